This design comes from an exercise in tuning for a short achievable clock period and few clock cycles on the open sky130 flow, not from production work.
The RTL was checked by simulation tests, not by an equivalence proof against the original design.
Runs are listed by start time; runs that overlapped did not see each other's results, and the first one shown may already differ from the original design.
Not every run is shown, and edits may drop behaviour that the tests do not exercise.
Power is estimated from default activity; no workload was simulated.

`flow/config.mk`:
```
export PLATFORM = sky130hd
export DESIGN_NAME = cpu
export DESIGN_NICKNAME = cpu
export VERILOG_FILES = /design/flow/design.v
export SDC_FILE = /design/flow/constraint.sdc
export NUM_CORES = 4
export LEC_CHECK = 0
export CAP_MARGIN = 20
export CORE_MARGIN = 2
export CORE_UTILIZATION = 40
export SLEW_MARGIN = 20
```
`flow/constraint.sdc`:
```
create_clock -name core_clock -period 20.0 [get_ports {clk}]
set_input_delay 4.0000 -clock core_clock [delete_from_list [all_inputs] [get_ports {clk}]]
set_output_delay 4.0000 -clock core_clock [all_outputs]
set_load 0.01 [all_outputs]
```
`flow/design.v`:
```
module Extend1to32(in, out);
	input wire in;
	output wire [31:0] out;
	assign out = {{31{1'b0}}, {in}};
endmodule
module Extend26to28(in, out);
	input wire [25:0] in;
	output wire [27:0] out;
	assign out = {{2{1'b0}}, {in}};
endmodule
module Extend8to32(in, out);
	input wire [7:0] in;
	output wire [31:0] out;
	assign out = {{24{1'b0}}, {in}};
endmodule
module Load(mem_data, load_type, out_data);
  input wire [1:0] load_type;
  input wire [31:0] mem_data;
  output wire [31:0] out_data;
  assign out_data = (load_type == 2'b00) ? { {24{mem_data[7]}} , mem_data[7:0] } : ((load_type == 2'b01)? { {16{mem_data[15]}} , mem_data[15:0] } : ((load_type == 2'b10)? mem_data : ((load_type == 2'b11)? 32'b0 : 32'b0)));
endmodule
module ShiftLeft2(in,out);
	input wire [31:0] in;
	output wire [31:0] out;
	assign out = in << 2;
endmodule
module SignExtend16to32(in, out);
	input wire [15:0] in;
	output wire [31:0] out;
	assign out = (in[15] == 1'b1) ? {{16{1'b1}}, {in}} : {{16{1'b0}}, {in}};
endmodule
module Store(MemData, B, StoreType, data);
	input wire [1:0] StoreType;
	input wire [31:0] B;
	input wire [31:0] MemData;
	output wire [31:0] data;
	assign data = (StoreType == 2'd0)?{MemData[31:8], B[7:0]}:  
		(StoreType == 2'd1)?{MemData[31:16], B[15:0]}:  
		(StoreType == 2'd2)?{B}: 
		(StoreType == 2'd3); 
endmodule
module mux16(in_0, in_1, in_2, in_3, in_4, in_5, in_6, in_7, in_8, in_9, in_10, in_11, in_12, in_13, in_14, in_15, control, out);
	input wire [31:0] in_0, in_1, in_2, in_3, in_4, in_5, in_6, in_7, in_8, in_9, in_10, in_11, in_12, in_13, in_14, in_15;
	input wire [3:0] control;
	output reg [31:0] out;
	always @(*) begin
		case(control)
			4'b0000: out = in_0;
			4'b0001: out = in_1;
			4'b0010: out = in_2;
			4'b0011: out = in_3;
			4'b0100: out = in_4;
			4'b0101: out = in_5;
			4'b0110: out = in_6;
			4'b0111: out = in_7;
			4'b1000: out = in_8;
			4'b1001: out = in_9;
			4'b1010: out = in_10;
			4'b1011: out = in_11;
			4'b1100: out = in_12;
			4'b1101: out = in_13;
			4'b1110: out = in_14;
			4'b1111: out = in_15;
		endcase
	end
endmodule	
module mux2(in_0, in_1, control, out);
	input wire [31:0] in_0, in_1;
	input wire control;
	output reg [31:0] out;
	always @(*) begin
		case(control)
			0: out = in_0;
			1: out = in_1;
		endcase
	end
endmodule	
module mux4(in_0, in_1, in_2, in_3, control, out);
	input wire [31:0] in_0, in_1, in_2, in_3;
	input wire [1:0] control;
	output reg [31:0] out;
	always @(*) begin
		case(control)
			2'b00: out = in_0;
			2'b01: out = in_1;
			2'b10: out = in_2;
			2'b11: out = in_3;
		endcase
	end
endmodule	
module mux8(in_0, in_1, in_2, in_3, in_4, in_5, in_6, in_7, control, out);
	input wire [31:0] in_0, in_1, in_2, in_3, in_4, in_5, in_6, in_7;
	input wire [2:0] control;
	output reg [31:0] out;
	always @(*) begin
		case(control)
			3'b000: out = in_0;
			3'b001: out = in_1;
			3'b010: out = in_2;
			3'b011: out = in_3;
			3'b100: out = in_4;
			3'b101: out = in_5;
			3'b110: out = in_6;
			3'b111: out = in_7;
		endcase
	end
endmodule	
module Registrador(clk, reset, load, entrada, saida);
	input wire clk, reset, load;
	input wire [31:0] entrada;
	output reg [31:0] saida;
	always @(posedge clk) begin
		if (reset)
			saida <= 32'd0;
		else if (load)
			saida <= entrada;
	end
endmodule
module Instr_Reg(clk, reset, load_ir, entrada, instr31_26, instr25_21, instr20_16, instr15_0);
	input wire clk, reset, load_ir;
	input wire [31:0] entrada;
	output reg [5:0] instr31_26;
	output reg [4:0] instr25_21;
	output reg [4:0] instr20_16;
	output reg [15:0] instr15_0;
	always @(posedge clk) begin
		if (reset) begin
			instr31_26 <= 6'd0;
			instr25_21 <= 5'd0;
			instr20_16 <= 5'd0;
			instr15_0  <= 16'd0;
		end else if (load_ir) begin
			instr31_26 <= entrada[31:26];
			instr25_21 <= entrada[25:21];
			instr20_16 <= entrada[20:16];
			instr15_0  <= entrada[15:0];
		end
	end
endmodule
module Banco_reg(clk, reset, regWrite, readReg1, readReg2, writeReg, writeData, readData1, readData2);
	input wire clk, reset, regWrite;
	input wire [4:0] readReg1, readReg2, writeReg;
	input wire [31:0] writeData;
	output wire [31:0] readData1, readData2;
	reg [31:0] Reg [0:31];
	integer i;
	assign readData1 = Reg[readReg1];
	assign readData2 = Reg[readReg2];
	always @(posedge clk) begin
		if (reset) begin
			for (i = 0; i < 32; i = i + 1)
				Reg[i] <= 32'd0;
		end else if (regWrite) begin
			Reg[writeReg] <= writeData;
		end
	end
endmodule
module RegDesloc(clk, reset, shift, n, entrada, saida);
	input wire clk, reset;
	input wire [2:0] shift;
	input wire [4:0] n;
	input wire [31:0] entrada;
	output wire [31:0] saida;
	reg [31:0] temp;
	assign saida = temp;
	always @(posedge clk) begin
		if (reset)
			temp <= 32'd0;
		else begin
			case (shift)
				3'b001: temp <= entrada;
				3'b010: temp <= temp << n;
				3'b011: temp <= temp >> n;
				3'b100: temp <= $signed(temp) >>> n;
				3'b101: temp <= (temp >> n) | (temp << (6'd32 - {1'b0, n}));
				3'b110: temp <= (temp << n) | (temp >> (6'd32 - {1'b0, n}));
				default: temp <= temp;
			endcase
		end
	end
endmodule
module Ula32(a, b, seletor, s, overflow, negativo, z, igual, maior, menor);
	input wire [31:0] a, b;
	input wire [2:0] seletor;
	output reg [31:0] s;
	output wire overflow, negativo, z, igual, maior, menor;
	reg [31:0] novo_B;
	wire [31:0] soma_temp;
	wire [32:0] carry;
	wire cin = seletor[1];
	always @(*) begin
		case (seletor)
			3'b001: novo_B = b;
			3'b100: novo_B = 32'd1;
			default: novo_B = ~b;
		endcase
	end
	assign carry[0] = cin;
	genvar k;
	generate
		for (k = 0; k < 32; k = k + 1) begin : g_add
			assign soma_temp[k] = a[k] ^ novo_B[k] ^ carry[k];
			assign carry[k+1] = (carry[k] & (a[k] | novo_B[k])) | (a[k] & novo_B[k]);
		end
	endgenerate
	always @(*) begin
		case (seletor)
			3'b000: s = a;
			3'b001: s = soma_temp;
			3'b010: s = soma_temp;
			3'b011: s = a & b;
			3'b110: s = a ^ b;
			3'b101: s = ~a;
			3'b100: s = soma_temp;
			default: s = 32'd0;
		endcase
	end
	assign overflow = carry[32] ^ carry[31];
	assign negativo = s[31];
	assign z = (s == 32'd0);
	assign igual = (soma_temp == 32'd0) ? ~overflow : 1'b0;
	assign maior = ((~soma_temp[31] & ~overflow) | (overflow & ~a[31])) & ~igual;
	assign menor = (soma_temp[31] & ~overflow) | (overflow & a[31]);
endmodule
module mult(clk, rst, mult_start, mult_end, A, B, hi, lo);
input wire clk, rst, mult_start;
input wire signed [31:0] A, B;
output reg [31:0] hi, lo;
output reg mult_end;
reg signed [63:0] ADD, SUB, P;
reg [31:0] mult_control;
reg [4:0] N;
reg diff_bit, do_mult;
always @(posedge clk) begin
	if (rst) begin
		N <= 5'd0;
		P <= 64'd0;
		diff_bit <= 0;
		mult_end <= 1'b0;
		do_mult <= 1'b0;
	end
	else if (~do_mult && mult_start) begin
		ADD <= { {32{A[31]}}, {A[31:0]} };
		SUB <= -{ {32{A[31]}}, {A[31:0]} };
		mult_control <= B;
		P <=  64'b0;
		do_mult <= 1'b1;
		mult_end <= 1'b0;
	end
	else if (do_mult) begin
		if (N!=5'd31) begin
			if (diff_bit!=mult_control[0]) begin
				if (diff_bit) begin
					P <= P + (ADD<<N);
				end
				else begin
					P <= P + (SUB<<N);
				end
			end
			diff_bit <= mult_control[0];
			mult_control <= mult_control >> 1;
			N <= N + 5'b1;
		end
		else begin
			if (diff_bit!=mult_control[0]) begin
				if (diff_bit) begin
					{hi,lo} <= P + (ADD<<N);
					P <= P + (ADD<<N);
				end
				else begin
					{hi,lo} <= P + (SUB<<N);
					P <= P + (SUB<<N);
				end
			end
			else begin
				{hi,lo} <= P;
			end
			do_mult <= 1'b0;
			diff_bit <= 1'b0;
			mult_end <= 1'b1;
			N <= 5'b0;
		end
	end
	else begin
		mult_end <= 1'b0;
	end
end
endmodule
module div(clk, rst, div_start, dividend, divisor, div_end, hi, lo, div_by_zero);
input wire clk, rst, div_start;
input wire signed [31:0] dividend, divisor;
output reg div_end, div_by_zero;
output reg [31:0] hi, lo;
reg signed [63:0] divisor_acc, dividend_acc;
reg signed [31:0] quotient;
reg [4:0] N;
reg do_div, diff_bit;
always @(posedge clk) begin
	if (rst) begin
		do_div = 1'b0;
		div_end <= 1'b0;
		div_by_zero <= 1'b0;
	end
	else if (~do_div && div_start) begin
		if (divisor==32'b0) begin  
			div_by_zero <= 1'b1;
		end else begin
			if (divisor[31]!=dividend[31]) begin  
				divisor_acc <=  { {~divisor[31]}, {-divisor[31:0]}, {31{1'b0}} };
				diff_bit<=1'b1;
			end
			else begin  
				divisor_acc <=  { {divisor[31]}, {divisor[31:0]}, {31{1'b0}} };	
				diff_bit<=1'b0;
			end
			dividend_acc <=  { {32{dividend[31]}} , {dividend[31:0]} };
			quotient <= 32'd0;
			do_div <= 1'b1;
			div_end <= 1'b0;
			N = 5'd31;
		end
	end
	else if (do_div) begin
		if (N!=0) begin
			if ( (dividend_acc>=divisor_acc && ~divisor_acc[63]) || (dividend_acc<=divisor_acc && divisor_acc[63]) ) begin
				dividend_acc <= dividend_acc - divisor_acc;
				quotient <= (diff_bit) ? quotient - (32'b1 << N) : quotient + (32'b1 << N);
			end
			divisor_acc <= divisor_acc >>> 1;
			N <= N-1;
		end
		else begin
			if ((dividend_acc>=divisor_acc && ~divisor_acc[63]) || (dividend_acc<=divisor_acc && divisor_acc[63])) begin
				hi <= (dividend_acc[31:0] - divisor_acc[31:0]);
				lo <= (diff_bit) ? quotient - (32'b1 << N) : quotient + (32'b1 << N);
			end
			else begin
				hi <= dividend_acc[31:0];
				lo <= quotient;
			end
			div_end <= 1'b1;
			N = 5'd31;
			do_div = 1'b0;
		end
	end
	else begin
		div_end <= 1'b0;
		div_by_zero <= 1'b0;
	end
end
endmodule
module controle (next_state, clock, reset, div_zero, overflow, mult_ctrl, div_ctrl, ir_write, reg_write, alu_out_write, write_mem, epc_write, pc_write, pc_write_cond, hi_ctrl, lo_ctrl, load_type, store_type, branch_type, alu_srca, alu_srcb, shift_srca, shift_srcb, alu_op, iord, pc_src, reg_dst, shift, mem_to_reg, mult_end, div_end, funct, opcode);
  input wire clock;
  input wire reset;
  input wire div_zero;
  input wire overflow;
  input wire mult_end;
  input wire div_end;
  input wire [5:0] funct;
  input wire [5:0] opcode;
  output reg mult_ctrl;
  output reg div_ctrl;
  output reg ir_write;
  output reg reg_write;
  output reg alu_out_write;
  output reg write_mem;
  output reg epc_write;
  output reg pc_write;
  output reg pc_write_cond;
  output reg hi_ctrl;
  output reg lo_ctrl;
  output reg [1:0] load_type;
  output reg [1:0] store_type;
  output reg [1:0] branch_type;
  output reg [1:0] alu_srca;
  output reg [1:0] alu_srcb;
  output reg [1:0] shift_srca;
  output reg [1:0] shift_srcb;
  output reg [2:0] alu_op;
  output reg [2:0] iord;
  output reg [2:0] pc_src;
  output reg [2:0] reg_dst;
  output reg [2:0] shift;
  output reg [3:0] mem_to_reg;
  reg opcode_inex;
  reg ovf_en;  
  reg overflow_ctrl;
  reg div_zero_ctrl;
  reg [5:0] wait_counter;
  output reg [5:0] next_state;
  parameter RESET = 6'h0;
  parameter FETCH = 6'h1;
  parameter FETCH_WAIT = 6'h2;
  parameter DECODE = 6'h4;
  parameter ADD = 6'h5;
  parameter AND = 6'h6;
  parameter DIV = 6'h7;
  parameter MULT = 6'h8;
  parameter JR = 6'h9;
  parameter MFHI = 6'hA;
  parameter MFLO = 6'hB;
  parameter SLL = 6'hC;
  parameter SLLV = 6'hD;
  parameter SLT = 6'hE;
  parameter SRA = 6'hF;
  parameter SRAV = 6'h10;
  parameter SRL = 6'h11;
  parameter SUB = 6'h12;
  parameter BREAK = 6'h13;
  parameter RTE = 6'h14;
  parameter ADDI = 6'h15;
  parameter ADDIU = 6'h16;
  parameter BEQ = 6'h17;
  parameter BNE = 6'h18;
  parameter BLE = 6'h19;
  parameter BGT = 6'h1A;
  parameter BEQM = 6'h1B;
  parameter LB = 6'h1C;
  parameter LH = 6'h1D;
  parameter LUI = 6'h1E;
  parameter LW = 6'h1F;
  parameter SB = 6'h20;
  parameter SH = 6'h21;
  parameter SLTI = 6'h22;
  parameter SW = 6'h23;
  parameter J = 6'h24;
  parameter JAL = 6'h25;
  parameter ALU_EXECUTE = 6'h26;
  parameter IMEDIATE_END = 6'h27;
  parameter DIV_WAIT = 6'h28;
  parameter DIV_END = 6'h29;
  parameter MULT_WAIT = 6'h2A;
  parameter MULT_END = 6'h2B;
  parameter SHIFT_END = 6'h2C;
  parameter SLT_2 = 6'h2D;
  parameter SLTI_2 = 6'h2E;
  parameter BEQM_WAIT = 6'h2F;
  parameter BEQM_END = 6'h30;
  parameter LOAD_WAIT = 6'h31;
  parameter LOAD_END = 6'h32;
  parameter STORE_WAIT = 6'h33;
  parameter EXCEPTION = 6'h34;
  parameter OVERFLOW = 6'h35;
  parameter DIV_ZERO = 6'h36;
  parameter OPCODE_INEX = 6'h37;
  parameter EXCEPTION_WAIT = 6'h38;
  parameter EXCEPTION_END = 6'h39;
  parameter SHIFT_INIT = 6'h3A;
  parameter LOAD_STORE_INIT = 6'h3B;
  parameter LOAD_BEFORE_STORE = 6'h3C;
  parameter LOAD_BEFORE_STORE_WAIT = 6'h3D;
  parameter LUI_END = 6'h3E;
  parameter OPCODE_R = 6'h0;
  parameter OPCODE_ADDI = 6'h8;
  parameter OPCODE_ADDIU = 6'h9;
  parameter OPCODE_BEQ = 6'h4;
  parameter OPCODE_BNE = 6'h5;
  parameter OPCODE_BLE = 6'h6;
  parameter OPCODE_BGT = 6'h7;
  parameter OPCODE_BEQM = 6'h1;
  parameter OPCODE_LB = 6'h20;
  parameter OPCODE_LH = 6'h21;
  parameter OPCODE_LUI = 6'hf;
  parameter OPCODE_LW = 6'h23;
  parameter OPCODE_SB = 6'h28;
  parameter OPCODE_SH = 6'h29;
  parameter OPCODE_SLTI = 6'ha;
  parameter OPCODE_SW = 6'h2b;
  parameter OPCODE_J = 6'h2;
  parameter OPCODE_JAL = 6'h3;
  parameter FUNCT_ADD = 6'h20;
  parameter FUNCT_AND = 6'h24;
  parameter FUNCT_DIV = 6'h1a;
  parameter FUNCT_MULT = 6'h18;
  parameter FUNCT_JR = 6'h8;
  parameter FUNCT_MFHI = 6'h10;
  parameter FUNCT_MFLO = 6'h12;
  parameter FUNCT_SLL = 6'h0;
  parameter FUNCT_SLLV = 6'h4;
  parameter FUNCT_SLT = 6'h2a;
  parameter FUNCT_SRA = 6'h3;
  parameter FUNCT_SRAV = 6'h7;
  parameter FUNCT_SRL = 6'h2;
  parameter FUNCT_SUB = 6'h22;
  parameter FUNCT_BREAK = 6'hd;
  parameter FUNCT_RTE = 6'h13;
  always @ (posedge clock)
    begin: control
      ovf_en <= 1'b0;
      if (reset == 1'b1) begin
        overflow_ctrl <= 1'b0;
        div_zero_ctrl <= 1'b0;
        opcode_inex <= 1'b0;
        wait_counter <= 6'd0;
        iord <= 1'b0;
        write_mem <= 1'b0;
        ir_write <= 1'b0;
        alu_srca <= 2'b00;
        alu_srcb <= 2'b00;
        alu_op <= 3'b000;
        pc_src <= 3'b001;
        pc_write <= 1'b0;
        mult_ctrl <= 1'b0;
        div_ctrl <= 1'b0;
        reg_write <= 1'b0;
        epc_write <= 1'b0;
        pc_write_cond <= 1'b0;
        hi_ctrl <= 1'b0;
        lo_ctrl <= 1'b0;
        load_type <= 2'b0;
        store_type <= 2'b0;
        branch_type <= 2'b0;
        shift_srca <= 2'b0;
        shift_srcb <= 2'b0;
        reg_dst <= 3'b0;
        shift <= 3'b0;
        mem_to_reg <= 4'b0;
        alu_out_write <=1'b0;
        reg_dst <= 3'b100;
        mem_to_reg <= 4'b0110;
        reg_write <= 1'b1;
        next_state <= FETCH;
      end
      else if (overflow_ctrl == 1'b0 && overflow == 1'b1 && ovf_en == 1'b1 || div_zero_ctrl == 1'b0 && div_zero == 1'b1) begin
        div_zero_ctrl <= div_zero;
        overflow_ctrl <= overflow;
        next_state <= EXCEPTION;
      end 
      else begin
         case (next_state)
        FETCH: begin
          iord <= 1'b0;
          write_mem <= 1'b0;
          ir_write <= 1'b0;
          alu_srca <= 2'b00;
          alu_srcb <= 2'b01;
          alu_op <= 3'b001;
          pc_src <= 3'b001;
          pc_write <= 1'b0;
          mult_ctrl <= 1'b0;
          div_ctrl <= 1'b0;
          reg_write <= 1'b0;
          epc_write <= 1'b0;
          pc_write_cond <= 1'b0;
          hi_ctrl <= 1'b0;
          lo_ctrl <= 1'b0;
          load_type <= 2'b0;
          store_type <= 2'b0;
          branch_type <= 2'b0;
          shift_srca <= 2'b0;
          shift_srcb <= 2'b0;
          reg_dst <= 3'b0;
          shift <= 3'b0;
          mem_to_reg <= 4'b0;
          alu_out_write <=1'b1;
          next_state <= FETCH_WAIT;
        end
        FETCH_WAIT: begin
          pc_write <= 1'b0;
          reg_write <= 1'b0;
          ir_write <= 1'b0;
          alu_out_write <=1'b0;
          if(wait_counter==6'd2)begin
            wait_counter=6'd0;
            next_state <= DECODE;
          end 
          else if (wait_counter==6'd1) begin
            ir_write <= 1'b1;
            pc_write <= 1'b1;
            wait_counter <= wait_counter +1;
          end
          else begin
            wait_counter <= wait_counter + 1;
          end  
        end
        DECODE: begin
          iord <= 1'b0;
          write_mem <= 1'b0;
          ir_write <= 1'b0;
          alu_srca <= 2'b00;
          alu_srcb <= 2'b00;
          alu_op <= 3'b000;
          pc_src <= 3'b001;
          pc_write <= 1'b0;
          mult_ctrl <= 1'b0;
          div_ctrl <= 1'b0;
          reg_write <= 1'b0;
          epc_write <= 1'b0;
          pc_write_cond <= 1'b0;
          hi_ctrl <= 1'b0;
          lo_ctrl <= 1'b0;
          load_type <= 2'b0;
          store_type <= 2'b0;
          branch_type <= 2'b0;
          shift_srca <= 2'b0;
          shift_srcb <= 2'b0;
          reg_dst <= 3'b0;
          shift <= 3'b0;
          mem_to_reg <= 4'b0;
          alu_out_write <=1'b0;
          alu_srca <= 2'b00;
          alu_srcb <= 2'b11;
          alu_op <= 3'b001;
          alu_out_write <=1'b1;
          case (opcode)
            OPCODE_R: begin
              case (funct)
                FUNCT_ADD: begin
                  next_state <= ADD;
                end
                FUNCT_AND: begin
                  next_state <= AND;
                end
                FUNCT_SUB: begin
                  next_state <= SUB;
                end
                FUNCT_DIV: begin
                  next_state <= DIV;
                end
                FUNCT_MULT: begin
                  next_state <= MULT;
                end
                FUNCT_MFHI: begin
                  next_state <= MFHI;
                end
                FUNCT_MFLO: begin
                  next_state <= MFLO;
                end
                FUNCT_JR: begin
                  next_state <= JR;
                end
                FUNCT_BREAK: begin
                  next_state <= BREAK;
                end
                FUNCT_RTE: begin
                  next_state <= RTE;
                end
                FUNCT_SLL: begin
                  shift_srca <= 2'b01;
                  shift_srcb <= 2'b00;
                  shift <= 001;
                  next_state <= SHIFT_INIT;
                end
                FUNCT_SLLV: begin
                  shift_srca <= 2'b00;
                  shift_srcb <= 2'b01;
                  shift <= 001;
                  next_state <= SHIFT_INIT;
                end
                FUNCT_SRA: begin
                  next_state <= SHIFT_INIT;
                  shift_srca <= 2'b01;
                  shift_srcb <= 2'b00;
                  shift <= 001;
                end
                FUNCT_SRAV: begin
                  shift_srca <= 2'b00;
                  shift_srcb <= 2'b01;
                  shift <= 001;
                  next_state <= SHIFT_INIT;
                end
                FUNCT_SRL: begin
                  shift_srca <= 2'b01;
                  shift_srcb <= 2'b00;
                  shift <= 001;
                  next_state <= SHIFT_INIT;
                end
                FUNCT_SLT: begin
                  next_state <= SLT;
                end
                default: begin
                  opcode_inex <= 1'b1;
                  next_state <= EXCEPTION;
                end
              endcase
            end
            OPCODE_ADDI: begin
              next_state <= ADDI;
            end
            OPCODE_ADDIU: begin
              next_state <= ADDIU;
            end
            OPCODE_LUI: begin
              shift_srca <= 2'b10;
              shift_srcb <= 2'b10;
              shift <= 001;
              next_state <= SHIFT_INIT;
            end
            OPCODE_SLTI: begin
              next_state <= SLTI;
            end
            OPCODE_BEQ: begin
              next_state <= BEQ;
            end
            OPCODE_BNE: begin
              next_state <= BNE;
            end
            OPCODE_BLE: begin
              next_state <= BLE;
            end
            OPCODE_BGT: begin
              next_state <= BGT;
            end
            OPCODE_BEQM: begin
              next_state <= BEQM;
            end
            OPCODE_LB: begin
              next_state <= LOAD_STORE_INIT;
            end
            OPCODE_LH: begin
              next_state <= LOAD_STORE_INIT;
            end
            OPCODE_LW: begin
              next_state <= LOAD_STORE_INIT;
            end
            OPCODE_SB: begin
              next_state <= LOAD_STORE_INIT;
            end
            OPCODE_SH: begin
              next_state <= LOAD_STORE_INIT;
            end
            OPCODE_SW: begin
              next_state <= LOAD_STORE_INIT;
            end
            OPCODE_J: begin
              next_state <= J;
            end
            OPCODE_JAL: begin
              next_state <= JAL;
            end
            default: begin
              opcode_inex <= 1'b1;
              next_state <= EXCEPTION;
            end
          endcase
        end
        ADD: begin
          iord <= 1'b0;
          write_mem <= 1'b0;
          ir_write <= 1'b0;
          alu_srca <= 2'b00;
          alu_srcb <= 2'b00;
          alu_op <= 3'b000;
          pc_src <= 3'b001;
          pc_write <= 1'b0;
          mult_ctrl <= 1'b0;
          div_ctrl <= 1'b0;
          reg_write <= 1'b0;
          epc_write <= 1'b0;
          pc_write_cond <= 1'b0;
          hi_ctrl <= 1'b0;
          lo_ctrl <= 1'b0;
          load_type <= 2'b0;
          store_type <= 2'b0;
          branch_type <= 2'b0;
          shift_srca <= 2'b0;
          shift_srcb <= 2'b0;
          reg_dst <= 3'b0;
          shift <= 3'b0;
          mem_to_reg <= 4'b0;
          alu_out_write <=1'b0;
          alu_srca <= 2'b01;
          alu_srcb <= 2'b00;
          alu_op <= 3'b001;
          alu_out_write <=1'b1;
          ovf_en <= 1'b1;
          next_state <= ALU_EXECUTE;
        end
        AND: begin
          iord <= 1'b0;
          write_mem <= 1'b0;
          ir_write <= 1'b0;
          alu_srca <= 2'b00;
          alu_srcb <= 2'b00;
          alu_op <= 3'b000;
          pc_src <= 3'b001;
          pc_write <= 1'b0;
          mult_ctrl <= 1'b0;
          div_ctrl <= 1'b0;
          reg_write <= 1'b0;
          epc_write <= 1'b0;
          pc_write_cond <= 1'b0;
          hi_ctrl <= 1'b0;
          lo_ctrl <= 1'b0;
          load_type <= 2'b0;
          store_type <= 2'b0;
          branch_type <= 2'b0;
          shift_srca <= 2'b0;
          shift_srcb <= 2'b0;
          reg_dst <= 3'b0;
          shift <= 3'b0;
          mem_to_reg <= 4'b0;
          alu_out_write <=1'b0;
          alu_srca <= 2'b01;
          alu_srcb <= 2'b00;
          alu_op <= 3'b011;
          alu_out_write <=1'b1;
          next_state <= ALU_EXECUTE;
        end
        SUB: begin
          iord <= 1'b0;
          write_mem <= 1'b0;
          ir_write <= 1'b0;
          alu_srca <= 2'b00;
          alu_srcb <= 2'b00;
          alu_op <= 3'b000;
          pc_src <= 3'b001;
          pc_write <= 1'b0;
          mult_ctrl <= 1'b0;
          div_ctrl <= 1'b0;
          reg_write <= 1'b0;
          epc_write <= 1'b0;
          pc_write_cond <= 1'b0;
          hi_ctrl <= 1'b0;
          lo_ctrl <= 1'b0;
          load_type <= 2'b0;
          store_type <= 2'b0;
          branch_type <= 2'b0;
          shift_srca <= 2'b0;
          shift_srcb <= 2'b0;
          reg_dst <= 3'b0;
          shift <= 3'b0;
          mem_to_reg <= 4'b0;
          alu_out_write <=1'b0;
          alu_srca <= 2'b01;
          alu_srcb <= 2'b00;
          alu_op <= 3'b010;
          alu_out_write <=1'b1;
          ovf_en <= 1'b1;
          next_state <= ALU_EXECUTE;
        end
        ALU_EXECUTE: begin
          iord <= 1'b0;
          write_mem <= 1'b0;
          ir_write <= 1'b0;
          alu_srca <= 2'b00;
          alu_srcb <= 2'b00;
          alu_op <= 3'b000;
          pc_src <= 3'b001;
          pc_write <= 1'b0;
          mult_ctrl <= 1'b0;
          div_ctrl <= 1'b0;
          reg_write <= 1'b0;
          epc_write <= 1'b0;
          pc_write_cond <= 1'b0;
          hi_ctrl <= 1'b0;
          lo_ctrl <= 1'b0;
          load_type <= 2'b0;
          store_type <= 2'b0;
          branch_type <= 2'b0;
          shift_srca <= 2'b0;
          shift_srcb <= 2'b0;
          reg_dst <= 3'b0;
          shift <= 3'b0;
          mem_to_reg <= 4'b0;
          alu_out_write <=1'b0;
          mem_to_reg <= 4'b0000;
          reg_write <= 1'b1;
          reg_dst <= 3'b001;
          next_state <= FETCH;
        end
        DIV: begin
          iord <= 1'b0;
          write_mem <= 1'b0;
          ir_write <= 1'b0;
          alu_srca <= 2'b00;
          alu_srcb <= 2'b00;
          alu_op <= 3'b000;
          pc_src <= 3'b001;
          pc_write <= 1'b0;
          mult_ctrl <= 1'b0;
          div_ctrl <= 1'b0;
          reg_write <= 1'b0;
          epc_write <= 1'b0;
          pc_write_cond <= 1'b0;
          hi_ctrl <= 1'b0;
          lo_ctrl <= 1'b0;
          load_type <= 2'b0;
          store_type <= 2'b0;
          branch_type <= 2'b0;
          shift_srca <= 2'b0;
          shift_srcb <= 2'b0;
          reg_dst <= 3'b0;
          shift <= 3'b0;
          mem_to_reg <= 4'b0;
          alu_out_write <=1'b0;
          div_ctrl <= 1'b1;
          next_state <= DIV_WAIT;
        end
        DIV_WAIT: begin
          div_ctrl <= 1'b0;
          hi_ctrl <= 1'b1;
          lo_ctrl <= 1'b1;
          if (div_end == 1'b1) begin
            next_state <= DIV_END;
          end else begin
            next_state <= DIV_WAIT;
          end
        end
        DIV_END: begin
          iord <= 1'b0;
          write_mem <= 1'b0;
          ir_write <= 1'b0;
          alu_srca <= 2'b00;
          alu_srcb <= 2'b00;
          alu_op <= 3'b000;
          pc_src <= 3'b001;
          pc_write <= 1'b0;
          mult_ctrl <= 1'b0;
          div_ctrl <= 1'b0;
          reg_write <= 1'b0;
          epc_write <= 1'b0;
          pc_write_cond <= 1'b0;
          hi_ctrl <= 1'b0;
          lo_ctrl <= 1'b0;
          load_type <= 2'b0;
          store_type <= 2'b0;
          branch_type <= 2'b0;
          shift_srca <= 2'b0;
          shift_srcb <= 2'b0;
          reg_dst <= 3'b0;
          shift <= 3'b0;
          mem_to_reg <= 4'b0;
          alu_out_write <=1'b0;
          hi_ctrl <= 1'b1;
          lo_ctrl <= 1'b1;
          next_state <= FETCH;
        end
        MULT: begin
          iord <= 1'b0;
          write_mem <= 1'b0;
          ir_write <= 1'b0;
          alu_srca <= 2'b00;
          alu_srcb <= 2'b00;
          alu_op <= 3'b000;
          pc_src <= 3'b001;
          pc_write <= 1'b0;
          mult_ctrl <= 1'b0;
          div_ctrl <= 1'b0;
          reg_write <= 1'b0;
          epc_write <= 1'b0;
          pc_write_cond <= 1'b0;
          hi_ctrl <= 1'b0;
          lo_ctrl <= 1'b0;
          load_type <= 2'b0;
          store_type <= 2'b0;
          branch_type <= 2'b0;
          shift_srca <= 2'b0;
          shift_srcb <= 2'b0;
          reg_dst <= 3'b0;
          shift <= 3'b0;
          mem_to_reg <= 4'b0;
          alu_out_write <=1'b0;
          mult_ctrl <= 1'b1;
          next_state <= MULT_WAIT;
        end
        MULT_WAIT: begin
          mult_ctrl <= 1'b0;
          hi_ctrl <= 1'b0;
          lo_ctrl <= 1'b0;
          if (mult_end == 1'b1) begin
            next_state <= MULT_END;
          end else begin
            next_state <= MULT_WAIT;
          end
        end
        MULT_END: begin
          iord <= 1'b0;
          write_mem <= 1'b0;
          ir_write <= 1'b0;
          alu_srca <= 2'b00;
          alu_srcb <= 2'b00;
          alu_op <= 3'b000;
          pc_src <= 3'b001;
          pc_write <= 1'b0;
          mult_ctrl <= 1'b0;
          div_ctrl <= 1'b0;
          reg_write <= 1'b0;
          epc_write <= 1'b0;
          pc_write_cond <= 1'b0;
          hi_ctrl <= 1'b0;
          lo_ctrl <= 1'b0;
          load_type <= 2'b0;
          store_type <= 2'b0;
          branch_type <= 2'b0;
          shift_srca <= 2'b0;
          shift_srcb <= 2'b0;
          reg_dst <= 3'b0;
          shift <= 3'b0;
          mem_to_reg <= 4'b0;
          alu_out_write <=1'b0;
          hi_ctrl <= 1'b0;
          lo_ctrl <= 1'b0;
          next_state <= FETCH;
        end
        MFHI: begin
          iord <= 1'b0;
          write_mem <= 1'b0;
          ir_write <= 1'b0;
          alu_srca <= 2'b00;
          alu_srcb <= 2'b00;
          alu_op <= 3'b000;
          pc_src <= 3'b001;
          pc_write <= 1'b0;
          mult_ctrl <= 1'b0;
          div_ctrl <= 1'b0;
          reg_write <= 1'b0;
          epc_write <= 1'b0;
          pc_write_cond <= 1'b0;
          hi_ctrl <= 1'b0;
          lo_ctrl <= 1'b0;
          load_type <= 2'b0;
          store_type <= 2'b0;
          branch_type <= 2'b0;
          shift_srca <= 2'b0;
          shift_srcb <= 2'b0;
          reg_dst <= 3'b0;
          shift <= 3'b0;
          mem_to_reg <= 4'b0;
          alu_out_write <=1'b0;
          reg_dst <= 3'b001;
          mem_to_reg <= 4'b0100;
          reg_write <= 1'b1;
          next_state <= FETCH;
        end
        MFLO: begin
          iord <= 1'b0;
          write_mem <= 1'b0;
          ir_write <= 1'b0;
          alu_srca <= 2'b00;
          alu_srcb <= 2'b00;
          alu_op <= 3'b000;
          pc_src <= 3'b001;
          pc_write <= 1'b0;
          mult_ctrl <= 1'b0;
          div_ctrl <= 1'b0;
          reg_write <= 1'b0;
          epc_write <= 1'b0;
          pc_write_cond <= 1'b0;
          hi_ctrl <= 1'b0;
          lo_ctrl <= 1'b0;
          load_type <= 2'b0;
          store_type <= 2'b0;
          branch_type <= 2'b0;
          shift_srca <= 2'b0;
          shift_srcb <= 2'b0;
          reg_dst <= 3'b0;
          shift <= 3'b0;
          mem_to_reg <= 4'b0;
          alu_out_write <=1'b0;
          reg_dst <= 3'b001;
          mem_to_reg <= 4'b0101;
          reg_write <= 1'b1;
          next_state <= FETCH;
        end
        JR: begin
          iord <= 1'b0;
          write_mem <= 1'b0;
          ir_write <= 1'b0;
          alu_srca <= 2'b00;
          alu_srcb <= 2'b00;
          alu_op <= 3'b000;
          pc_src <= 3'b001;
          pc_write <= 1'b0;
          mult_ctrl <= 1'b0;
          div_ctrl <= 1'b0;
          reg_write <= 1'b0;
          epc_write <= 1'b0;
          pc_write_cond <= 1'b0;
          hi_ctrl <= 1'b0;
          lo_ctrl <= 1'b0;
          load_type <= 2'b0;
          store_type <= 2'b0;
          branch_type <= 2'b0;
          shift_srca <= 2'b0;
          shift_srcb <= 2'b0;
          reg_dst <= 3'b0;
          shift <= 3'b0;
          mem_to_reg <= 4'b0;
          alu_out_write <=1'b0;
          pc_src <= 3'b100;
          pc_write <= 1'b1;
          next_state <= FETCH;
        end
        BREAK: begin
          iord <= 1'b0;
          write_mem <= 1'b0;
          ir_write <= 1'b0;
          alu_srca <= 2'b00;
          alu_srcb <= 2'b00;
          alu_op <= 3'b000;
          pc_src <= 3'b001;
          pc_write <= 1'b0;
          mult_ctrl <= 1'b0;
          div_ctrl <= 1'b0;
          reg_write <= 1'b0;
          epc_write <= 1'b0;
          pc_write_cond <= 1'b0;
          hi_ctrl <= 1'b0;
          lo_ctrl <= 1'b0;
          load_type <= 2'b0;
          store_type <= 2'b0;
          branch_type <= 2'b0;
          shift_srca <= 2'b0;
          shift_srcb <= 2'b0;
          reg_dst <= 3'b0;
          shift <= 3'b0;
          mem_to_reg <= 4'b0;
          alu_out_write <=1'b0;
          alu_srca <= 2'b00;
          alu_srcb <= 2'b01;
          alu_op <= 3'b010;
          pc_src <= 3'b001;
          pc_write <= 1'b1;
          alu_out_write <=1'b1;
          next_state <= FETCH;
        end
        RTE: begin
          iord <= 1'b0;
          write_mem <= 1'b0;
          ir_write <= 1'b0;
          alu_srca <= 2'b00;
          alu_srcb <= 2'b00;
          alu_op <= 3'b000;
          pc_src <= 3'b001;
          pc_write <= 1'b0;
          mult_ctrl <= 1'b0;
          div_ctrl <= 1'b0;
          reg_write <= 1'b0;
          epc_write <= 1'b0;
          pc_write_cond <= 1'b0;
          hi_ctrl <= 1'b0;
          lo_ctrl <= 1'b0;
          load_type <= 2'b0;
          store_type <= 2'b0;
          branch_type <= 2'b0;
          shift_srca <= 2'b0;
          shift_srcb <= 2'b0;
          reg_dst <= 3'b0;
          shift <= 3'b0;
          mem_to_reg <= 4'b0;
          alu_out_write <=1'b0;
          pc_src <= 3'b010;
          pc_write <= 1'b1;
          next_state <= FETCH;
        end
        SHIFT_INIT: begin
          shift <= 3'b001;
          case(opcode)
            OPCODE_R: begin
              case (funct) 
                FUNCT_SLL: begin
                  next_state <= SLL;
                end
                FUNCT_SLLV: begin
                  next_state <= SLLV;
                end
                FUNCT_SRA: begin
                  next_state <= SRA;
                end
                FUNCT_SRAV: begin
                  next_state <= SRAV;
                end
                FUNCT_SRL: begin
                  next_state <= SRL;
                end
              endcase 
            end
            OPCODE_LUI:begin
              next_state <= LUI;
            end
          endcase
        end
        SLL: begin
          iord <= 1'b0;
          write_mem <= 1'b0;
          ir_write <= 1'b0;
          alu_srca <= 2'b00;
          alu_srcb <= 2'b00;
          alu_op <= 3'b000;
          pc_src <= 3'b001;
          pc_write <= 1'b0;
          mult_ctrl <= 1'b0;
          div_ctrl <= 1'b0;
          reg_write <= 1'b0;
          epc_write <= 1'b0;
          pc_write_cond <= 1'b0;
          hi_ctrl <= 1'b0;
          lo_ctrl <= 1'b0;
          load_type <= 2'b0;
          store_type <= 2'b0;
          branch_type <= 2'b0;
          shift_srca <= 2'b0;
          shift_srcb <= 2'b0;
          reg_dst <= 3'b0;
          shift <= 3'b0;
          mem_to_reg <= 4'b0;
          alu_out_write <=1'b0;
          shift_srca <= 2'b01;
          shift_srcb <= 2'b00;
          shift <= 3'b010;
          next_state <= SHIFT_END;
        end
        SLLV: begin
          iord <= 1'b0;
          write_mem <= 1'b0;
          ir_write <= 1'b0;
          alu_srca <= 2'b0;
          alu_srcb <= 2'b0;
          alu_op <= 3'b0;
          pc_src <= 3'b0;
          pc_write <= 1'b0;
          mult_ctrl <= 1'b0;
          div_ctrl <= 1'b0;
          reg_write <= 1'b0;
          epc_write <= 1'b0;
          pc_write_cond <= 1'b0;
          hi_ctrl <= 1'b0;
          lo_ctrl <= 1'b0;
          load_type <= 2'b0;
          store_type <= 2'b0;
          branch_type <= 2'b0;
          reg_dst <= 3'b0;
          mem_to_reg <= 4'b0;
          shift_srca <= 2'b0;
          shift_srcb <= 2'b0;
          shift <= 3'b0;
          alu_out_write <=1'b0;
          shift_srca <= 2'b00;
          shift_srcb <= 2'b01;
          shift <= 3'b010;
          next_state <= SHIFT_END;
        end
        SRA: begin
          iord <= 1'b0;
          write_mem <= 1'b0;
          ir_write <= 1'b0;
          alu_srca <= 2'b0;
          alu_srcb <= 2'b0;
          alu_op <= 3'b0;
          pc_src <= 3'b0;
          pc_write <= 1'b0;
          mult_ctrl <= 1'b0;
          div_ctrl <= 1'b0;
          reg_write <= 1'b0;
          epc_write <= 1'b0;
          pc_write_cond <= 1'b0;
          hi_ctrl <= 1'b0;
          lo_ctrl <= 1'b0;
          load_type <= 2'b0;
          store_type <= 2'b0;
          branch_type <= 2'b0;
          reg_dst <= 3'b0;
          mem_to_reg <= 4'b0;
          shift_srca <= 2'b0;
          shift_srcb <= 2'b0;
          shift <= 3'b0;
          alu_out_write <=1'b0;
          shift_srca <= 2'b01;
          shift_srcb <= 2'b00;
          shift <= 3'b100;
          next_state <= SHIFT_END;
        end
        SRAV: begin
          iord <= 1'b0;
          write_mem <= 1'b0;
          ir_write <= 1'b0;
          alu_srca <= 2'b0;
          alu_srcb <= 2'b0;
          alu_op <= 3'b0;
          pc_src <= 3'b0;
          pc_write <= 1'b0;
          mult_ctrl <= 1'b0;
          div_ctrl <= 1'b0;
          reg_write <= 1'b0;
          epc_write <= 1'b0;
          pc_write_cond <= 1'b0;
          hi_ctrl <= 1'b0;
          lo_ctrl <= 1'b0;
          load_type <= 2'b0;
          store_type <= 2'b0;
          branch_type <= 2'b0;
          reg_dst <= 3'b0;
          mem_to_reg <= 4'b0;
          shift_srca <= 2'b0;
          shift_srcb <= 2'b0;
          shift <= 3'b0;
          alu_out_write <=1'b0;
          shift_srca <= 2'b00;
          shift_srcb <= 2'b01;
          shift <= 3'b100;
          next_state <= SHIFT_END;
        end
        SRL: begin
          iord <= 1'b0;
          write_mem <= 1'b0;
          ir_write <= 1'b0;
          alu_srca <= 2'b0;
          alu_srcb <= 2'b0;
          alu_op <= 3'b0;
          pc_src <= 3'b0;
          pc_write <= 1'b0;
          mult_ctrl <= 1'b0;
          div_ctrl <= 1'b0;
          reg_write <= 1'b0;
          epc_write <= 1'b0;
          pc_write_cond <= 1'b0;
          hi_ctrl <= 1'b0;
          lo_ctrl <= 1'b0;
          load_type <= 2'b0;
          store_type <= 2'b0;
          branch_type <= 2'b0;
          reg_dst <= 3'b0;
          mem_to_reg <= 4'b0;
          shift_srca <= 2'b0;
          shift_srcb <= 2'b0;
          shift <= 3'b0;
          alu_out_write <=1'b0;
          shift_srca <= 2'b01;
          shift_srcb <= 2'b00;
          shift <= 3'b011;
          next_state <= SHIFT_END;
        end
        SHIFT_END: begin
          iord <= 1'b0;
          write_mem <= 1'b0;
          ir_write <= 1'b0;
          alu_srca <= 2'b0;
          alu_srcb <= 2'b0;
          alu_op <= 3'b0;
          pc_src <= 3'b0;
          pc_write <= 1'b0;
          mult_ctrl <= 1'b0;
          div_ctrl <= 1'b0;
          reg_write <= 1'b0;
          epc_write <= 1'b0;
          pc_write_cond <= 1'b0;
          hi_ctrl <= 1'b0;
          lo_ctrl <= 1'b0;
          load_type <= 2'b0;
          store_type <= 2'b0;
          branch_type <= 2'b0;
          reg_dst <= 3'b0;
          mem_to_reg <= 4'b0;
          shift_srca <= 2'b0;
          shift_srcb <= 2'b0;
          shift <= 3'b0;
          alu_out_write <=1'b0;
          mem_to_reg <= 4'b1010;
          reg_dst <= 3'b01;
          reg_write <= 1'b1;
          next_state <= FETCH;
        end
        SLT: begin
          iord <= 1'b0;
          write_mem <= 1'b0;
          ir_write <= 1'b0;
          alu_srca <= 2'b0;
          alu_srcb <= 2'b0;
          alu_op <= 3'b0;
          pc_src <= 3'b0;
          pc_write <= 1'b0;
          mult_ctrl <= 1'b0;
          div_ctrl <= 1'b0;
          reg_write <= 1'b0;
          epc_write <= 1'b0;
          pc_write_cond <= 1'b0;
          hi_ctrl <= 1'b0;
          lo_ctrl <= 1'b0;
          load_type <= 2'b0;
          store_type <= 2'b0;
          branch_type <= 2'b0;
          reg_dst <= 3'b0;
          mem_to_reg <= 4'b0;
          shift_srca <= 2'b0;
          shift_srcb <= 2'b0;
          shift <= 3'b0;
          alu_out_write <=1'b0;
          alu_srca <= 2'b01;
          alu_srcb <= 2'b00;
          alu_op <= 3'b111;
          alu_out_write <=1'b1;
          mem_to_reg <= 4'b0011;
          reg_dst <= 3'b01;
          reg_write <= 1'b1;
          next_state <= FETCH;
        end
        ADDI: begin
          iord <= 1'b0;
          write_mem <= 1'b0;
          ir_write <= 1'b0;
          alu_srca <= 2'b00;
          alu_srcb <= 2'b00;
          alu_op <= 3'b000;
          pc_src <= 3'b001;
          pc_write <= 1'b0;
          mult_ctrl <= 1'b0;
          div_ctrl <= 1'b0;
          reg_write <= 1'b0;
          epc_write <= 1'b0;
          pc_write_cond <= 1'b0;
          hi_ctrl <= 1'b0;
          lo_ctrl <= 1'b0;
          load_type <= 2'b00;
          store_type <= 2'b00;
          branch_type <= 2'b00;
          shift_srca <= 2'b00;
          shift_srcb <= 2'b00;
          reg_dst <= 3'b000;
          shift <= 3'b000;
          mem_to_reg <= 4'b0000;
          alu_out_write <=1'b0;
          alu_srca <= 2'b01;
          alu_srcb <= 2'b10;
          alu_op <= 3'b001;
          alu_out_write <=1'b1;
          ovf_en <= 1'b1;
          next_state <= IMEDIATE_END;
        end
        ADDIU: begin
          iord <= 1'b0;
          write_mem <= 1'b0;
          ir_write <= 1'b0;
          alu_srca <= 2'b00;
          alu_srcb <= 2'b00;
          alu_op <= 3'b000;
          pc_src <= 3'b001;
          pc_write <= 1'b0;
          mult_ctrl <= 1'b0;
          div_ctrl <= 1'b0;
          reg_write <= 1'b0;
          epc_write <= 1'b0;
          pc_write_cond <= 1'b0;
          hi_ctrl <= 1'b0;
          lo_ctrl <= 1'b0;
          load_type <= 2'b00;
          store_type <= 2'b00;
          branch_type <= 2'b00;
          shift_srca <= 2'b00;
          shift_srcb <= 2'b00;
          reg_dst <= 3'b000;
          shift <= 3'b000;
          mem_to_reg <= 4'b0000;
          alu_out_write <=1'b0;
          alu_srca <= 2'b01;
          alu_srcb <= 2'b10;
          alu_op <= 3'b001;
          alu_out_write <=1'b1;
          next_state <= IMEDIATE_END;
        end
        LUI: begin
          iord <= 1'b0;
          write_mem <= 1'b0;
          ir_write <= 1'b0;
          alu_srca <= 2'b00;
          alu_srcb <= 2'b00;
          alu_op <= 3'b000;
          pc_src <= 3'b001;
          pc_write <= 1'b0;
          mult_ctrl <= 1'b0;
          div_ctrl <= 1'b0;
          reg_write <= 1'b0;
          epc_write <= 1'b0;
          pc_write_cond <= 1'b0;
          hi_ctrl <= 1'b0;
          lo_ctrl <= 1'b0;
          load_type <= 2'b00;
          store_type <= 2'b00;
          branch_type <= 2'b00;
          shift_srca <= 2'b00;
          shift_srcb <= 2'b00;
          reg_dst <= 3'b000;
          shift <= 3'b000;
          mem_to_reg <= 4'b0000;
          alu_out_write <=1'b0;
          shift_srca <= 2'b10;
          shift_srcb <= 2'b10;
          shift <= 3'b010;
          next_state <= LUI_END;
        end
        LUI_END: begin
          iord <= 1'b0;
          write_mem <= 1'b0;
          ir_write <= 1'b0;
          alu_srca <= 2'b00;
          alu_srcb <= 2'b00;
          alu_op <= 3'b000;
          pc_src <= 3'b001;
          pc_write <= 1'b0;
          mult_ctrl <= 1'b0;
          div_ctrl <= 1'b0;
          reg_write <= 1'b0;
          epc_write <= 1'b0;
          pc_write_cond <= 1'b0;
          hi_ctrl <= 1'b0;
          lo_ctrl <= 1'b0;
          load_type <= 2'b00;
          store_type <= 2'b00;
          branch_type <= 2'b00;
          shift_srca <= 2'b00;
          shift_srcb <= 2'b00;
          reg_dst <= 3'b000;
          shift <= 3'b000;
          mem_to_reg <= 4'b0000;
          alu_out_write <=1'b0;
          mem_to_reg <= 4'b1010;
          reg_dst <= 3'b000;
          reg_write <= 1'b1;
          next_state <= FETCH;
        end
        IMEDIATE_END: begin
          iord <= 1'b0;
          write_mem <= 1'b0;
          ir_write <= 1'b0;
          alu_srca <= 2'b00;
          alu_srcb <= 2'b00;
          alu_op <= 3'b000;
          pc_src <= 3'b001;
          pc_write <= 1'b0;
          mult_ctrl <= 1'b0;
          div_ctrl <= 1'b0;
          reg_write <= 1'b0;
          epc_write <= 1'b0;
          pc_write_cond <= 1'b0;
          hi_ctrl <= 1'b0;
          lo_ctrl <= 1'b0;
          load_type <= 2'b00;
          store_type <= 2'b00;
          branch_type <= 2'b00;
          shift_srca <= 2'b00;
          shift_srcb <= 2'b00;
          reg_dst <= 3'b000;
          shift <= 3'b000;
          mem_to_reg <= 4'b0000;
          alu_out_write <=1'b0;
          mem_to_reg <= 4'b0000;
          reg_dst <= 3'b000;
          reg_write <= 1'b1;
          next_state <= FETCH;
        end
        SLTI: begin
          iord <= 1'b0;
          write_mem <= 1'b0;
          ir_write <= 1'b0;
          alu_srca <= 2'b00;
          alu_srcb <= 2'b00;
          alu_op <= 3'b000;
          pc_src <= 3'b001;
          pc_write <= 1'b0;
          mult_ctrl <= 1'b0;
          div_ctrl <= 1'b0;
          reg_write <= 1'b0;
          epc_write <= 1'b0;
          pc_write_cond <= 1'b0;
          hi_ctrl <= 1'b0;
          lo_ctrl <= 1'b0;
          load_type <= 2'b00;
          store_type <= 2'b00;
          branch_type <= 2'b00;
          shift_srca <= 2'b00;
          shift_srcb <= 2'b00;
          reg_dst <= 3'b000;
          shift <= 3'b000;
          mem_to_reg <= 4'b0000;
          alu_out_write <=1'b0;
          alu_srca <= 2'b01;
          alu_srcb <= 2'b10;
          alu_op <= 3'b111;
          alu_out_write <=1'b1;
          mem_to_reg <= 4'b0011;
          reg_dst <= 3'b000;
          reg_write <= 1'b1;
          next_state <= FETCH;
        end
        BEQ: begin
          iord <= 1'b0;
          write_mem <= 1'b0;
          ir_write <= 1'b0;
          alu_srca <= 2'b00;
          alu_srcb <= 2'b00;
          alu_op <= 3'b000;
          pc_src <= 3'b001;
          pc_write <= 1'b0;
          mult_ctrl <= 1'b0;
          div_ctrl <= 1'b0;
          reg_write <= 1'b0;
          epc_write <= 1'b0;
          pc_write_cond <= 1'b0;
          hi_ctrl <= 1'b0;
          lo_ctrl <= 1'b0;
          load_type <= 2'b00;
          store_type <= 2'b00;
          branch_type <= 2'b00;
          shift_srca <= 2'b00;
          shift_srcb <= 2'b00;
          reg_dst <= 3'b000;
          shift <= 3'b000;
          mem_to_reg <= 4'b0000;
          alu_out_write <=1'b0;
          alu_srca <= 2'b01;
          alu_srcb <= 2'b00;
          alu_op <= 3'b010;
          alu_out_write <=1'b1;
          pc_src <= 3'b011;
          branch_type <= 2'b10;
          pc_write_cond <= 1'b1;
          next_state <= FETCH;
        end
        BNE: begin
          iord <= 1'b0;
          write_mem <= 1'b0;
          ir_write <= 1'b0;
          alu_srca <= 2'b00;
          alu_srcb <= 2'b00;
          alu_op <= 3'b000;
          pc_src <= 3'b001;
          pc_write <= 1'b0;
          mult_ctrl <= 1'b0;
          div_ctrl <= 1'b0;
          reg_write <= 1'b0;
          epc_write <= 1'b0;
          pc_write_cond <= 1'b0;
          hi_ctrl <= 1'b0;
          lo_ctrl <= 1'b0;
          load_type <= 2'b00;
          store_type <= 2'b00;
          branch_type <= 2'b00;
          shift_srca <= 2'b00;
          shift_srcb <= 2'b00;
          reg_dst <= 3'b000;
          shift <= 3'b000;
          mem_to_reg <= 4'b0000;
          alu_out_write <=1'b0;
          alu_srca <= 2'b01;
          alu_srcb <= 2'b00;
          alu_op <= 3'b010;
          alu_out_write <=1'b1;
          pc_src <= 3'b011;
          branch_type <= 2'b11;
          pc_write_cond <= 1'b1;
          next_state <= FETCH;
        end
        BLE: begin
          iord <= 1'b0;
          write_mem <= 1'b0;
          ir_write <= 1'b0;
          alu_srca <= 2'b00;
          alu_srcb <= 2'b00;
          alu_op <= 3'b000;
          pc_src <= 3'b001;
          pc_write <= 1'b0;
          mult_ctrl <= 1'b0;
          div_ctrl <= 1'b0;
          reg_write <= 1'b0;
          epc_write <= 1'b0;
          pc_write_cond <= 1'b0;
          hi_ctrl <= 1'b0;
          lo_ctrl <= 1'b0;
          load_type <= 2'b00;
          store_type <= 2'b00;
          branch_type <= 2'b00;
          shift_srca <= 2'b00;
          shift_srcb <= 2'b00;
          reg_dst <= 3'b000;
          shift <= 3'b000;
          mem_to_reg <= 4'b0000;
          alu_out_write <=1'b0;
          alu_srca <= 2'b01;
          alu_srcb <= 2'b00;
          alu_op <= 3'b111;
          alu_out_write <=1'b1;
          pc_src <= 3'b011;
          branch_type <= 2'b00;
          pc_write_cond <= 1'b1;
          next_state <= FETCH;
        end
        BGT: begin
          iord <= 1'b0;
          write_mem <= 1'b0;
          ir_write <= 1'b0;
          alu_srca <= 2'b00;
          alu_srcb <= 2'b00;
          alu_op <= 3'b000;
          pc_src <= 3'b001;
          pc_write <= 1'b0;
          mult_ctrl <= 1'b0;
          div_ctrl <= 1'b0;
          reg_write <= 1'b0;
          epc_write <= 1'b0;
          pc_write_cond <= 1'b0;
          hi_ctrl <= 1'b0;
          lo_ctrl <= 1'b0;
          load_type <= 2'b00;
          store_type <= 2'b00;
          branch_type <= 2'b00;
          shift_srca <= 2'b00;
          shift_srcb <= 2'b00;
          reg_dst <= 3'b000;
          shift <= 3'b000;
          mem_to_reg <= 4'b0000;
          alu_out_write <=1'b0;
          alu_srca <= 2'b01;
          alu_srcb <= 2'b00;
          alu_op <= 3'b111;
          alu_out_write <=1'b1;
          pc_src <= 3'b011;
          branch_type <= 2'b01;
          pc_write_cond <= 1'b1;
          next_state <= FETCH;
        end
        BEQM: begin
          iord <= 1'b0;
          write_mem <= 1'b0;
          ir_write <= 1'b0;
          alu_srca <= 2'b00;
          alu_srcb <= 2'b00;
          alu_op <= 3'b000;
          pc_src <= 3'b001;
          pc_write <= 1'b0;
          mult_ctrl <= 1'b0;
          div_ctrl <= 1'b0;
          reg_write <= 1'b0;
          epc_write <= 1'b0;
          pc_write_cond <= 1'b0;
          hi_ctrl <= 1'b0;
          lo_ctrl <= 1'b0;
          load_type <= 2'b00;
          store_type <= 2'b00;
          branch_type <= 2'b00;
          shift_srca <= 2'b00;
          shift_srcb <= 2'b00;
          reg_dst <= 3'b000;
          shift <= 3'b000;
          mem_to_reg <= 4'b0000;
          alu_out_write <=1'b0;
          iord <= 3'b001;
          write_mem <= 1'b0;
          load_type <= 2'b10;
          next_state <= BEQM_WAIT;
        end
        BEQM_WAIT: begin
          if (wait_counter==6'd1) begin
            next_state <= BEQM_END;
            wait_counter <=6'd0;
          end
          else begin
          wait_counter <= wait_counter + 1;
          end
        end
        BEQM_END: begin
          iord <= 1'b0;
          write_mem <= 1'b0;
          ir_write <= 1'b0;
          alu_srca <= 2'b00;
          alu_srcb <= 2'b00;
          alu_op <= 3'b000;
          pc_src <= 3'b001;
          pc_write <= 1'b0;
          mult_ctrl <= 1'b0;
          div_ctrl <= 1'b0;
          reg_write <= 1'b0;
          epc_write <= 1'b0;
          pc_write_cond <= 1'b0;
          hi_ctrl <= 1'b0;
          lo_ctrl <= 1'b0;
          load_type <= 2'b00;
          store_type <= 2'b00;
          branch_type <= 2'b00;
          shift_srca <= 2'b00;
          shift_srcb <= 2'b00;
          reg_dst <= 3'b000;
          shift <= 3'b000;
          mem_to_reg <= 4'b0000;
          alu_out_write <=1'b0;
          alu_srca <= 2'b10;
          alu_srcb <= 2'b00;
          alu_op <= 3'b010;
          alu_out_write <=1'b1;
          pc_src <= 3'b011;
          branch_type <= 2'b10;
          pc_write_cond <= 1'b1;
          next_state <= FETCH;
        end
        LOAD_STORE_INIT: begin
          iord <= 1'b0;
          write_mem <= 1'b0;
          ir_write <= 1'b0;
          alu_srca <= 2'b00;
          alu_srcb <= 2'b00;
          alu_op <= 3'b000;
          pc_src <= 3'b001;
          pc_write <= 1'b0;
          mult_ctrl <= 1'b0;
          div_ctrl <= 1'b0;
          reg_write <= 1'b0;
          epc_write <= 1'b0;
          pc_write_cond <= 1'b0;
          hi_ctrl <= 1'b0;
          lo_ctrl <= 1'b0;
          load_type <= 2'b00;
          store_type <= 2'b00;
          branch_type <= 2'b00;
          shift_srca <= 2'b00;
          shift_srcb <= 2'b00;
          reg_dst <= 3'b000;
          shift <= 3'b000;
          mem_to_reg <= 4'b0000;
          alu_out_write <=1'b0;
          alu_srca <= 2'b01;
          alu_srcb <= 2'b10;
          alu_op <= 3'b001;
          alu_out_write <=1'b1;
          case(opcode)
            OPCODE_LB: begin
              next_state <= LB;
            end
            OPCODE_LH: begin
              next_state <= LH;
            end
            OPCODE_LW: begin
              next_state <= LW;
            end
            OPCODE_SB: begin
              next_state <= LOAD_BEFORE_STORE;
            end
            OPCODE_SH: begin
              next_state <= LOAD_BEFORE_STORE;
            end
            OPCODE_SW: begin
              next_state <= LOAD_BEFORE_STORE;
            end
          endcase
        end
        LB: begin
          iord <= 1'b0;
          write_mem <= 1'b0;
          ir_write <= 1'b0;
          alu_srca <= 2'b00;
          alu_srcb <= 2'b00;
          alu_op <= 3'b000;
          pc_src <= 3'b001;
          pc_write <= 1'b0;
          mult_ctrl <= 1'b0;
          div_ctrl <= 1'b0;
          reg_write <= 1'b0;
          epc_write <= 1'b0;
          pc_write_cond <= 1'b0;
          hi_ctrl <= 1'b0;
          lo_ctrl <= 1'b0;
          load_type <= 2'b00;
          store_type <= 2'b00;
          branch_type <= 2'b00;
          shift_srca <= 2'b00;
          shift_srcb <= 2'b00;
          reg_dst <= 3'b000;
          shift <= 3'b000;
          mem_to_reg <= 4'b0000;
          alu_out_write <=1'b0;
          iord <= 3'b101;
          write_mem <= 1'b0;
          load_type <= 2'b00;
          next_state <= LOAD_WAIT;
        end
        LH: begin
          iord <= 1'b0;
          write_mem <= 1'b0;
          ir_write <= 1'b0;
          alu_srca <= 2'b00;
          alu_srcb <= 2'b00;
          alu_op <= 3'b000;
          pc_src <= 3'b001;
          pc_write <= 1'b0;
          mult_ctrl <= 1'b0;
          div_ctrl <= 1'b0;
          reg_write <= 1'b0;
          epc_write <= 1'b0;
          pc_write_cond <= 1'b0;
          hi_ctrl <= 1'b0;
          lo_ctrl <= 1'b0;
          load_type <= 2'b00;
          store_type <= 2'b00;
          branch_type <= 2'b00;
          shift_srca <= 2'b00;
          shift_srcb <= 2'b00;
          reg_dst <= 3'b000;
          shift <= 3'b000;
          mem_to_reg <= 4'b0000;
          alu_out_write <=1'b0;
          iord <= 3'b101;
          write_mem <= 1'b0;
          load_type <= 2'b01;
          next_state <= LOAD_WAIT;
        end
        LW: begin
          iord <= 1'b0;
          write_mem <= 1'b0;
          ir_write <= 1'b0;
          alu_srca <= 2'b00;
          alu_srcb <= 2'b00;
          alu_op <= 3'b000;
          pc_src <= 3'b001;
          pc_write <= 1'b0;
          mult_ctrl <= 1'b0;
          div_ctrl <= 1'b0;
          reg_write <= 1'b0;
          epc_write <= 1'b0;
          pc_write_cond <= 1'b0;
          hi_ctrl <= 1'b0;
          lo_ctrl <= 1'b0;
          load_type <= 2'b00;
          store_type <= 2'b00;
          branch_type <= 2'b00;
          shift_srca <= 2'b00;
          shift_srcb <= 2'b00;
          reg_dst <= 3'b000;
          shift <= 3'b000;
          mem_to_reg <= 4'b0000;
          alu_out_write <=1'b0;
          iord <= 3'b101;
          write_mem <= 1'b0;
          load_type <= 2'b10;
          next_state <= LOAD_WAIT;
        end
        LOAD_WAIT: begin
          if (wait_counter==6'd1) begin
            next_state <= LOAD_END;
            wait_counter <=6'd0;
          end
          else begin
          wait_counter <= wait_counter + 1;
          end
        end
        LOAD_END: begin
          iord <= 1'b0;
          write_mem <= 1'b0;
          ir_write <= 1'b0;
          alu_srca <= 2'b00;
          alu_srcb <= 2'b00;
          alu_op <= 3'b000;
          pc_src <= 3'b001;
          pc_write <= 1'b0;
          mult_ctrl <= 1'b0;
          div_ctrl <= 1'b0;
          reg_write <= 1'b0;
          epc_write <= 1'b0;
          pc_write_cond <= 1'b0;
          hi_ctrl <= 1'b0;
          lo_ctrl <= 1'b0;
          load_type <= 2'b00;
          store_type <= 2'b00;
          branch_type <= 2'b00;
          shift_srca <= 2'b00;
          shift_srcb <= 2'b00;
          reg_dst <= 3'b000;
          shift <= 3'b000;
          mem_to_reg <= 4'b0000;
          alu_out_write <=1'b0;
          mem_to_reg <= 4'b0001;
          reg_dst <= 3'b000;
          reg_write <= 1'b1;
          next_state <= FETCH;
        end
        LOAD_BEFORE_STORE: begin
          iord <= 1'b0;
          write_mem <= 1'b0;
          ir_write <= 1'b0;
          alu_srca <= 2'b00;
          alu_srcb <= 2'b00;
          alu_op <= 3'b000;
          pc_src <= 3'b001;
          pc_write <= 1'b0;
          mult_ctrl <= 1'b0;
          div_ctrl <= 1'b0;
          reg_write <= 1'b0;
          epc_write <= 1'b0;
          pc_write_cond <= 1'b0;
          hi_ctrl <= 1'b0;
          lo_ctrl <= 1'b0;
          load_type <= 2'b0;
          store_type <= 2'b0;
          branch_type <= 2'b0;
          shift_srca <= 2'b0;
          shift_srcb <= 2'b0;
          reg_dst <= 3'b0;
          shift <= 3'b0;
          mem_to_reg <= 4'b0;
          alu_out_write <=1'b0;
          iord <= 3'b101;
          write_mem <= 1'b0;
          load_type <= 2'b10;
          next_state <= LOAD_BEFORE_STORE_WAIT;
        end
        LOAD_BEFORE_STORE_WAIT: begin
          case(opcode)
            OPCODE_SB: begin
              next_state <= SB;
            end
            OPCODE_SH: begin
              next_state <= SH;
            end
            OPCODE_SW: begin
              next_state <= SW;
            end
          endcase
        end
        SB: begin
          iord <= 1'b0;
          write_mem <= 1'b0;
          ir_write <= 1'b0;
          alu_srca <= 2'b00;
          alu_srcb <= 2'b00;
          alu_op <= 3'b000;
          pc_src <= 3'b001;
          pc_write <= 1'b0;
          mult_ctrl <= 1'b0;
          div_ctrl <= 1'b0;
          reg_write <= 1'b0;
          epc_write <= 1'b0;
          pc_write_cond <= 1'b0;
          hi_ctrl <= 1'b0;
          lo_ctrl <= 1'b0;
          load_type <= 2'b0;
          store_type <= 2'b0;
          branch_type <= 2'b0;
          shift_srca <= 2'b0;
          shift_srcb <= 2'b0;
          reg_dst <= 3'b0;
          shift <= 3'b0;
          mem_to_reg <= 4'b0;
          alu_out_write <=1'b0;
          iord <= 3'b101;
          write_mem <= 1'b1;
          store_type <= 2'b00;
          next_state <= STORE_WAIT;
        end
        SH: begin
          iord <= 1'b0;
          write_mem <= 1'b0;
          ir_write <= 1'b0;
          alu_srca <= 2'b00;
          alu_srcb <= 2'b00;
          alu_op <= 3'b000;
          pc_src <= 3'b001;
          pc_write <= 1'b0;
          mult_ctrl <= 1'b0;
          div_ctrl <= 1'b0;
          reg_write <= 1'b0;
          epc_write <= 1'b0;
          pc_write_cond <= 1'b0;
          hi_ctrl <= 1'b0;
          lo_ctrl <= 1'b0;
          load_type <= 2'b0;
          store_type <= 2'b0;
          branch_type <= 2'b0;
          shift_srca <= 2'b0;
          shift_srcb <= 2'b0;
          reg_dst <= 3'b0;
          shift <= 3'b0;
          mem_to_reg <= 4'b0;
          alu_out_write <=1'b0;
          iord <= 3'b101;
          write_mem <= 1'b1;
          store_type <= 2'b01;
          next_state <= STORE_WAIT;
        end
        SW: begin
          iord <= 1'b0;
          write_mem <= 1'b0;
          ir_write <= 1'b0;
          alu_srca <= 2'b00;
          alu_srcb <= 2'b00;
          alu_op <= 3'b000;
          pc_src <= 3'b001;
          pc_write <= 1'b0;
          mult_ctrl <= 1'b0;
          div_ctrl <= 1'b0;
          reg_write <= 1'b0;
          epc_write <= 1'b0;
          pc_write_cond <= 1'b0;
          hi_ctrl <= 1'b0;
          lo_ctrl <= 1'b0;
          load_type <= 2'b0;
          store_type <= 2'b0;
          branch_type <= 2'b0;
          shift_srca <= 2'b0;
          shift_srcb <= 2'b0;
          reg_dst <= 3'b0;
          shift <= 3'b0;
          mem_to_reg <= 4'b0;
          alu_out_write <=1'b0;
          iord <= 3'b101;
          write_mem <= 1'b1;
          store_type <= 2'b10;
          next_state <= STORE_WAIT;
        end
        STORE_WAIT: begin
          next_state <= FETCH;
        end
        J: begin
          iord <= 1'b0;
          write_mem <= 1'b0;
          ir_write <= 1'b0;
          alu_srca <= 2'b0;
          alu_srcb <= 2'b0;
          alu_op <= 3'b0;
          pc_src <= 3'b0;
          pc_write <= 1'b0;
          mult_ctrl <= 1'b0;
          div_ctrl <= 1'b0;
          reg_write <= 1'b0;
          epc_write <= 1'b0;
          pc_write_cond <= 1'b0;
          hi_ctrl <= 1'b0;
          lo_ctrl <= 1'b0;
          load_type <= 2'b0;
          store_type <= 2'b0;
          branch_type <= 2'b0;
          reg_dst <= 3'b0;
          mem_to_reg <= 4'b0;
          shift_srca <= 2'b0;
          shift_srcb <= 2'b0;
          shift <= 3'b0;
          alu_out_write <=1'b0;
          pc_src <= 3'b101;
          pc_write <= 1'b1;
          next_state <= FETCH;
        end
        JAL: begin
          iord <= 1'b0;
          write_mem <= 1'b0;
          ir_write <= 1'b0;
          alu_srca <= 2'b0;
          alu_srcb <= 2'b0;
          alu_op <= 3'b0;
          pc_src <= 3'b0;
          pc_write <= 1'b0;
          mult_ctrl <= 1'b0;
          div_ctrl <= 1'b0;
          reg_write <= 1'b0;
          epc_write <= 1'b0;
          pc_write_cond <= 1'b0;
          hi_ctrl <= 1'b0;
          lo_ctrl <= 1'b0;
          load_type <= 2'b0;
          store_type <= 2'b0;
          branch_type <= 2'b0;
          reg_dst <= 3'b0;
          mem_to_reg <= 4'b0;
          shift_srca <= 2'b0;
          shift_srcb <= 2'b0;
          shift <= 3'b0;
          alu_out_write <=1'b0;
          mem_to_reg <= 4'b0010;
          reg_dst <= 3'b010;
          reg_write <= 1'b1;
          pc_src <= 3'b101;
          pc_write <= 1'b1;
          next_state <= FETCH;
        end
        EXCEPTION: begin
          iord <= 1'b0;
          write_mem <= 1'b0;
          ir_write <= 1'b0;
          alu_srca <= 2'b0;
          alu_srcb <= 2'b0;
          alu_op <= 3'b0;
          pc_src <= 3'b0;
          pc_write <= 1'b0;
          mult_ctrl <= 1'b0;
          div_ctrl <= 1'b0;
          reg_write <= 1'b0;
          epc_write <= 1'b0;
          pc_write_cond <= 1'b0;
          hi_ctrl <= 1'b0;
          lo_ctrl <= 1'b0;
          load_type <= 2'b0;
          store_type <= 2'b0;
          branch_type <= 2'b0;
          reg_dst <= 3'b0;
          mem_to_reg <= 4'b0;
          shift_srca <= 2'b0;
          shift_srcb <= 2'b0;
          shift <= 3'b0;
          alu_out_write <=1'b0;
          alu_srca <= 2'b00;
          alu_srcb <= 2'b01;
          alu_op <= 3'b010;
          alu_out_write <=1'b1;
          epc_write <= 1'b1;
          if(overflow_ctrl == 1'b1) begin
            next_state <= OVERFLOW;
          end
          else if (div_zero_ctrl == 1'b1) begin
            next_state <= DIV_ZERO;
          end
          else if (opcode_inex == 1'b1) begin
            next_state <= OPCODE_INEX;
          end
        end
        OVERFLOW: begin
          iord <= 1'b0;
          write_mem <= 1'b0;
          ir_write <= 1'b0;
          alu_srca <= 2'b0;
          alu_srcb <= 2'b0;
          alu_op <= 3'b0;
          pc_src <= 3'b0;
          pc_write <= 1'b0;
          mult_ctrl <= 1'b0;
          div_ctrl <= 1'b0;
          reg_write <= 1'b0;
          epc_write <= 1'b0;
          pc_write_cond <= 1'b0;
          hi_ctrl <= 1'b0;
          lo_ctrl <= 1'b0;
          load_type <= 2'b0;
          store_type <= 2'b0;
          branch_type <= 2'b0;
          reg_dst <= 3'b0;
          mem_to_reg <= 4'b0;
          shift_srca <= 2'b0;
          shift_srcb <= 2'b0;
          shift <= 3'b0;
          alu_out_write <=1'b0;
          iord <= 3'b011;
          write_mem <= 1'b0;
          overflow_ctrl <= 1'b0;
          next_state <= EXCEPTION_WAIT;
        end
        DIV_ZERO: begin
          iord <= 1'b0;
          write_mem <= 1'b0;
          ir_write <= 1'b0;
          alu_srca <= 2'b0;
          alu_srcb <= 2'b0;
          alu_op <= 3'b0;
          pc_src <= 3'b0;
          pc_write <= 1'b0;
          mult_ctrl <= 1'b0;
          div_ctrl <= 1'b0;
          reg_write <= 1'b0;
          epc_write <= 1'b0;
          pc_write_cond <= 1'b0;
          hi_ctrl <= 1'b0;
          lo_ctrl <= 1'b0;
          load_type <= 2'b0;
          store_type <= 2'b0;
          branch_type <= 2'b0;
          reg_dst <= 3'b0;
          mem_to_reg <= 4'b0;
          shift_srca <= 2'b0;
          shift_srcb <= 2'b0;
          shift <= 3'b0;
          alu_out_write <=1'b0;
          div_zero_ctrl <= 1'b0;
          iord <= 3'b100;
          write_mem <= 1'b0;
          next_state <= EXCEPTION_WAIT;
        end
        OPCODE_INEX: begin
          iord <= 1'b0;
          write_mem <= 1'b0;
          ir_write <= 1'b0;
          alu_srca <= 2'b00;
          alu_srcb <= 2'b00;
          alu_op <= 3'b000;
          pc_src <= 3'b001;
          pc_write <= 1'b0;
          mult_ctrl <= 1'b0;
          div_ctrl <= 1'b0;
          reg_write <= 1'b0;
          epc_write <= 1'b0;
          pc_write_cond <= 1'b0;
          hi_ctrl <= 1'b0;
          lo_ctrl <= 1'b0;
          load_type <= 2'b0;
          store_type <= 2'b0;
          branch_type <= 2'b0;
          shift_srca <= 2'b0;
          shift_srcb <= 2'b0;
          reg_dst <= 3'b0;
          shift <= 3'b0;
          mem_to_reg <= 4'b0;
          alu_out_write <=1'b0;
          opcode_inex <= 1'b0;
          iord <= 3'b010;
          write_mem <= 1'b0;
          next_state <= EXCEPTION_WAIT;
        end
        EXCEPTION_WAIT: begin
          next_state <= EXCEPTION_END;
        end
        EXCEPTION_END: begin
          iord <= 1'b0;
          write_mem <= 1'b0;
          ir_write <= 1'b0;
          alu_srca <= 2'b00;
          alu_srcb <= 2'b00;
          alu_op <= 3'b000;
          pc_src <= 3'b001;
          pc_write <= 1'b0;
          mult_ctrl <= 1'b0;
          div_ctrl <= 1'b0;
          reg_write <= 1'b0;
          epc_write <= 1'b0;
          pc_write_cond <= 1'b0;
          hi_ctrl <= 1'b0;
          lo_ctrl <= 1'b0;
          load_type <= 2'b0;
          store_type <= 2'b0;
          branch_type <= 2'b0;
          shift_srca <= 2'b0;
          shift_srcb <= 2'b0;
          reg_dst <= 3'b0;
          shift <= 3'b0;
          mem_to_reg <= 4'b0;
          alu_out_write <=1'b0;
          pc_src <= 3'b000;
          pc_write <= 1'b1;
          next_state <= FETCH;
        end
        default: begin
          iord <= 1'b0;
          write_mem <= 1'b0;
          ir_write <= 1'b0;
          alu_srca <= 2'b00;
          alu_srcb <= 2'b00;
          alu_op <= 3'b000;
          pc_src <= 3'b001;
          pc_write <= 1'b0;
          mult_ctrl <= 1'b0;
          div_ctrl <= 1'b0;
          reg_write <= 1'b0;
          epc_write <= 1'b0;
          pc_write_cond <= 1'b0;
          hi_ctrl <= 1'b0;
          lo_ctrl <= 1'b0;
          load_type <= 2'b0;
          store_type <= 2'b0;
          branch_type <= 2'b0;
          shift_srca <= 2'b0;
          shift_srcb <= 2'b0;
          reg_dst <= 3'b0;
          shift <= 3'b0;
          mem_to_reg <= 4'b0;
          alu_out_write <=1'b0;
          ir_write <= 1'b0;
          alu_srca <= 2'b00;
          alu_srcb <= 2'b01;
          alu_op <= 3'b001;
          alu_out_write <=1'b1;
          pc_src <= 3'b001;
          pc_write <= 1'b0;
          reg_dst <= 3'b100;
          mem_to_reg <= 4'b0110;
          reg_write <= 1'b1;
          next_state <= FETCH_WAIT;
        end
      endcase
      end 
    end
endmodule
module cpu(clk, rst, mem_addr, mem_wdata, mem_we, mem_rdata);
input wire clk, rst;
output wire [31:0] mem_addr;
output wire [31:0] mem_wdata;
output wire mem_we;
input wire [31:0] mem_rdata;
wire div_zero, overflow, mult_ctrl, div_ctrl, ir_write, reg_write, alu_out_write, write_mem, epc_write, pc_write, pc_write_cond, hi_ctrl, lo_ctrl, mult_end, div_end;
wire [1:0] alu_srca, alu_srcb, branch_type, shift_srca, shift_srcb, store_type, load_type;
wire [2:0] iord, pc_src, alu_op, shift, reg_dst;
wire [3:0] mem_to_reg;
wire out_PCWrite, out_PCWriteCond, out_NotEqual, out_LessOrEqual;
wire [5:0] out_IR_31_26;  
wire [4:0] out_IR_25_21;  
wire [4:0] out_IR_20_16;  
wire [15:0] out_IR_15_0;  
wire [4:0] out_IR_15_11;  
wire [4:0] out_IR_10_6;  
wire [5:0] out_IR_5_0;  
wire outZero_ALU, outGT_ALU, outLT_ALU, outET_ALU, outOVF_ALU,
out_BranchType, out_HILOWrite;
wire [4:0] out_RegDst, out_ShiftSrcB;
wire [31:0] out_PCSrc, out_PC, out_IorD, out_Mem, out_Extend8to32, 
out_LoadMem, out_StoreMem, out_MDR, outA_RegBank, outB_RegBank, 
out_JumpAddress, out_AluSrcA, out_AluSrcB, out_SignExtend16to32, 
out_BranchAddress, out_ALU, out_SetLessThanBit, out_ALUout, out_EPC, 
out_MemToReg, out_ShiftSrcA, out_Shifter, outHi_Mult, outLo_Mult, 
outHi_Div, outLo_Div, out_HICtrl, out_LOCtrl, out_HI, out_LO;
parameter OPCODE_INEX_HANDLER = 32'd253;
parameter OPCODE_INEX_CODE = 32'd1;
parameter OVERFLOW_HANDLER = 32'd254;
parameter OVERFLOW_CODE = 32'd2;
parameter DIV_ZERO_HANDLER = 32'd255;
parameter DIV_ZERO_CODE = 32'd3;
parameter REG_31 = 5'd31;
parameter REG_30 = 5'd30;
parameter REG_29 = 5'd29;
parameter STACK_TOP_ADDRESS = 32'd227;
parameter NULL = 0;
wire [5:0] next_state;
controle Controle (
	.clock(clk),  
	.reset(rst),
	.opcode(out_IR_31_26),
	.funct(out_IR_15_0[5:0]),
	.next_state(next_state),
	.div_zero(div_zero), 
	.overflow(overflow), 
	.mult_ctrl(mult_ctrl), 
	.div_ctrl(div_ctrl), 
	.ir_write(ir_write), 
	.reg_write(reg_write), 
	.alu_out_write(alu_out_write), 
	.write_mem(write_mem), 
	.epc_write(epc_write), 
	.pc_write(pc_write), 
	.pc_write_cond(pc_write_cond), 
	.hi_ctrl(hi_ctrl), 
	.lo_ctrl(lo_ctrl), 
	.load_type(load_type), 
	.store_type(store_type), 
	.branch_type(branch_type), 
	.alu_srca(alu_srca), 
	.alu_srcb(alu_srcb), 
	.shift_srca(shift_srca), 
	.shift_srcb(shift_srcb), 
	.alu_op(alu_op), 
	.iord(iord), 
	.pc_src(pc_src), 
	.reg_dst(reg_dst), 
	.shift(shift), 
	.mem_to_reg(mem_to_reg),
	.mult_end(mult_end), 
	.div_end(div_end)
	); 
Registrador PC( .clk(clk), .reset(rst), .load(out_PCWrite), .entrada(out_PCSrc), .saida(out_PC));
mux8 IorD(.in_0(out_PC), .in_1(outA_RegBank), .in_2(OPCODE_INEX_HANDLER), .in_3(OVERFLOW_HANDLER), .in_4(DIV_ZERO_HANDLER), .in_5(out_ALUout), .in_6(0), .in_7(0), .control(iord), .out(out_IorD));
assign mem_addr = out_IorD;
assign mem_wdata = out_StoreMem;
assign mem_we = write_mem;
assign out_Mem = mem_rdata;
Extend8to32 ExceptionHandlerAddress(.in(out_Mem[7:0]), .out(out_Extend8to32));
Load LoadMem(.mem_data(out_Mem), .load_type(load_type), .out_data(out_LoadMem));
Store StoreMem(.MemData(out_Mem), .B(outB_RegBank), .StoreType(store_type), .data(out_StoreMem));
Registrador MDR( .clk(clk), .reset(rst), .load(1'b1), .entrada(out_LoadMem), .saida(out_MDR));
Instr_Reg IR(.clk(clk), .reset(rst), .load_ir(ir_write), .entrada(out_Mem), .instr31_26(out_IR_31_26), .instr25_21(out_IR_25_21), .instr20_16(out_IR_20_16), .instr15_0(out_IR_15_0));
mux8 RegDst(.in_0(out_IR_20_16), .in_1(out_IR_15_0[15:11]), .in_2(REG_31), .in_3(REG_30), .in_4(REG_29), .in_5(0), .in_6(0), .in_7(0), .control(reg_dst), .out(out_RegDst));
Banco_reg RegBank(.clk(clk), .reset(rst), .regWrite(reg_write), .readReg1(out_IR_25_21), .readReg2(out_IR_20_16), .writeReg(out_RegDst), .writeData(out_MemToReg), .readData1(outA_RegBank), .readData2(outB_RegBank));
Extend26to28 JumpAddress(.in({ out_IR_25_21, out_IR_20_16, out_IR_15_0 }), .out(out_JumpAddress));
mux4 AluSrcA(.in_0(out_PC), .in_1(outA_RegBank), .in_2(out_MDR), .in_3(0), .control(alu_srca), .out(out_AluSrcA));
mux4 AluSrcB(.in_0(outB_RegBank), .in_1(32'd4), .in_2(out_SignExtend16to32), .in_3(out_BranchAddress), .control(alu_srcb), .out(out_AluSrcB));
SignExtend16to32 ExtendImediate(.in(out_IR_15_0), .out(out_SignExtend16to32));
ShiftLeft2 BranchAddress(.in(out_SignExtend16to32), .out(out_BranchAddress));
Ula32 ALU(.a(out_AluSrcA), .b(out_AluSrcB), .seletor(alu_op), .s(out_ALU), .overflow(overflow), .negativo(), .z(outZero_ALU), .igual(outET_ALU), .maior(outGT_ALU), .menor(outLT_ALU) );
Extend1to32 SetLessThanBit( .in(outLT_ALU), .out(out_SetLessThanBit));
Registrador ALUout( .clk(clk), .reset(rst), .load(alu_out_write), .entrada(out_ALU), .saida(out_ALUout));
Registrador EPC( .clk(clk), .reset(rst), .load(epc_write), .entrada(out_ALU), .saida(out_EPC));
mux8 PCSrc(.in_0(out_Extend8to32), .in_1(out_ALU), .in_2(out_EPC), .in_3(out_ALUout), .in_4(outA_RegBank), .in_5({out_PC[31:28], out_JumpAddress}), .in_6(0), .in_7(0), .control(pc_src), .out(out_PCSrc));
not NotEqual(out_NotEqual, outZero_ALU);
or LessOrEqual(out_LessOrEqual, outLT_ALU, outET_ALU);
mux4 BranchType(.in_0(out_LessOrEqual), .in_1(outGT_ALU), .in_2(outZero_ALU), .in_3(out_NotEqual), .control(branch_type), .out(out_BranchType));
and PCWriteCond(out_PCWriteCond, out_BranchType, pc_write_cond);
or PCWrite(out_PCWrite, pc_write, out_PCWriteCond);
mux16 MemToReg(.in_0(out_ALUout), .in_1(out_MDR), .in_2(out_PC), .in_3(out_SetLessThanBit), .in_4(out_HI), .in_5(out_LO), .in_6(STACK_TOP_ADDRESS), .in_7(OPCODE_INEX_CODE), .in_8(OVERFLOW_CODE), .in_9(DIV_ZERO_CODE), .in_10(out_Shifter), .in_11(0), .in_12(0), .in_13(0), .in_14(0), .in_15(0), .control(mem_to_reg), .out(out_MemToReg));
mux4 ShiftSrcA(.in_0(outA_RegBank), .in_1(outB_RegBank), .in_2(out_SignExtend16to32), .in_3(0), .control(shift_srca), .out(out_ShiftSrcA));
mux4 ShiftSrcB(.in_0(out_IR_15_0[10:6]), .in_1(outB_RegBank[4:0]), .in_2(5'd16), .in_3(0), .control(shift_srcb), .out(out_ShiftSrcB));
RegDesloc Shifter(.clk(clk), .reset(rst), .shift(shift), .n(out_ShiftSrcB), .entrada(out_ShiftSrcA), .saida(out_Shifter));
mult Mult(.clk(clk), .rst(rst), .mult_start(mult_ctrl), .mult_end(mult_end), .A(outA_RegBank), .B(outB_RegBank), .hi(outHi_Mult), .lo(outLo_Mult));
div Div(.clk(clk), .rst(rst), .div_start(div_ctrl), .dividend(outA_RegBank), .divisor(outB_RegBank), .div_end(div_end), .hi(outHi_Div), .lo(outLo_Div), .div_by_zero(div_zero));
mux2 HICtrl(.in_0(outHi_Mult), .in_1(outHi_Div), .control(hi_ctrl), .out(out_HICtrl));
mux2 LOCtrl(.in_0(outLo_Mult), .in_1(outLo_Div), .control(lo_ctrl), .out(out_LOCtrl));
or HILOWrite(out_HILOWrite, mult_end, div_end);
Registrador HI( .clk(clk), .reset(rst), .load(out_HILOWrite), .entrada(out_HICtrl), .saida(out_HI));
Registrador LO( .clk(clk), .reset(rst), .load(out_HILOWrite), .entrada(out_LOCtrl), .saida(out_LO));
endmodule
```
`flow/run.sh`:
```
#!/bin/bash
# synth_recipe.tcl (not shown) runs the flow's synth.tcl, then flattens the netlist and writes it again
# the make line also repeats each setting of config.mk as NAME=value (left out here)
make -C /OpenROAD-flow-scripts/flow DESIGN_CONFIG=/design/flow/config.mk WORK_HOME=/design/flow/orfs CLKGATE_MAP_FILE= SYNTH_SCRIPT=/design/flow/synth_recipe.tcl finish
```
==> flow_metrics.tcl, run 1 <==
set metrics [dict create \
    synth_top_area_cell "edfxtp_1" \
    slew_violations 0 \
    synth_compound_area_share_pct 15.9 \
    top_register "RegBank.Reg" \
    chipHeight_um 559 \
    finClkSkew_ps 122 \
    final_area_um2 136000 \
    clk_latency_ps 970 \
    power_frac_comb_pct 42.6 \
    grt_overflow 0 \
    synthArstFlopShare_pct 0 \
    num_vias 110000 \
    largest_reg_flops 1024 \
    synth_xor_area_share_pct 2.01 \
    worstPathMaxFanout 43 \
    crit_path_start_kind "flop" \
    cts_tree "built" \
    clock-root-buffer "clkbuf_16" \
    place_area_um2 129000 \
    ctsResizeCount 0 \
    yosys_most_used_dff "edfxtp_1" \
    seq_area_frac_synth_pct 41.7 \
    cts.sinks 1845 \
    max_freq_mhz 51.9 \
    fin_crit_ps 19260 \
    groute.usage.overall_pct 35.8 \
    drive_gt1_share_pct 13.8 \
    required_ps 20810 \
    hold_path_class "reg -> reg" \
    synth_commonest_cells "nor2_1 (2053), edfxtp_1 (1445), mux2i_1 (937), nand2_1 (931), clkbuf_1 (830)" \
    syn_inst 12500 \
    clkTransAtPathRegs_ps 60 \
    drc 0 \
    slew_headroom_pct 12.0 \
    met2_usage_pct 54.5 \
    grt_pass1_wl_um 796000 \
    p_per_area_nw_per_um2 112 \
    synth_adder_area_share_pct 3.31 \
    synth_top_cell_area_share_pct 35.2 \
    vias_per_cell 6.69 \
    die_w_um 559 \
    initial_core_util_pct 40.2 \
    holdPathStages 2 \
    crit_slowest_cell "dfxtp_4" \
    p_switching_uw 6530 \
    finish.net_count 12400 \
    synthTopCellsByArea "edfxtp_1 (35%), mux4_2 (9.3%), mux2i_1 (7.6%)" \
    die_area_um2 312000 \
    synth_top_family_by_area "multiplexers" \
    path_common_cell "fa_1" \
    reg2reg_depth 54 \
    seq_power_share_pct 31.2 \
    core_area_um2 306000 \
    drtPass1Iterations 12 \
    wl_per_cell_um 35.1 \
    critPathMaxStageDelay_ps 870 \
    worst_slack_ps 739 \
    gr-usage-met1_pct 44.2 \
    gp_congestion 1.04 \
    endpoint_kind "flop" \
    pwr-share-clk_pct 26.3 \
    met3_usage_pct 8.80 \
    postCtsHoldBufs 0 \
    hold_viol_final 0 \
    ir_worst_vdd_mv 0.0779 \
    post-cts-setup-buffers 0 \
    path_class "reg -> reg" \
    grt_max_degree 131 \
    syn_nets 12800 \
    grt_pass1_vias 104000 \
    leakagePower_uw 0.0466 \
    min_from "Controle.hi_ctrl$_SDFFE_PP0P_" \
    syn_area_um2 123000 \
    pre_cts_ws_ps 1070 \
    synth-simple-area-share_pct 14.2 \
    finalSetupViolCount 0 \
    clockBufferDepth 4 \
    synth.area.mux_share_pct 18.3 \
    yosys.cell_count.top_type "nor2_1" \
    ys_warn_count 25 \
    area_growth_pct 10.1 \
    arrival_ps 20070 \
    syn_area_per_cell_um2 9.89 \
    place_hpwl_um 396000 \
    grt_setup_unrepaired "false" \
    synth_cell_types 101 \
    rows 203 \
    h-tree-depth 4 \
    synth_edf_count 1445 \
    worstMarginPinSlew_ps 1310 \
    ys_ff_latch 1845 \
    switching_share_pct 42.8 \
    fillers 29000 \
    port_buffers 98 \
    grt_antenna_before_repair 37 \
    drv_cap 0 \
    intPower_uw 8720 \
    io_pins 99 \
    grt.busiest_layer "met2" \
    drt_iter0_markers 16900 \
    fin_crit_sh_pct 96.3 \
    status "timing/DRC/antenna clean" \
    numCtsBuffers 213 \
    tns_ps 0 \
    final_antenna_net_count 0 \
    wl_um 576000 \
    final_util_pct 44.3 \
]
==> layout make-up <==
type	count	area [um^2]	share of cell area, %
Tap cell	4100	5130	3.78
Clock inverter	119	1140	0.842
Sequential cell	1845	51500	38.0
Clock buffer	275	5780	4.26
Antenna cell	28	70.1	0.0517
Timing Repair Buffer	519	4220	3.11
Inverter	240	903	0.666
Multi-Input combinational cell	9264	66900	49.3
==> power by group through the flow <==
stage / logic [uW] / registers [uW] / clock network [uW]
global placement: 6180 / 4810 / 0
CTS: 6220 / 4740 / 4020
floorplan: 3850 / 4660 / 0
global route: 6730 / 4780 / 4160
detailed placement: 6190 / 4820 / 0
finish: 6500 / 4750 / 4000
==> worst max-delay path, delay by kind of cell, from the launching register on <==
kind            cells  cell delay (ps)
fa+ha+maj          31            12630
flops               1              870
mux                 2              280
simple gates        9             2360
buf+inv             5              970
xor+xnor            1              450
compound gates      6             1500
==> worst paths after layout <==
kind | to | slack [ps]
worst max-delay path | Controle.reg_dst[1]$_SDFFE_PP0P_ | 740
worst min-delay path | Controle.hi_ctrl$_SDFFE_PP0P_ | 480
worst max register to register | Controle.reg_dst[1]$_SDFFE_PP0P_ | 740
worst min register to register | Controle.hi_ctrl$_SDFFE_PP0P_ | 480
==> through the flow <==
stage / total power, uW / hold WS [ps] / cells
floorplan: 8510 / 454 / 12500
global placement: 11000 / 467 / 16000
detailed placement: 11000 / 473 / 16000
CTS: 15000 / 480 / 16400
global route: 15700 / 497 / 16400
finish: 15300 / 482 / 16400
==> cell usage in the layout, fill, tap and decap left out, drive strengths merged, types with 260 or more instances in the layout <==
cell    synthesis  layout
a22oi         260     260
nand2         931     931
a21oi         799     799
ha            267     267
dfxtp         400     400
clkbuf        831     275
nor2         2054    2054
buf           275     422
mux2i         938     938
mux4          506     506
edfxtp       1445    1445
a211oi        290     290
o21ai         672     672
==> cells by family (layout without fill, tap and decap cells) <==
logic type | after synthesis | in the layout
xor gates and xnor gates | 282 | 282
and+or+nand+nor | 4024 | 4024
buffers and inverters | 1346 | 1153
adders and majority gates | 304 | 304
AOI/OAI and AO/OA | 3059 | 3059
DFF | 1845 | 1845
muxes | 1595 | 1595
other | 0 | 28
==> per-layer routing <==
| metal | share of wire [%] | vias up |
|---|---|---|
| met5 | 0.031 | - |
| met4 | 8.6 | 26 |
| met3 | 11 | 1889 |
| met2 | 44 | 7784 |
| met1 | 36 | 54200 |
| li1 | - | 45800 |
Testbench counts, summed over its fixed seeds: cycles 111,466.
## Run 2: large edit since run 1, in outline
flow/design.v: 2476 -> 6539 lines; modules unchanged: 0
  mul_tree: new, 5900 lines, shown in part
  cpu: edited, 114 -> 560 lines
  div_unit: new, 79 lines
  removed: Extend1to32, Extend26to28, Extend8to32, Load, ShiftLeft2, SignExtend16to32, Store, mux16, mux2, mux4, mux8, Registrador, Instr_Reg, Banco_reg, RegDesloc, Ula32, mult, div, controle
==> module mul_tree as of run 2, first 112 of 5900 lines <==
module mul_tree(a, b, s, c);
  input wire [31:0] a, b;
  output wire [63:0] s, c;
  wire pp_0_0;
  wire pp_0_1;
  wire pp_0_2;
  wire pp_0_3;
  wire pp_0_4;
  wire pp_0_5;
  wire pp_0_6;
  wire pp_0_7;
  wire pp_0_8;
  wire pp_0_9;
  wire pp_0_10;
  wire pp_0_11;
  wire pp_0_12;
  wire pp_0_13;
  wire pp_0_14;
  wire pp_0_15;
  wire pp_0_16;
  wire pp_0_17;
  wire pp_0_18;
  wire pp_0_19;
  wire pp_0_20;
  wire pp_0_21;
  wire pp_0_22;
  wire pp_0_23;
  wire pp_0_24;
  wire pp_0_25;
  wire pp_0_26;
  wire pp_0_27;
  wire pp_0_28;
  wire pp_0_29;
  wire pp_0_30;
  wire pp_0_31;
  wire pp_1_0;
  wire pp_1_1;
  wire pp_1_2;
  wire pp_1_3;
  wire pp_1_4;
  wire pp_1_5;
  wire pp_1_6;
  wire pp_1_7;
  wire pp_1_8;
  wire pp_1_9;
  wire pp_1_10;
  wire pp_1_11;
  wire pp_1_12;
  wire pp_1_13;
  wire pp_1_14;
  wire pp_1_15;
  wire pp_1_16;
  wire pp_1_17;
  wire pp_1_18;
  wire pp_1_19;
  wire pp_1_20;
  wire pp_1_21;
  wire pp_1_22;
  wire pp_1_23;
  wire pp_1_24;
  wire pp_1_25;
  wire pp_1_26;
  wire pp_1_27;
  wire pp_1_28;
  wire pp_1_29;
  wire pp_1_30;
  wire pp_1_31;
  wire pp_2_0;
  wire pp_2_1;
  wire pp_2_2;
  wire pp_2_3;
  wire pp_2_4;
  wire pp_2_5;
  wire pp_2_6;
  wire pp_2_7;
  wire pp_2_8;
  wire pp_2_9;
  wire pp_2_10;
  wire pp_2_11;
  wire pp_2_12;
  wire pp_2_13;
  wire pp_2_14;
  wire pp_2_15;
  wire pp_2_16;
  wire pp_2_17;
  wire pp_2_18;
  wire pp_2_19;
  wire pp_2_20;
  wire pp_2_21;
  wire pp_2_22;
  wire pp_2_23;
  wire pp_2_24;
  wire pp_2_25;
  wire pp_2_26;
  wire pp_2_27;
  wire pp_2_28;
  wire pp_2_29;
  wire pp_2_30;
  wire pp_2_31;
  wire pp_3_0;
  wire pp_3_1;
  wire pp_3_2;
  wire pp_3_3;
  wire pp_3_4;
  wire pp_3_5;
  wire pp_3_6;
  wire pp_3_7;
  wire pp_3_8;
  wire pp_3_9;
  wire pp_3_10;
  wire pp_3_11;
  wire pp_3_12;
==> module cpu as of run 2 <==
module cpu(clk, rst, mem_addr, mem_wdata, mem_we, mem_rdata);
input wire clk, rst;
output wire [31:0] mem_addr;
output wire [31:0] mem_wdata;
output wire mem_we;
input wire [31:0] mem_rdata;
localparam K_NONE = 3'd0, K_FETCH = 3'd1, K_LOAD = 3'd2, K_RMW = 3'd3,
           K_WRITE = 3'd4, K_HREAD = 3'd5;
reg [31:0] ma;       
reg [31:0] wd;       
reg        we;       
reg [2:0]  k1;       
reg [2:0]  k2;       
reg [2:0]  k3;       
reg        k1p, k2p, k3p;    
reg [31:0] a2, a3p4;         
reg        ras_v;            
reg [31:0] ras, ras4;
reg        ras_upd;          
reg [31:0] ras_c;
reg        jp_busy;          
reg [31:0] jp_t;             
reg [1:0]  bv;
reg [31:0] bsrc0, bsrc1, bdst0, bdst1;
reg        bptr;
assign mem_addr = ma;
assign mem_wdata = wd;
assign mem_we = we;
reg [31:0] fa;               
reg        fetch_en;         
reg [31:0] q0, q1, q2, q3, q4;
reg [2:0]  qn;               
reg        pq0, pq1, pq2, pq3, pq4;    
reg        jq0, jq1, jq2, jq3, jq4;    
reg [31:0] pc;               
reg [31:0] pc4;              
reg [31:0] sel_s, sel_t;     
reg [31:0] rf [0:31];
reg [31:0] hi, lo, epc;
reg        lp;               
reg [4:0]  lp_rd;
reg [1:0]  lp_type;          
reg        wb;               
reg [31:0] mdr;
reg        rmw;              
reg [31:0] rmw_addr;
reg [31:0] rmw_data;
reg        rmw_half;
reg        lw_v;             
reg [31:0] lw_a, lw_d;
reg        exc_busy;         
reg        exc_sent;
reg [7:0]  exc_vec;
reg        e_valid;
reg [31:0] e_pc;
reg [31:0] e_a;              
reg [31:0] e_b;              
reg [31:0] e_bop;            
reg [4:0]  e_sh;
reg [4:0]  e_dst;
reg        e_wr;             
reg        e_load, e_sw, e_rmw, e_half;
reg [1:0]  e_ltype;
reg        e_add, e_addx, e_sub, e_and, e_slt, e_shl, e_shr, e_sra, e_shv, e_passb;
reg        e_mfhi, e_mflo, e_mult, e_div;
reg        e_beq, e_bne, e_ble, e_bgt, e_jr, e_unknown;
reg [31:0] e_brt, e_brt4;    
reg        e_pred;           
reg        e_pbad;           
reg        e_jrp;            
reg [31:0] e_pc4, e_pc8;
wire        iv = (qn != 3'd0);
wire [31:0] ir = q0;
wire [5:0]  op = ir[31:26];
wire [4:0]  rs = ir[25:21];
wire [4:0]  rt = ir[20:16];
wire [4:0]  rd = ir[15:11];
wire [4:0]  sh = ir[10:6];
wire [5:0]  fn = ir[5:0];
wire [15:0] imm = ir[15:0];
wire r_type  = (op == 6'h00);
wire f_add   = r_type & (fn == 6'h20);
wire f_sub   = r_type & (fn == 6'h22);
wire f_and   = r_type & (fn == 6'h24);
wire f_slt   = r_type & (fn == 6'h2a);
wire f_sll   = r_type & (fn == 6'h00);
wire f_srl   = r_type & (fn == 6'h02);
wire f_sra   = r_type & (fn == 6'h03);
wire f_sllv  = r_type & (fn == 6'h04);
wire f_srav  = r_type & (fn == 6'h07);
wire f_mult  = r_type & (fn == 6'h18);
wire f_div   = r_type & (fn == 6'h1a);
wire f_mfhi  = r_type & (fn == 6'h10);
wire f_mflo  = r_type & (fn == 6'h12);
wire f_jr    = r_type & (fn == 6'h08);
wire f_free  = r_type & ((fn == 6'h0d) | (fn == 6'h13));
wire o_j     = (op == 6'h02);
wire o_jal   = (op == 6'h03);
wire o_beq   = (op == 6'h04);
wire o_bne   = (op == 6'h05);
wire o_ble   = (op == 6'h06);
wire o_bgt   = (op == 6'h07);
wire o_addi  = (op == 6'h08);
wire o_addiu = (op == 6'h09);
wire o_slti  = (op == 6'h0a);
wire o_lui   = (op == 6'h0f);
wire o_lb    = (op == 6'h20);
wire o_lh    = (op == 6'h21);
wire o_lw    = (op == 6'h23);
wire o_sb    = (op == 6'h28);
wire o_sh    = (op == 6'h29);
wire o_sw    = (op == 6'h2b);
wire o_free  = (op == 6'h01);
wire f_known = f_add | f_sub | f_and | f_slt | f_sll | f_srl | f_sra | f_sllv |
               f_srav | f_mult | f_div | f_mfhi | f_mflo | f_jr | f_free;
wire unknown = r_type ? ~f_known :
               ~(o_j | o_jal | o_beq | o_bne | o_ble | o_bgt | o_addi | o_addiu |
                 o_slti | o_lui | o_lb | o_lh | o_lw | o_sb | o_sh | o_sw | o_free);
wire is_load  = o_lb | o_lh | o_lw;
wire is_rmw   = o_sb | o_sh;
wire is_mem   = is_load | is_rmw | o_sw;
wire use_imm  = o_addi | o_addiu | o_slti | is_mem;
wire shift_v  = f_sllv | f_srav;
wire shift_i  = f_sll | f_srl | f_sra;
wire is_br    = o_beq | o_bne | o_ble | o_bgt;
wire uses_rs  = f_add | f_sub | f_and | f_slt | shift_v | f_mult | f_div | f_jr |
                o_addi | o_addiu | o_slti | is_mem | is_br;
wire uses_rt  = f_add | f_sub | f_and | f_slt | shift_i | shift_v | f_mult | f_div |
                o_sw | is_rmw | is_br;
wire wr_rd    = f_add | f_sub | f_and | f_slt | shift_i | shift_v | f_mfhi | f_mflo;
wire wr_rt    = o_addi | o_addiu | o_slti | o_lui | is_load;
wire writes   = wr_rd | wr_rt | o_jal;
wire [4:0] dst = o_jal ? 5'd31 : (wr_rd ? rd : rt);
wire is_md    = f_mfhi | f_mflo | f_mult | f_div;
reg [31:0] va_rf, vb_rf;
integer n;
always @(*) begin
  va_rf = 32'd0;
  vb_rf = 32'd0;
  for (n = 0; n < 32; n = n + 1) begin
    va_rf = va_rf | ({32{sel_s[n]}} & rf[n]);
    vb_rf = vb_rf | ({32{sel_t[n]}} & rf[n]);
  end
end
wire [31:0] e_res;                                   
wire byp_a = e_valid & e_wr & (e_dst == rs);
wire byp_b = e_valid & e_wr & (e_dst == rt);
wire byp_la = wb & (lp_rd == rs);                    
wire byp_lb = wb & (lp_rd == rt);
wire [31:0] va = byp_a ? e_res : (byp_la ? mdr : va_rf);
wire [31:0] vb = byp_b ? e_res : (byp_lb ? mdr : vb_rf);
wire [31:0] simm = {{16{imm[15]}}, imm};
wire [31:0] bop = o_lui ? {imm, 16'd0} : (o_jal ? pc4 : (use_imm ? simm : vb));
wire [31:0] boff = {simm[29:0], 2'b00};
wire [31:0] br_t = pc4 + boff;
wire [31:0] br_t4 = pc + boff + 32'd8;
wire [31:0] j_t = {pc4[31:28], 2'b00, ir[25:0]};
wire [31:0] j_t4 = {pc4[31:28], 2'b00, ir[25:0]} + 32'd4;
wire br_seq = (imm == 16'd0);
wire j_seq = (pc4[27:26] == 2'b00) & (ir[25:0] == pc4[25:0]);
wire [31:0] sum = e_a + e_bop;
wire [32:0] dif = {e_a[31], e_a} - {e_bop[31], e_bop};
wire ovf_add = (e_a[31] == e_bop[31]) & (sum[31] != e_a[31]);
wire ovf_sub = (e_a[31] != e_bop[31]) & (dif[31] != e_a[31]);
wire lt = dif[32];                        
wire eq = (e_a == e_b);
wire [4:0]  samt = e_shv ? e_b[4:0] : e_sh;
wire [31:0] ssrc = e_shv ? e_a : e_b;
wire [31:0] shl  = ssrc << samt;
wire [31:0] shr  = $signed({e_sra & ssrc[31], ssrc}) >>> samt;
wire        md_hilo_we;           
wire [31:0] md_hi, md_lo;
wire [31:0] hi_now = md_hilo_we ? md_hi : hi;
wire [31:0] lo_now = md_hilo_we ? md_lo : lo;
assign e_res =
    ({32{e_add}} & sum) |
    ({32{e_sub}} & dif[31:0]) |
    ({32{e_and}} & (e_a & e_b)) |
    ({32{e_slt}} & {31'd0, lt}) |
    ({32{e_shl}} & shl) |
    ({32{e_shr}} & shr) |
    ({32{e_passb}} & e_bop) |
    ({32{e_mfhi}} & hi_now) |
    ({32{e_mflo}} & lo_now);
wire a_zero = (e_a == 32'd0);
wire b_zero = (e_b == 32'd0);
wire exc_ovf = (e_addx & ovf_add) | (e_sub & ovf_sub);
wire exc_div0 = e_div & b_zero;
wire e_exc = e_valid & (exc_ovf | exc_div0 | e_unknown);
wire e_ok = e_valid & ~(exc_ovf | exc_div0 | e_unknown);
wire taken = (e_beq & eq) | (e_bne & ~eq) | (e_ble & (lt | eq)) | (e_bgt & ~(lt | eq));
wire jr_ok = e_jrp & (e_a == jp_t);
wire e_redirect = e_valid & ((taken ^ e_pred) | e_pbad | (e_jr & ~jr_ok));
wire e_fall = e_pred | e_pbad;               
wire [31:0] e_tgt = e_jr ? e_a : (e_fall ? e_pc4 : e_brt);
wire [31:0] e_tgt4 = e_jr ? (e_a + 32'd4) : (e_fall ? e_pc8 : e_brt4);
wire btb_put = e_valid & taken & ~e_pred;
wire e_flush = e_redirect | e_exc;
wire e_mem_go = e_valid & (e_load | e_sw | e_rmw);
wire md_zero = e_valid & ((e_mult & (a_zero | b_zero)) | (e_div & a_zero & ~b_zero));
wire div_busy;
wire rmw_now = (k3 == K_RMW);
wire ld_e = e_valid & e_load;
wire ld_any = (lp & ~wb) | ld_e;                   
wire [4:0] ld_dst = ld_e ? e_dst : lp_rd;
wire lp_hit = ld_any & ((uses_rs & (rs == ld_dst)) | (uses_rt & (rt == ld_dst)) |
                        (writes & (dst == ld_dst)));
wire mem_block = is_mem & ((rmw & ~rmw_now) | (e_valid & e_rmw) | (is_load & ld_any));
wire md_block = is_md & (div_busy | (e_valid & e_div & ~a_zero));
wire stall = lp_hit | mem_block | md_block;
wire d_go = iv & ~stall & ~exc_busy;             
wire d_adv = d_go & ~e_flush;
wire d_redirect = d_adv & (o_j | o_jal) & ~j_seq & ~jq0;
wire [31:0] d_addr = rf[0] + simm;
wire d_mem_dir = is_mem & (rs == 5'd0) & ~(e_valid & e_wr & (e_dst == 5'd0)) &
                 ~(wb & (lp_rd == 5'd0)) & ~e_mem_go & ~rmw_now;
wire [31:0] lw_off = lw_a - rf[0];
wire d_same = o_sw & lw_v & ~byp_b & ~byp_lb & (vb_rf == lw_d) & (simm == lw_off);
wire d_issue = d_adv & d_mem_dir & ~d_same;
wire d_skip = d_adv & d_mem_dir & d_same;
wire hit0 = bv[0] & (fa == bsrc0);
wire hit1 = bv[1] & (fa == bsrc1);
wire redir = e_redirect | d_redirect;
wire [31:0] redir_t = e_redirect ? e_tgt : j_t;
wire [31:0] redir_t4 = e_redirect ? e_tgt4 : j_t4;
wire flush = e_flush | d_redirect;               
reg rst_r;
always @(posedge clk) rst_r <= rst;
wire rf_we = e_valid & e_wr & ~exc_ovf;            
integer i;
always @(posedge clk) begin
  if (rst_r) begin
    for (i = 0; i < 32; i = i + 1)
      rf[i] <= (i == 29) ? 32'd227 : 32'd0;
  end else begin
    for (i = 0; i < 32; i = i + 1) begin
      if (rf_we && e_dst == i)
        rf[i] <= e_res;
      else if (wb && lp_rd == i)
        rf[i] <= mdr;
    end
  end
end
wire arrive = (k3 == K_FETCH) & ~flush;
wire [2:0] nfetch = {2'd0, k1 == K_FETCH} + {2'd0, k2 == K_FETCH} + {2'd0, k3 == K_FETCH};
wire fetch_ok = fetch_en & (({1'b0, qn} + {1'b0, nfetch}) < 4'd5);
wire [31:0] aj_t = {a3p4[31:28], 2'b00, mem_rdata[25:0]};
wire aj = arrive & ~k3p & ((mem_rdata[31:26] == 6'h02) | (mem_rdata[31:26] == 6'h03)) &
          (mem_rdata[7:2] != a3p4[7:2]);
wire ajr = arrive & ~k3p & ras_v & ~jp_busy & (mem_rdata[31:26] == 6'h00) &
           (mem_rdata[5:0] == 6'h08) & (mem_rdata[25:21] == 5'd31);
wire fflush = flush | aj | ajr;              
wire hread_go = exc_busy & ~exc_sent & ~rmw & ~rmw_now;
reg [31:0] ma_b, fa_b;
reg [2:0]  k1_b;
reg        k1p_b, we_n;
always @(*) begin
  ma_b = fa;                     
  fa_b = fa;
  k1_b = K_NONE;
  k1p_b = 1'b0;
  we_n = 1'b0;
  if (rmw_now) begin
    ma_b = rmw_addr;
    we_n = 1'b1;
    k1_b = K_WRITE;
    if (redir) fa_b = redir_t;
  end else if (e_mem_go) begin
    ma_b = sum;
    we_n = e_sw;
    k1_b = e_sw ? K_WRITE : (e_rmw ? K_RMW : K_LOAD);
    if (redir) fa_b = redir_t;
  end else if (d_issue) begin
    ma_b = d_addr;
    we_n = o_sw;
    k1_b = o_sw ? K_WRITE : (is_rmw ? K_RMW : K_LOAD);
  end else if (hread_go) begin
    ma_b = {24'd0, exc_vec};
    k1_b = K_HREAD;
  end else if (redir) begin
    ma_b = redir_t;
    fa_b = redir_t4;
    k1_b = K_FETCH;
  end else if (fetch_ok && !flush) begin
    ma_b = fa;
    fa_b = hit0 ? bdst0 : (hit1 ? bdst1 : fa + 32'd4);
    k1p_b = hit0 | hit1;
    k1_b = K_FETCH;
  end
end
wire aj_busy = rmw_now | e_mem_go | (d_go & d_mem_dir);
wire ajx = aj | ajr;
wire [31:0] ajx_t = aj ? aj_t : ras;
wire [31:0] ajx_t4 = aj ? (aj_t + 32'd4) : ras4;
wire [31:0] ma_n = (ajx & ~aj_busy) ? ajx_t : ma_b;
wire [31:0] fa_n = ajx ? (aj_busy ? ajx_t : ajx_t4) : fa_b;
wire [2:0]  k1_n = (ajx & ~aj_busy) ? K_FETCH : k1_b;
wire        k1p_n = (ajx & ~aj_busy) ? 1'b0 : k1p_b;
wire [31:0] wd_n = rmw_now ? (rmw_half ? {mem_rdata[31:16], rmw_data[15:0]} : {mem_rdata[31:8], rmw_data[7:0]}) :
                   (e_mem_go ? e_b : vb);
wire [2:0] qn_g = qn - {2'd0, d_go};
wire q0_from_mem = d_go ? (arrive && qn_g == 3'd0) : (arrive && qn == 3'd0);
always @(posedge clk) begin
  if (rst) begin
    ma <= 32'd0;
    k1 <= K_FETCH;
    k2 <= K_NONE;
    k3 <= K_NONE;
    we <= 1'b0;
    fa <= 32'd4;
    fetch_en <= 1'b1;
    qn <= 3'd0;
    lp <= 1'b0;
    wb <= 1'b0;
    rmw <= 1'b0;
    exc_busy <= 1'b0;
    exc_sent <= 1'b0;
    e_valid <= 1'b0;
    bv <= 2'b00;
    bptr <= 1'b0;
    k1p <= 1'b0;
    lw_v <= 1'b0;
    ras_v <= 1'b0;
    ras_upd <= 1'b0;
    jp_busy <= 1'b0;
  end else begin
    ras_upd <= aj & mem_rdata[26];            
    ras_c <= a3p4;
    if (ras_upd) begin
      ras_v <= 1'b1;
      ras <= ras_c;
      ras4 <= ras_c + 32'd4;
    end
    if (flush || (e_valid && e_jrp))
      jp_busy <= 1'b0;
    else if (ajr)
      jp_busy <= 1'b1;
    if (!jp_busy)
      jp_t <= ras;                            
    if (btb_put) begin
      if (bptr) begin
        bsrc1 <= e_pc;
        bdst1 <= e_brt;
        bv[1] <= 1'b1;
      end else begin
        bsrc0 <= e_pc;
        bdst0 <= e_brt;
        bv[0] <= 1'b1;
      end
      bptr <= ~bptr;
    end
    k2 <= (fflush && k1 == K_FETCH) ? K_NONE : k1;
    k3 <= (fflush && k2 == K_FETCH) ? K_NONE : k2;
    a2 <= ma;
    a3p4 <= a2 + 32'd4;
    k2p <= k1p;
    k3p <= k2p;
    if (we_n) begin
      lw_v <= 1'b1;
      lw_a <= ma_n;
      lw_d <= wd_n;
    end
    ma <= ma_n;
    fa <= fa_n;
    k1 <= k1_n;
    k1p <= k1p_n;
    we <= we_n;
    if (flush) begin
      qn <= 3'd0;
    end else begin
      qn <= qn_g + {2'd0, arrive};
      if (d_go) begin
        jq0 <= (arrive && qn_g == 3'd0) ? (aj | ajr) : jq1;
        jq1 <= (arrive && qn_g == 3'd1) ? (aj | ajr) : jq2;
        jq2 <= (arrive && qn_g == 3'd2) ? (aj | ajr) : jq3;
        jq3 <= (arrive && qn_g == 3'd3) ? (aj | ajr) : jq4;
        pq0 <= (arrive && qn_g == 3'd0) ? k3p : pq1;
        pq1 <= (arrive && qn_g == 3'd1) ? k3p : pq2;
        pq2 <= (arrive && qn_g == 3'd2) ? k3p : pq3;
        pq3 <= (arrive && qn_g == 3'd3) ? k3p : pq4;
        q0 <= (arrive && qn_g == 3'd0) ? mem_rdata : q1;
        q1 <= (arrive && qn_g == 3'd1) ? mem_rdata : q2;
        q2 <= (arrive && qn_g == 3'd2) ? mem_rdata : q3;
        q3 <= (arrive && qn_g == 3'd3) ? mem_rdata : q4;
      end else begin
        if (arrive && qn == 3'd0) jq0 <= aj | ajr;
        if (arrive && qn == 3'd1) jq1 <= aj | ajr;
        if (arrive && qn == 3'd2) jq2 <= aj | ajr;
        if (arrive && qn == 3'd3) jq3 <= aj | ajr;
        if (arrive && qn == 3'd0) pq0 <= k3p;
        if (arrive && qn == 3'd1) pq1 <= k3p;
        if (arrive && qn == 3'd2) pq2 <= k3p;
        if (arrive && qn == 3'd3) pq3 <= k3p;
        if (arrive && qn == 3'd0) q0 <= mem_rdata;
        if (arrive && qn == 3'd1) q1 <= mem_rdata;
        if (arrive && qn == 3'd2) q2 <= mem_rdata;
        if (arrive && qn == 3'd3) q3 <= mem_rdata;
      end
      if (arrive && qn_g == 3'd4) q4 <= mem_rdata;
      if (arrive && qn_g == 3'd4) pq4 <= k3p;
      if (arrive && qn_g == 3'd4) jq4 <= aj | ajr;
    end
    if (q0_from_mem) begin
      sel_s <= 32'd1 << mem_rdata[25:21];
      sel_t <= 32'd1 << mem_rdata[20:16];
    end else if (d_go) begin
      sel_s <= 32'd1 << q1[25:21];
      sel_t <= 32'd1 << q1[20:16];
    end
    if (rst_r) begin
      pc <= 32'd0;
      pc4 <= 32'd4;
    end else if (e_redirect) begin
      pc <= e_tgt;
      pc4 <= e_tgt4;
    end else if (d_redirect) begin
      pc <= j_t;
      pc4 <= j_t4;
    end else if (d_go && jq0 && f_jr) begin
      pc <= jp_t;
      pc4 <= jp_t + 32'd4;
    end else if (d_go && jq0) begin
      pc <= j_t;
      pc4 <= j_t4;
    end else if (d_go && pq0 && is_br) begin
      pc <= br_t;
      pc4 <= br_t4;
    end else if (d_go) begin
      pc <= pc4;
      pc4 <= pc4 + 32'd4;
    end
    e_valid <= d_adv;
    if (e_mem_go && e_load) begin
      lp <= 1'b1;
      lp_rd <= e_dst;
      lp_type <= e_ltype;
    end else if (d_issue && is_load) begin
      lp <= 1'b1;
      lp_rd <= dst;
      lp_type <= o_lw ? 2'd2 : (o_lh ? 2'd1 : 2'd0);
    end else if (wb) begin
      lp <= 1'b0;
    end
    wb <= (k3 == K_LOAD);
    if (k3 == K_LOAD)
      mdr <= (lp_type == 2'd2) ? mem_rdata :
             (lp_type == 2'd1) ? {{16{mem_rdata[15]}}, mem_rdata[15:0]} :
                                 {{24{mem_rdata[7]}}, mem_rdata[7:0]};
    if (e_mem_go && e_rmw) begin
      rmw <= 1'b1;
      rmw_addr <= sum;
      rmw_data <= e_b;
      rmw_half <= e_half;
    end else if (d_issue && is_rmw) begin
      rmw <= 1'b1;
      rmw_addr <= d_addr;
      rmw_data <= vb;
      rmw_half <= o_sh;
    end else if (rmw_now) begin
      rmw <= 1'b0;
    end
    if (e_exc && !rst_r) begin
      epc <= e_pc;
    end
    if (e_exc) begin
      exc_busy <= 1'b1;
      exc_sent <= 1'b0;
      exc_vec <= e_unknown ? 8'hFD : (exc_ovf ? 8'hFE : 8'hFF);
      fetch_en <= 1'b0;
    end else if (hread_go) begin
      exc_sent <= 1'b1;
    end
    if (k3 == K_HREAD) begin
      fa <= {24'd0, mem_rdata[7:0]};
      if (!rst_r) begin
        pc <= {24'd0, mem_rdata[7:0]};
        pc4 <= {24'd0, mem_rdata[7:0]} + 32'd4;
      end
      fetch_en <= 1'b1;
      exc_busy <= 1'b0;
    end
    if (rst_r) begin
      hi <= 32'd0;
      lo <= 32'd0;
      epc <= 32'd0;
    end else if (md_hilo_we) begin
      hi <= md_hi;
      lo <= md_lo;
    end else if (md_zero) begin
      hi <= 32'd0;
      lo <= 32'd0;
    end
  end
  if (d_go) begin
    e_pc <= pc;
    e_a <= va;
    e_b <= vb;
    e_bop <= bop;
    e_sh <= sh;
    e_dst <= dst;
    e_wr <= writes & ~is_load;
    e_load <= is_load & ~d_mem_dir;           
    e_sw <= o_sw & ~d_mem_dir;                
    e_rmw <= is_rmw & ~d_mem_dir;
    e_half <= o_sh;
    e_ltype <= o_lw ? 2'd2 : (o_lh ? 2'd1 : 2'd0);
    e_add <= f_add | o_addi | o_addiu;
    e_addx <= f_add | o_addi;
    e_sub <= f_sub;
    e_and <= f_and;
    e_slt <= f_slt | o_slti;
    e_shl <= f_sll | f_sllv;
    e_shr <= f_srl | f_sra | f_srav;
    e_sra <= f_sra | f_srav;
    e_shv <= shift_v;
    e_passb <= o_lui | o_jal;
    e_mfhi <= f_mfhi;
    e_mflo <= f_mflo;
    e_mult <= f_mult;
    e_div <= f_div;
    e_beq <= o_beq & ~br_seq;
    e_bne <= o_bne & ~br_seq;
    e_ble <= o_ble & ~br_seq;
    e_bgt <= o_bgt & ~br_seq;
    e_jr <= f_jr;
    e_unknown <= unknown;
    e_brt <= br_t;
    e_brt4 <= br_t4;
    e_pred <= pq0 & is_br;
    e_jrp <= jq0 & f_jr;
    e_pbad <= pq0 & ~is_br & ~o_j & ~o_jal;
    e_pc4 <= pc4;
    e_pc8 <= pc4 + 32'd4;
  end
end
always @(posedge clk)
  wd <= wd_n;
reg        m2;
reg [63:0] ms, mc;
wire [63:0] ts, tc;
mul_tree MT(.a(e_a), .b(e_b), .s(ts), .c(tc));
wire [63:0] mprod = ms + mc;
always @(posedge clk) begin
  if (rst)
    m2 <= 1'b0;
  else
    m2 <= e_valid & e_mult & ~md_zero;
  if (e_mult) begin
    ms <= ts;
    mc <= tc;
  end
end
wire        d_done;
wire [31:0] d_q, d_r;
div_unit DU(.clk(clk), .rst(rst), .start(e_valid & e_div & ~b_zero & ~md_zero), .a(e_a), .b(e_b),
            .busy(div_busy), .done(d_done), .q(d_q), .r(d_r));
assign md_hilo_we = m2 | d_done;
assign md_hi = m2 ? mprod[63:32] : d_r;
assign md_lo = m2 ? mprod[31:0] : d_q;
endmodule
==> module div_unit as of run 2 <==
module div_unit(clk, rst, start, a, b, busy, done, q, r);
input wire clk, rst, start;
input wire [31:0] a, b;
output wire busy;
output wire done;
output wire [31:0] q, r;
reg        s_abs, s_pre, s_run, s_fin;
reg [31:0] ra, rb;           
reg [31:0] ua, ub;           
reg        sa, sb;           
reg        nq, nr;           
reg [31:0] x;                
reg [31:0] qq;               
reg [33:0] rr;               
reg [33:0] d1, d2, d3;
reg [3:0]  cnt;
wire a_lt_b = (ua < ub);
function [5:0] clz;
  input [31:0] v;
  integer j;
  begin
    clz = 6'd32;
    for (j = 0; j < 32; j = j + 1)
      if (v[j]) clz = 6'd31 - j[5:0];
  end
endfunction
wire [6:0] ksum = {1'b0, clz(ua)} - {1'b0, clz(ub)} + 7'd31;
wire [3:0] k = ksum[4:1];
wire [63:0] pre = {32'd0, ua} << {k, 1'b0};
wire [35:0] t = {rr, x[31:30]};
wire [35:0] s1 = t - {2'b00, d1};
wire [35:0] s2 = t - {2'b00, d2};
wire [35:0] s3 = t - {2'b00, d3};
wire [1:0]  dig = !s3[35] ? 2'd3 : (!s2[35] ? 2'd2 : (!s1[35] ? 2'd1 : 2'd0));
wire [33:0] rnext = !s3[35] ? s3[33:0] : (!s2[35] ? s2[33:0] : (!s1[35] ? s1[33:0] : t[33:0]));
assign busy = s_abs | s_pre | s_run;
assign done = s_fin;
assign q = nq ? (32'd0 - qq) : qq;
assign r = nr ? (32'd0 - rr[31:0]) : rr[31:0];
always @(posedge clk) begin
  if (rst) begin
    s_abs <= 1'b0;
    s_pre <= 1'b0;
    s_run <= 1'b0;
    s_fin <= 1'b0;
  end else begin
    s_abs <= start;
    s_pre <= s_abs;
    s_run <= (s_pre & ~a_lt_b) | (s_run & (cnt != 4'd15));
    s_fin <= (s_pre & a_lt_b) | (s_run & (cnt == 4'd15));
  end
  if (start) begin
    ra <= a;
    rb <= b;
  end
  if (s_abs) begin
    ua <= ra[31] ? (32'd0 - ra) : ra;
    ub <= rb[31] ? (32'd0 - rb) : rb;
    sa <= ra[31];
    sb <= rb[31];
  end
  if (s_pre) begin
    nq <= ~a_lt_b & (sa ^ sb);
    nr <= sa;
    x <= pre[31:0];
    qq <= 32'd0;
    rr <= a_lt_b ? {2'b00, ua} : {2'b00, pre[63:32]};
    d1 <= {2'b00, ub};
    d2 <= {1'b0, ub, 1'b0};
    d3 <= {2'b00, ub} + {1'b0, ub, 1'b0};
    cnt <= k;
  end else if (s_run) begin
    x <= {x[29:0], 2'd0};
    qq <= {qq[29:0], dig};
    rr <= rnext;
    cnt <= cnt + 4'd1;
  end
end
endmodule
removed: flow/run.sh
==> flow/flow/run.sh (new file) <==
#!/bin/bash
set -uo pipefail
export SETUP_SLACK_MARGIN=${SETUP_SLACK_MARGIN_OVERRIDE:-15}
export PRE_IO_PLACEMENT_TCL=$(pwd)/flow/pins.tcl
bash standard.sh synth > synth.log 2>&1 || { tail -20 synth.log; exit 1; }
bash standard.sh > layout.log 2>&1 || { tail -20 layout.log; exit 1; }
==> flow/flow/pins.tcl (new file) <==
# Memory bus ports (and rst) together on the left edge, so that the bus
# flip-flops, their port buffers and the logic around them sit close together.
set bus_pins {}
foreach p {mem_addr mem_wdata mem_rdata} {
  for {set i 0} {$i < 32} {incr i} { lappend bus_pins "${p}\[$i\]" }
}
lappend bus_pins mem_we rst
set_io_pin_constraint -pin_names $bus_pins -region left:*
==> flow/standard.sh (new file) <==
#!/bin/bash
# synth_recipe.tcl (not shown) runs the flow's synth.tcl, then flattens the netlist and writes it again
# the make line also repeats each setting of config.mk as NAME=value (left out here)
make -C /OpenROAD-flow-scripts/flow DESIGN_CONFIG=/design/flow/config.mk WORK_HOME=/design/flow/orfs CLKGATE_MAP_FILE= SYNTH_SCRIPT=/design/flow/synth_recipe.tcl "${@:-finish}"
--- a/flow/config.mk
+++ b/flow/config.mk
@@ -9,3 +9,4 @@
 export CORE_MARGIN = 2
-export CORE_UTILIZATION = 40
+export CORE_UTILIZATION = 30
+export PLACE_DENSITY = 0.42
 export SLEW_MARGIN = 20
==> run 2 against run 1 <==
  * The flow now stops in global routing (5_1_grt)
  * Synthesized cell count up 68%
  * Area after synthesis up 59%
==> flow_metrics.tcl, run 2 <==
set metrics [dict create \
    status "did not finish" \
    lastStage "global routing (5_1_grt)" \
    firstError "[ERROR GRT-0232] Routing congestion too high. Check the congestion heatmap in the GUI." \
    pre_cts_ws_ps 11510 \
    syn_area_um2 196000 \
    port_buffers 98 \
    synthArstFlopShare_pct 0 \
    seq_area_frac_synth_pct 35.4 \
    synthTopCellsByArea "edfxtp_1 (23%), dfxtp_1 (12%), fa_1 (9.3%)" \
    rows 296 \
    yosys.cell_count.top_type "nor2_1" \
    grt_max_degree 184 \
    ys_ff_latch 2704 \
    syn_nets 22500 \
    gp_congestion 0.981 \
    io_pins 99 \
    cts.sinks 2704 \
    die_w_um 812 \
    place_hpwl_um 786000 \
    initial_core_util_pct 30.1 \
    synth_top_cell_area_share_pct 23.3 \
    syn_area_per_cell_um2 9.33 \
    chipHeight_um 812 \
    numCtsBuffers 350 \
    synth_top_area_cell "edfxtp_1" \
    synth_commonest_cells "nor2_1 (1697), clkbuf_1 (1602), a211oi_1 (1536), edfxtp_1 (1518), inv_1 (1460)" \
    yosys_most_used_dff "edfxtp_1" \
    synth_edf_count 1518 \
    clockBufferDepth 4 \
    clock-root-buffer "clkbuf_16" \
    ys_warn_count 3 \
    syn_inst 21000 \
    synth_cell_types 112 \
    h-tree-depth 5 \
]
## run 2: how the worst max path moves through the flow
stage,to,slack [ps],start
2_1_floorplan,bdst1[0]$_DFFE_PP_,13100,rst
3_3_place_gp,fa[4]$_SDFFE_PP0P_,11550,mem_rdata[5]
3_5_place_dp,fa[4]$_SDFFE_PP0P_,11510,mem_rdata[5]
4_1_cts,mem_wdata[19],14270,wd[19]$_DFF_P_
## run 2: kinds of logic after synthesis
group	after synthesis	share of synthesized area (%)
DFF	2704	35.4
AOI/OAI and AO/OA	5437	19.5
and+or+nand+nor	5972	15.0
buffers and inverters	3294	6.40
muxes	1295	7.18
xor gates and xnor gates	844	3.78
adders and majority gates	1439	12.7
## run 2: repair_timing
item / in CTS
cloned: 194
gates resized for setup: 2753
hold buffers: 0
pin swaps: 428
buffers inserted: 796
setup endpoints to repair: 2561
## run 2: power by group through the flow
stage	clock (uW)	sequential, uW	combinational, uW
3_3_place_gp	0	10400	43500
3_5_place_dp	0	10400	43500
4_1_cts	6740	10400	51100
2_1_floorplan	0	9940	23800
## run 2: per-stage QoR
step / area (um^2) / utilization (%) / instances
floorplan: 198000 / - / 21000
global placement: 209000 / 32.2 / 28700
detailed placement: 209000 / 32.2 / 28700
CTS: 243000 / 37.4 / 30300
Testbench counts for the RTL of run 2, summed over its fixed seeds: cycles 19,975.
==> run 3, diff against run 2 <==
==> flow/design.v: back to that of run 1 <==
==> flow/run.sh (new file) <==
#!/bin/bash
# synth_recipe.tcl (not shown) runs the flow's synth.tcl, then flattens the netlist and writes it again
# the make line also repeats each setting of config.mk as NAME=value (left out here)
make -C /OpenROAD-flow-scripts/flow DESIGN_CONFIG=/design/flow/config.mk WORK_HOME=/design/flow/orfs CLKGATE_MAP_FILE= SYNTH_SCRIPT=/design/flow/synth_recipe.tcl finish
--- a/flow/config.mk
+++ b/flow/config.mk
@@ -9,4 +9,4 @@
 export CORE_MARGIN = 2
-export CORE_UTILIZATION = 30
-export PLACE_DENSITY = 0.42
+export CORE_UTILIZATION = 40
+export SETUP_SLACK_MARGIN = 5
 export SLEW_MARGIN = 20
removed: flow/flow/run.sh
removed: flow/flow/pins.tcl
removed: flow/standard.sh
==> run 3 against run 2 <==
  * Now clean on timing, DRC and antenna
  * Synthesized cell count decreased by 41%
  * Area after synthesis decreased by 37%
==> flow_metrics.tcl, run 3 <==
set metrics [dict create \
    fin_crit_ps 15940 \
    grt_antenna_before_repair 46 \
    wl_um 594000 \
    syn_inst 12500 \
    clockBufferDepth 4 \
    synth_cell_types 101 \
    postCtsHoldBufs 0 \
    h-tree-depth 4 \
    chipHeight_um 559 \
    clk_latency_ps 970 \
    yosys_most_used_dff "edfxtp_1" \
    finalSetupViolCount 0 \
    leakagePower_uw 0.0478 \
    hold_viol_final 0 \
    yosys.cell_count.top_type "nor2_1" \
    path_common_cell "fa_2" \
    most-common-layout-cells "nor2_1 (2033), edfxtp_1 (1445), mux2i_1 (919)" \
    synth_edf_count 1445 \
    wl_per_cell_um 36.1 \
    syn_area_um2 123000 \
    grt_overflow 0 \
    cts_tree "built" \
    drv_cap 0 \
    clock-root-buffer "clkbuf_16" \
    drive_gt1_share_pct 15.7 \
    synth_commonest_cells "nor2_1 (2053), edfxtp_1 (1445), mux2i_1 (937), nand2_1 (931), clkbuf_1 (830)" \
    grt_max_degree 121 \
    die_area_um2 312000 \
    crit_slowest_cell "or4_4" \
    synthArstFlopShare_pct 0 \
    synth_top_cell_area_share_pct 35.2 \
    tns_ps 0 \
    seq_area_frac_synth_pct 41.7 \
    status "timing/DRC/antenna clean" \
    crit_path_start_kind "flop" \
    io_pins 99 \
    endpoint_kind "flop" \
    syn_nets 12800 \
    clkTransAtPathRegs_ps 70 \
    core_area_um2 306000 \
    path_class "reg -> reg" \
    fin_crit_sh_pct 79.7 \
    critPathMaxStageDelay_ps 580 \
    pre_cts_ws_ps 2450 \
    top_register "RegBank.Reg" \
    numCtsBuffers 213 \
    ys_warn_count 25 \
    min_from "EPC.saida[4]$_SDFFE_PP0P_" \
    finalPower_uw 15700 \
    finish.net_count 12500 \
    final_common_cell "nor2_1" \
    cts.sinks 1845 \
    grt_pass1_vias 104000 \
    drtPass1Iterations 10 \
    drc 0 \
    finClkSkew_ps 114 \
    ir_worst_vdd_mv 0.0913 \
    gp_congestion 1.02 \
    worst_slack_ps 4060 \
    arrival_ps 16770 \
    worstPathMaxFanout 26 \
    drt_iter0_markers 17600 \
    slew_violations 0 \
    ys_ff_latch 1845 \
    grt_setup_unrepaired "true" \
    largest_reg_flops 1024 \
    p_per_area_nw_per_um2 114 \
    slew_headroom_pct 14.1 \
    syn_area_per_cell_um2 9.89 \
    synthTopCellsByArea "edfxtp_1 (35%), mux4_2 (9.3%), mux2i_1 (7.6%)" \
    initial_core_util_pct 40.2 \
    die_w_um 559 \
    port_buffers 98 \
    area_growth_pct 12.1 \
    groute.usage.overall_pct 37.0 \
    grt_pass1_wl_um 818000 \
    place_hpwl_um 403000 \
    vias_per_cell 6.69 \
    final_antenna_net_count 0 \
    hold_path_class "reg -> reg" \
    synth_top_area_cell "edfxtp_1" \
    num_vias 110000 \
    rows 203 \
    worstMarginPinSlew_ps 1280 \
    max_freq_mhz 62.7 \
    required_ps 20830 \
]
-- run 3: changes by cell type after synthesis, moves of 710 or more --
| cell | previous run | this run |
|---|---|---|
| inv_1 | 1460 | 229 |
| fa_1 | 913 | 37 |
| a211oi_1 | 1536 | 290 |
| and2_1 | 820 | 110 |
| dfxtp_1 | 1186 | 400 |
| clkbuf_1 | 1602 | 830 |
-- run 3: area by class of cell --
class                           count  area (um^2)
Inverter                          240          912
Tap cell                         4100         5130
Clock inverter                    117         1280
Sequential cell                  1845        51500
Fill cell                       28600       168000
Antenna cell                       27         67.6
Clock buffer                      276         5780
Timing Repair Buffer              585         5380
Multi-Input combinational cell   9274        68000
-- run 3: cells by family after synthesis --
family	count (synthesis)	share of synthesized area [%]
and+or+nand+nor	4024	14.2
AOI/OAI and AO/OA	3059	15.9
DFF	1845	41.7
muxes	1595	18.3
buffers and inverters	1346	4.53
adders and majority gates	304	3.31
xor gates and xnor gates	282	2.01
-- run 3: final timing paths --
path,end,slack (ps),depth (start not counted)
worst min-delay path,EPC.saida[4]$_SDFFE_PP0P_,490,2
worst max-delay path,PC.saida[12]$_SDFFE_PP0P_,4060,51
worst min register to register,EPC.saida[4]$_SDFFE_PP0P_,490,2
worst max register to register,PC.saida[12]$_SDFFE_PP0P_,4060,51
-- run 3: stage by stage --
stage / cell area, um^2 / hold slack, ps / cells / util [%]
final: 138000 / 487 / 16500 / 45.1
after global routing: 138000 / 487 / 16400 / 45.1
after CTS: 137000 / 483 / 16400 / 44.9
after detailed placement: 129000 / 476 / 15900 / 42.1
after global placement: 129000 / 467 / 15900 / 42.0
after floorplan: 124000 / 454 / 12500 / -
-- run 3: critical path, delay by kind of cell, from the launching register on --
family          cells  cell delay [ps]
fa+ha+maj          29            10500
simple gates        8             2040
buf+inv             6             1260
compound gates      5              970
mux                 3              610
flops               1              350
-- run 3: report_power, final --
group	switching, uW	total (uW)	internal [uW]
clock	1770	4070	2310
sequential	317	4770	4450
combinational	4670	6870	2200
total	6760	15700	8960
-- run 3: layer usage --
metal | GRT usage (%) | wire length [um] | vias to the layer above | share of wire (%)
met5 | 0 | 189 | - | 0.032
met4 | 25.4 | 50200 | 28 | 8.4
met3 | 9.27 | 68600 | 1835 | 12
met2 | 55.4 | 255000 | 7822 | 43
met1 | 47.0 | 220000 | 54500 | 37
li1 | - | - | 46000 | -
-- run 3: timing repair --
item,4_1_cts,5_1_grt
pin swaps,39,35
cloned,18,2
gates resized for setup,144,70
buffers inserted,74,9
endpoints found under the setup margin,129,91
Testbench counts for the RTL of run 3, summed over its fixed seeds: cycles 111,466.

-- port drivers added, routing unchanged --
How much do the figures lean on ideal ports? The routed layouts below were timed once more, with nothing changed but the port constraints. Step 1, drivers: a clkbuf_16 drives clk and a buf_2 each remaining input, both assumed. Step 2 moves the port delays by t, midway between the first and last clock arrival at a register: inputs arrive t later, outputs are due t later. That takes back most of the time a late clock gives input paths. a / b / c = ideal / step 1 / step 2; a / b = the first two.
run	shift t [ns]	setup slack, ns	cell pins on the clock port's net
run 1	1.016	0.739 / 0.739 / 0.739	1
run 3	1.025	4.061 / 4.061 / 4.061	1
After both steps every run listed still meets setup and hold.
